This design comes from an exercise in tuning for small area on the open sky130 flow, not from production work.
At most, simulation tests tie the RTL to the original design; equivalence was not proved.
The runs stand in the order in which they began. Some may have run side by side, so a run need not build on the results above it, and the first need not be the original design.
Some runs may be left out. An edit can pass the tests and still lose a function that they never use.
Only the layout flow was run in runs 3 to 7, 13 and 14; the RTL was not checked for function there.
Power figures rest on the tool's default switching activity, not on a simulated workload. The flow treats the clock pin as an ideal source, which a real chip does not have.

--- design/flow/config.mk ---
export PLATFORM = sky130hd
export DESIGN_NAME = FIFO
export DESIGN_NICKNAME = FIFO
export VERILOG_FILES = /design/flow/design.v
export SDC_FILE = /design/flow/constraint.sdc
export NUM_CORES = 4
export LEC_CHECK = 0
export CAP_MARGIN = 20
export CORE_MARGIN = 2
export CORE_UTILIZATION = 40
export SLEW_MARGIN = 20
--- design/flow/constraint.sdc ---
create_clock -name core_clock -period 5.0 [get_ports {clk}]
set_input_delay 1.0000 -clock core_clock [delete_from_list [all_inputs] [get_ports {clk}]]
set_output_delay 1.0000 -clock core_clock [all_outputs]
set_load 0.01 [all_outputs]
--- design/flow/design.v ---
module FIFO #(
  parameter DEPTH   = 16,
  parameter DATA_W  = 32
)(
  input         wire              clk,
  input         wire              reset,
  input         wire              push_i,
  input         wire[DATA_W-1:0]  push_data_i,
  input         wire              pop_i,
  output        wire[DATA_W-1:0]  pop_data_o,
  output        wire              full_o,
  output        wire              empty_o
);
  logic [DATA_W - 1 : 0] mem [DEPTH - 1 : 0];  
  logic [$clog2(DEPTH) : 0] wp;  
  logic [$clog2(DEPTH) : 0] rp;  
  logic [DATA_W - 1 : 0] data_out;  
  always_ff @(posedge clk or posedge reset)
    begin
      if(reset)
        wp <= 0;
      else if(push_i & ~full_o)
        wp <= wp + 1;
      else
        wp <= wp;
    end
  always_ff @(posedge clk or posedge reset)
    begin
      if(reset)
        rp <= 0;
      else if(pop_i & ~empty_o)
        rp <= rp + 1;
      else
        rp <= rp;
    end
  assign full_o = (wp[$clog2(DEPTH)] != rp[$clog2(DEPTH)] &
                   wp[$clog2(DEPTH) - 1 : 0] == rp[$clog2(DEPTH) - 1 : 0]);
  assign empty_o = (wp == rp);
  always_ff @(posedge clk or posedge reset)
    begin
      if(reset)
        begin
          for(int i =0; i<DEPTH; i++)
            begin
              mem[i] <= 0;
            end
        end
      else if(push_i & ~full_o)
        mem[wp[$clog2(DEPTH) - 1 : 0]] <= push_data_i;
      else
        mem[wp[$clog2(DEPTH) - 1 : 0]] <= mem[wp[$clog2(DEPTH) - 1 : 0]] ;
    end
  always_ff @(posedge clk or posedge reset)
    begin
      if(reset)
        data_out <= 0;
      else if(pop_i & ~empty_o)
        data_out <= mem[rp[$clog2(DEPTH) - 1 : 0]];
      else
        data_out <= 0;
    end
  assign pop_data_o = data_out;
endmodule 
--- design/flow/run.sh ---
#!/bin/bash
# synth_recipe.tcl (not shown) runs the flow's synth.tcl, then flattens the netlist and writes it again
# the make line also repeats each setting of config.mk as NAME=value (left out here)
make -C /OpenROAD-flow-scripts/flow DESIGN_CONFIG=/design/flow/config.mk WORK_HOME=/design/flow/orfs CLKGATE_MAP_FILE= SYNTH_SCRIPT=/design/flow/synth_recipe.tcl finish
==> results of run 1 <==
-- through the flow --
stage,cell area [µm²],hold WS [ns]
after floorplan,28300,0.458
after global placement,29800,0.483
after detailed placement,29900,0.491
after CTS,31800,0.504
after global routing,31800,0.527
final,31800,0.505
-- flip-flops by register name, summed over array words and instances (netlist names) --
register	count
rp	5
data_out	32
wp	5
mem	512
-- path summary, 6_finish.rpt --
path                             start          end  depth (start not counted)
setup / recovery                 wp[3]       full_o                          4
hold / removal             mem[10][11]  mem[10][11]                          2
setup reg to reg                 wp[3]  mem[10][23]                          7
hold reg to reg            mem[10][11]  mem[10][11]                          2
max in group asynchronous        reset        rp[2]                          3
min in group asynchronous        reset    mem[1][3]                          2
-- layout make-up --
class | instances | area, µm² | area share (%)
well taps | 940 | 1180 | 3.69
clock inverters | 19 | 181 | 0.570
clock buffers | 91 | 1800 | 5.66
flip-flops and latches | 554 | 13900 | 43.6
repair buffers | 170 | 1590 | 5.01
multi-input cells | 2101 | 13000 | 40.9
inverters | 47 | 180 | 0.566
-- power groups by stage --
stage | Clock [W] | Sequential, W | Combinational, W
after detailed placement | 0 | 0.00893 | 0.0129
after global routing | 0.00479 | 0.00921 | 0.0142
final | 0.00454 | 0.00895 | 0.0132
after CTS | 0.00459 | 0.00887 | 0.0129
after global placement | 0 | 0.00884 | 0.0126
after floorplan | 0 | 0.00818 | 0.00887
-- cell usage after synthesis (38+ instances only) --
cell type    n
a221oi_1   103
a222oi_1    79
nand2_1    562
nand3_1     67
mux2_2      41
o21ai_0    540
a22o_1      70
a22oi_1     76
clkbuf_1   235
nor2_1      80
a21oi_1     87
inv_1       47
o211ai_1    38
dfrtp_1    554
-- critical path, delay by kind of cell, from the launching register on --
kind,cells,cell delay [ns]
flops,1,0.82
buf+inv,1,0.66
simple gates,2,0.64
xor+xnor,1,0.19
-- per-layer routing --
| metal | up-vias | GRT usage (%) | part of all wire [%] |
|---|---|---|---|
| li1 | 11000 | - | - |
| met3 | 340 | 6.07 | 11 |
| met5 | - | 0 | 0 |
| met2 | 1634 | 44.4 | 44 |
| met1 | 12500 | 40.0 | 40 |
| met4 | 0 | 13.9 | 4.9 |
-- placed cells by master, fill, tap and decap left out, types with 41 or more instances in the layout --
cell             synthesis  final
clkbuf_16                0     63
nor2_1                  80     80
a22oi_1                 76     76
nand3_1                 67     67
mux2_2                  41     41
a22o_1                  70     70
o21ai_0                540    540
clkdlybuf4s50_1          0     68
a222oi_1                79     79
a21oi_1                 87     86
dfrtp_1                554    550
inv_1                   47     45
buf_4                   16     89
a221oi_1               103    103
nand2_1                562    546
-- cells by family after synthesis --
group           share of synthesized area, %
compound gates                          28.3
xor+xnor                               0.433
fa+ha+maj                              0.353
buf+inv                                 5.86
flops                                   48.9
mux                                     3.75
simple gates                            12.4
==> Implementation_results.wiki, run 1 <==
{| class="wikitable"
! Metric !! Value
|-
| Run status || complete, no violations
|-
| Antenna violations before repair || 2
|-
| Antenna diode instance count || 0
|-
| Maximum vdd ir drop || 0.000412 V
|-
| Clk root buf || clkbuf_16
|-
| Shortest clock period the worst path allows after layout || 3.96 ns
|-
| Total nets after synthesis || about 3100
|-
| Worst relative slew slack || a little over a quarter
|-
| Number of cells produced by synthesis || between 3000 and 4000
|-
| Cell Rows || 97
|-
| Core utilization of the finished layout || a little under half
|-
| Remaining routing DRC violations || 0
|-
| Core area || 70000 µm²
|-
| Endpoint required time on the critical path || 4.00 ns
|-
| EDFF count, synth || 0
|-
| # IOs || 70
|-
| Seq/Total Area, Yosys || between 40% and 50%
|-
| Setup fix buffers added after clock tree synthesis || 0
|-
| CP peak stage delay || 0.82 ns
|-
| Timing-limited maximum frequency || around 250 MHz
|-
| Seq cells post-synth || between 500 and 600
|-
| Number of global-route vias before repair || around 25000
|-
| Placed instance count || 3812
|-
| Detailed-route wire length || between 100000 and 150000 µm
|-
| Area contributors post-synth || dfrtp_1 49%, o21ai_0 9.5%, nand2_1 7.4%, a221oi_1 3.2%, clkbuf_1 3.1%
|-
| Data arrival time of the worst path || 2.96 ns
|-
| Start-to-end type of the worst setup path || flip-flop to output pin
|-
| Deepest clock path buffer count || 3
|-
| Power per Cell Area || ~840 nW/µm²
|-
| Count of vias placed by the detailed router || 25500
|-
| Routability congestion estimate || a little under 0.9
|-
| Area share of the largest cell type after synthesis || between 40% and 50%
|-
| Final std cells w/o fill || approximately 3900
|-
| Max-slew violation count || 0
|-
| CTS Buf Count || around 60
|-
| Internal power || approximately 0.014 W
|-
| Register clock-pin slew on the reported worst setup and hold paths || 0.06 ns
|-
| Library cell occupying the most area in the post-synthesis netlist || dfrtp_1
|-
| Capturing element type of the critical path || output pin
|-
| Slew of the pin with the lowest slew margin || 1.11 ns
|-
| Synth-to-Final Area Change || 12.4%
|-
| Die footprint || about 73000 µm²
|-
| H-tree depth || 2
|-
| TritonCTS sink count || between 500 and 600
|-
| Part of the total power dissipated in combinational logic || roughly 50%
|-
| Fin nets || approximately 3000
|-
| Count of hold buffers inserted by post-cts repair || 0
|-
| Switching power of the nets || ~0.013 W
|-
| Setup total negative slack || 0 ns
|-
| Hold WC Path Type || flip-flop to flip-flop
|-
| Mean routed wirelength per cell || between 20 and 30 µm
|-
| Wire length of the first global-routing pass || ~160000 µm
|-
| Fill cell instance count of the final layout || approximately 6600
|-
| Proportion of total power due to net switching || a little under half
|-
| Post-CTS sizing || 0
|-
| Fraction of the cycle the final worst path needs || 79.2%
|-
| Flip-flop cell with the highest count after synthesis || dfrtp_1
|-
| Fraction of final layout cells with drive strength greater than 1 || a little over a tenth
|-
| Critical Path Slowest Stage Cell || dfrtp_4
|-
| Share of flip-flops with an asynchronous set or reset || 100%
|-
| Unrepaired setup endpoints after global routing || false
|-
| Post-DP HPWL || roughly 62000 µm
|-
| Post-route total power || 0.0267 W
|-
| Max Cap Viol || 0
|-
| Starting utilization of the core area || 40.5%
|-
| Later-pin clock latency in the skew report || between 0.6 and 0.7 ns
|-
| Average vias per placed instance || 6.50
|-
| Hold Violations, Final || 0
|-
| Largest net degree at the start of global routing || 151
|-
| Cell breakdown of the critical path || xnor2_1, nand4_1, nor2_1, clkdlybuf4s50_1
|-
| Worst clock skew || between 0.01 and 0.015 ns
|-
| Proportion of power drawn by the clock network || 17.0%
|-
| Height of the die || around 270 µm
|-
| Number of iterations in the first detailed-routing pass || 10
|-
| Reported leakage power || 13.5 nW
|-
| Count of port buffers added during placement || 69
|-
| Number of DRC markers after the initial detailed-route iteration || around 3900
|-
| GR Overflow Total || 0
|-
| Mapped cell area || 28300 µm²
|-
| Avg Cell Area, Syn || slightly above 9 µm²
|-
| Distinct cell type count after synthesis || 62
|-
| TritonCTS clock tree || done
|-
| Largest fanout of any net on the critical path || 44
|-
| Synthesis warning total || 2
|-
| Post-route ant nets || 0
|-
| DIE WIDTH || approximately 270 µm
|-
| Share of power burned in registers || roughly a third
|-
| Launching element type of the critical path || flip-flop
|-
| PnR worst setup slack || between 1 and 1.5 ns
|-
| Dpl ws || roughly 1.3 ns
|-
| Register-to-register path setup slack || 1.25 ns
|-
| Number of setup violations in the final report || 0
|-
| Overall track demand over capacity in global routing || 29.3%
|}
==> inputs of run 2 (changes only) <==
==> design/flow/design.v (replaced) <==
module FIFO #(
  parameter DEPTH   = 16,
  parameter DATA_W  = 32
)(
  input         wire              clk,
  input         wire              reset,
  input         wire              push_i,
  input         wire[DATA_W-1:0]  push_data_i,
  input         wire              pop_i,
  output        wire[DATA_W-1:0]  pop_data_o,
  output        wire              full_o,
  output        wire              empty_o
);
  localparam AW = $clog2(DEPTH);
  logic [DATA_W-1:0] mem [DEPTH];   
  logic [AW:0]       cnt;           
  logic              popped;        
  assign full_o  = cnt[AW];
  assign empty_o = (cnt == 0);
  wire push_ok = push_i & ~full_o;
  wire pop_ok  = pop_i & ~empty_o;
  always_ff @(posedge clk or posedge reset)
    if (reset) begin
      cnt    <= '0;
      popped <= 1'b0;
    end else begin
      cnt    <= cnt + {{AW{1'b0}}, push_ok} - {{AW{1'b0}}, pop_ok};
      popped <= pop_ok;
    end
  always_ff @(posedge clk)
    if (push_ok) begin
      mem[0] <= push_data_i;
      for (int i = 1; i < DEPTH; i++)
        mem[i] <= mem[i-1];
    end
  assign pop_data_o = popped ? mem[cnt[AW-1:0]] : '0;
endmodule
==> run 2 against run 1 <==
Effect of this change: still clean; first-iteration DRC count down 64%; combinational power down 68%; cell count down 54%; register-to-register slack better by 0.37 ns; global-route usage down 11 points; power down 45%; flip-flop and latch count down 36; via count down 58%.
==> Implementation_results.wiki, run 2 <==
{| class="wikitable"
! Metric !! Value
|-
| Run status || complete, no violations
|-
| Post-route ant nets || 0 (unchanged)
|-
| Area contributors post-synth || edfxtp_1 79%, a22o_1 4.5%, a222oi_1 2.9%, mux2_2 1.5%, a221oi_1 1.2%
|-
| Overall track demand over capacity in global routing || 18.1% (-11 points)
|-
| Worst R2R Start || cnt[0]
|-
| Remaining routing DRC violations || 0 (unchanged)
|-
| Clk root buf || clkbuf_16
|-
| Registers with the most flip-flops || mem x512, cnt x5, popped x1
|-
| Max-slew violation count || 0 (unchanged)
|-
| Number of cell instances on the worst register-to-register path || 12 (+5)
|-
| Cell Rows || 80 (-18%)
|-
| Largest fanout of any net on the critical path || 44 (unchanged)
|-
| Unrepaired setup endpoints after global routing || false
|-
| Maximum vdd ir drop || 0.000345 V (-16%)
|-
| Max Cap Viol || 0 (unchanged)
|-
| Number of cells produced by synthesis || 1065 (-65%)
|-
| Die footprint || 50500 µm² (-31%)
|-
| Fill cell instance count of the final layout || 4040 (-39%)
|-
| Hold WC Path Type || flip-flop to flip-flop
|-
| Count of vias placed by the detailed router || 10700 (-58%)
|-
| H-tree depth || 2 (unchanged)
|-
| Largest delay share family, worst path || buffers and inverters
|-
| Detailed-route wire length || 46100 µm (-58%)
|-
| GR Overflow Total || 0 (unchanged)
|-
| Start-to-end type of the worst setup path || flip-flop to output pin
|-
| Number of setup violations in the final report || 0 (unchanged)
|-
| Antenna diode instance count || 0 (unchanged)
|-
| Largest net degree at the start of global routing || 100 (-34%)
|-
| Critical Path Slowest Stage Cell || clkdlybuf4s50_1
|-
| Total stage count of the critical path || 9 (+5)
|-
| Count of port buffers added during placement || 69 (unchanged)
|-
| Post-DP HPWL || 25200 µm (-59%)
|-
| Library cell occupying the most area in the post-synthesis netlist || edfxtp_1
|-
| Later-pin clock latency in the skew report || 0.60 ns (-0.04 ns)
|-
| Most common library cell in the layout ignoring fill and taps || edfxtp_1
|-
| Average vias per placed instance || 5.96 (-8.3%)
|-
| DIE WIDTH || 225 µm (-17%)
|-
| Slew of the pin with the lowest slew margin || 0.923 ns (-0.182 ns)
|-
| Core utilization of the finished layout || 47.2% (+1.7 points)
|-
| Power per Cell Area || 648 nW/µm² (-23%)
|-
| Launching element type of the critical path || flip-flop
|-
| Shortest clock period the worst path allows after layout || 4.78 ns (+0.821 ns)
|-
| Number of iterations in the first detailed-routing pass || 8 (-2)
|-
| Core area || 47900 µm² (-32%)
|-
| Starting utilization of the core area || 40.7% (+0.22 points)
|-
| Height of the die || 225 µm (-17%)
|-
| Flip-flop cell with the highest count after synthesis || edfxtp_1
|-
| Number of global-route vias before repair || 10900 (-57%)
|-
| Worst relative slew slack || 38.5% (+12 points)
|-
| Seq/Total Area, Yosys || 79.6% (+31 points)
|-
| Min-Delay Endpoint || mem[3][19]
|-
| EDFF count, synth || 512 (+512)
|-
| Worst slack on hold paths || 0.432 ns (-0.0729 ns)
|-
| CP peak stage delay || 0.62 ns (-0.20 ns)
|-
| Post-CTS sizing || 0 (unchanged)
|-
| Register-to-register path setup slack || 1.62 ns (+0.37 ns)
|-
| Switching power of the nets || 0.00474 W (-62%)
|-
| Most prevalent standard cell on the critical path || buf_4
|-
| Endpoint required time on the critical path || 4.00 ns (about the same)
|-
| Part of the total power dissipated in combinational logic || 28.4% (-21 points)
|-
| Worst clock skew || 0.0291 ns (+0.0163 ns)
|-
| # IOs || 70 (unchanged)
|-
| Flip-flop count of the largest register, all copies and words added || 512 (unchanged)
|-
| Internal power || 0.00993 W (-30%)
|-
| Routability congestion estimate || 0.770 (-14%)
|-
| Total nets after synthesis || 1110 (-64%)
|-
| CTS Buf Count || 52 (-15%)
|-
| Register name with the most flops || mem
|-
| Mean routed wirelength per cell || 25.6 µm (-7.4%)
|-
| Capturing element type of the critical path || output pin
|-
| TritonCTS sink count || 518 (-6.5%)
|-
| Timing-limited maximum frequency || 209 MHz (-17%)
|-
| Synthesis warning total || 2 (unchanged)
|-
| Area share of the largest cell type after synthesis || 78.8% (+30 points)
|-
| Leading post-synthesis cells by instance count || 512 x edfxtp_1, 100 x a22o_1, 57 x a222oi_1
|-
| Distinct cell type count after synthesis || 48 (-23%)
|-
| Number of DRC markers after the initial detailed-route iteration || 1390 (-64%)
|-
| Setup fix buffers added after clock tree synthesis || 0 (unchanged)
|-
| Capture point of the worst reg-to-reg path || cnt[4]
|-
| Fraction of the cycle the final worst path needs || 95.7% (+16 points)
|-
| Share of flip-flops with an asynchronous set or reset || 1.16% (-99 points)
|-
| Leading cell type by number of instances after synthesis || edfxtp_1
|-
| Fraction of final layout cells with drive strength greater than 1 || 12.5% (+1.9 points)
|-
| Register clock-pin slew on the reported worst setup and hold paths || 0.06 ns (about the same)
|-
| Share of power burned in registers || 45.5% (+12 points)
|-
| Fin nets || 1188 (-60%)
|-
| Synth-to-Final Area Change || 16.0%
|-
| TritonCTS clock tree || done
|-
| Reported leakage power || 7.33 nW (-45%)
|-
| Cell breakdown of the critical path || inv_1, ha_2, buf_4, nor3b_4, buf_4, nand2_1, and3_1, a31oi_1, clkdlybuf4s50_1
|-
| Most frequent cells in the layout || 512 x edfxtp_1, 100 x a22o_1, 69 x clkdlybuf4s50_1, 57 x a222oi_1, 54 x clkbuf_16
|-
| Mapped cell area || 19500 µm² (-31%)
|-
| Wire length of the first global-routing pass || 68500 µm (-58%)
|-
| Hold Violations, Final || 0 (unchanged)
|-
| Deepest clock path buffer count || 3 (unchanged)
|-
| Proportion of power drawn by the clock network || 26.1% (+9.1 points)
|-
| Data arrival time of the worst path || 3.78 ns (+0.82 ns)
|-
| Seq cells post-synth || 518 (-6.5%)
|-
| Antenna violations before repair || 0 (-2)
|-
| Count of hold buffers inserted by post-cts repair || 0 (unchanged)
|-
| Worst path buffer plus inverter count || 4 (+3)
|-
| Worst hold path startpoint || mem[2][19]
|-
| Proportion of total power due to net switching || 32.3% (-15 points)
|-
| Avg Cell Area, Syn || 18.3 µm² (+96%)
|-
| Cell count of the worst hold path || 0 (-2)
|}
-- run 2: kinds of logic after synthesis --
group	Yosys count	synth area share (%)
compound gates	301	12.4
mux	38	2.12
fa+ha+maj	9	0.616
buf+inv	91	2.32
simple gates	104	2.80
flops	518	79.6
xor+xnor	4	0.180
-- run 2: area by class of cell --
class	instances	area [µm²]	share of cell area, %
repair buffers	104	1070	4.71
clock buffers	67	1410	6.23
inverters	11	45.0	0.199
flip-flops and latches	518	15500	68.6
clock inverters	29	251	1.11
multi-input cells	456	3560	15.7
well taps	615	769	3.40
-- run 2: how the worst max path moves through the flow --
stage	startpoint	to	slack, ns
CTS	cnt[3]	pop_data_o[9]	0.23
finish	cnt[3]	pop_data_o[5]	0.22
detailed placement	cnt[3]	pop_data_o[9]	0.90
global route	cnt[2]	pop_data_o[18]	0.08
global placement	cnt[3]	pop_data_o[5]	0.94
floorplan	push_i	mem[0][0]	-4.16
-- run 2: worst reg2reg max path: cells and delay by family (launching register included) --
family / cells / cell delay [ns]
buffers and inverters: 4 / 0.82
flip-flops: 1 / 0.77
AND/OR/NAND/NOR: 2 / 0.51
adder cells (fa/ha/maj): 3 / 0.89
AO/OA/AOI/OAI: 2 / 0.20
XOR/XNOR: 1 / 0.13
-- run 2: per-layer routing --
metal / global-route usage, % / part of all wire [%]
met5: 0 / 0
met4: 5.47 / 2.4
met3: 3.38 / 7.7
met2: 28.8 / 48
met1: 25.5 / 42
-- run 2: per-stage QoR --
step           setup WS [ns]  area (µm²)  power (W)  TNS (ns)  cells
2_1_floorplan          -4.16       19500    0.00938  -2128.29   1065
3_3_place_gp           0.936       21000     0.0108         0   1704
3_5_place_dp           0.897       21000     0.0109         0   1704
4_1_cts                0.227       22600     0.0148         0   1800
5_1_grt               0.0849       22600     0.0153         0   1800
6_report               0.217       22600     0.0147         0   1800
-- run 2: power by group through the flow --
stage                     clock network (W)  logic [W]  registers, W
final                               0.00383    0.00416       0.00667
after floorplan                           0    0.00261       0.00676
after global routing                0.00408    0.00446       0.00677
after detailed placement                  0    0.00416       0.00674
after global placement                    0    0.00414       0.00671
after CTS                           0.00393    0.00419       0.00667
==> inputs of run 3 (changes only) <==
--- a/design/flow/design.v
+++ b/design/flow/design.v
@@ -34,4 +34,29 @@
         mem[i] <= mem[i-1];
     end
-  assign pop_data_o = popped ? mem[cnt[AW-1:0]] : '0;
+  logic [15:0] sel;
+  always_comb
+    for (int i = 0; i < 16; i++)
+      sel[i] = popped & (cnt[AW-1:0] == AW'(i));
+  for (genvar b = 0; b < DATA_W; b++) begin : g_rd
+    wire [5:0] t;
+    wire [1:0] u;
+    FIFO_aoi222 u_t0 (.a(sel[0]),  .b(mem[0][b]),  .c(sel[1]),  .d(mem[1][b]),  .e(sel[2]),  .f(mem[2][b]),  .y(t[0]));
+    FIFO_aoi222 u_t1 (.a(sel[3]),  .b(mem[3][b]),  .c(sel[4]),  .d(mem[4][b]),  .e(sel[5]),  .f(mem[5][b]),  .y(t[1]));
+    FIFO_aoi222 u_t2 (.a(sel[6]),  .b(mem[6][b]),  .c(sel[7]),  .d(mem[7][b]),  .e(sel[8]),  .f(mem[8][b]),  .y(t[2]));
+    FIFO_aoi222 u_t3 (.a(sel[9]),  .b(mem[9][b]),  .c(sel[10]), .d(mem[10][b]), .e(sel[11]), .f(mem[11][b]), .y(t[3]));
+    FIFO_aoi222 u_t4 (.a(sel[12]), .b(mem[12][b]), .c(sel[13]), .d(mem[13][b]), .e(sel[14]), .f(mem[14][b]), .y(t[4]));
+    FIFO_nand2  u_t5 (.a(sel[15]), .b(mem[15][b]), .y(t[5]));
+    FIFO_nand3  u_u0 (.a(t[0]), .b(t[1]), .c(t[2]), .y(u[0]));
+    FIFO_nand3  u_u1 (.a(t[3]), .b(t[4]), .c(t[5]), .y(u[1]));
+    assign pop_data_o[b] = u[0] | u[1];
+  end
 endmodule
+module FIFO_aoi222 (input wire a, b, c, d, e, f, output wire y);
+  assign y = ~((a & b) | (c & d) | (e & f));
+endmodule
+module FIFO_nand2 (input wire a, b, output wire y);
+  assign y = ~(a & b);
+endmodule
+module FIFO_nand3 (input wire a, b, c, output wire y);
+  assign y = ~(a & b & c);
+endmodule
--- a/design/flow/config.mk
+++ b/design/flow/config.mk
@@ -8,4 +8,6 @@
 export CAP_MARGIN = 20
 export CORE_MARGIN = 2
-export CORE_UTILIZATION = 40
+export CORE_UTILIZATION = 60
+export CTS_BUF_LIST = sky130_fd_sc_hd__clkbuf_2 sky130_fd_sc_hd__clkbuf_4 sky130_fd_sc_hd__clkbuf_8
 export SLEW_MARGIN = 20
+export SYNTH_HIERARCHICAL = 1
==> run 3 against run 2 <==
Effect of this change: critical path type unchanged; synthesized area decreased by 7.0%; flip-flop and latch count unchanged; register-to-register slack improved by 0.78 ns; combinational power shrank 42%.
==> Implementation_results.wiki, run 3 <==
{| class="wikitable"
! Metric !! Value
|-
| TritonCTS sink count || 518 (unchanged)
|-
| Slew of the pin with the lowest slew margin || 0.780 ns (-0.143 ns)
|-
| Number of DRC markers after the initial detailed-route iteration || 1842 (+33%)
|-
| Most common library cell in the layout ignoring fill and taps || edfxtp_1
|-
| Worst R2R Start || cnt[3]
|-
| Worst relative slew slack || 47.9% (+9.4 points)
|-
| Power per Cell Area || 580 nW/µm² (-11%)
|-
| Seq/Total Area, Yosys || 85.6% (+6.0 points)
|-
| Worst slack on hold paths || 0.441 ns (+0.00882 ns)
|-
| Start-to-end type of the worst setup path || flip-flop to output pin
|-
| Detailed-route wire length || 38300 µm (-17%)
|-
| Share of power burned in registers || 53.4% (+7.9 points)
|-
| Setup fix buffers added after clock tree synthesis || 0 (unchanged)
|-
| Starting utilization of the core area || 61.1% (+20 points)
|-
| Number of setup violations in the final report || 0 (unchanged)
|-
| Core utilization of the finished layout || 71.5% (+24 points)
|-
| Fraction of the mapped netlist area in simple logic gates || 4.38% (+1.6 points)
|-
| Flip-flop cell with the highest count after synthesis || edfxtp_1
|-
| Area share of the largest cell type after synthesis || 84.7% (+5.9 points)
|-
| Reported leakage power || 7.11 nW (-3.1%)
|-
| Launching element type of the critical path || flip-flop
|-
| Area contributors post-synth || edfxtp_1 85%, a222oi_1 8.8%, nand3_1 1.8%, or2_2 1.1%, dfrtp_1 0.83%
|-
| Main combinational cell family by area after synthesis || compound AO/OA/AOI/OAI gates
|-
| Timing endpoint of the critical path || pop_data_o[11]
|-
| Fraction of final layout cells with drive strength greater than 1 || 18.6% (+6.1 points)
|-
| Most frequent cells in the layout || 512 x edfxtp_1, 160 x a222oi_1, 82 x clkbuf_8, 69 x clkdlybuf4s50_1, 64 x nand3_1
|-
| Fill cell instance count of the final layout || 1821 (-55%)
|-
| Endpoint required time on the critical path || 4.00 ns (about the same)
|-
| Unrepaired setup endpoints after global routing || false
|-
| Count of port buffers added during placement || 69 (unchanged)
|-
| Part of the total power dissipated in combinational logic || 19.5% (-8.9 points)
|-
| Distinct cell type count after synthesis || 21 (-56%)
|-
| Later-pin clock latency in the skew report || 0.59 ns (about the same)
|-
| Worst clock skew || 0.0249 ns (-0.00422 ns)
|-
| Cell Rows || 63 (-21%)
|-
| Count of hold buffers inserted by post-cts repair || 0 (unchanged)
|-
| Run status || complete, no violations
|-
| Proportion of total power due to net switching || 27.7% (-4.6 points)
|-
| Fin nets || 1089 (-8.3%)
|-
| Number of cells produced by synthesis || 862 (-19%)
|-
| Max Cap Viol || 0 (unchanged)
|-
| Deepest clock path buffer count || 3 (unchanged)
|-
| GR Overflow Total || 0 (unchanged)
|-
| Fraction of the cycle the final worst path needs || 92.3% (-3.4 points)
|-
| Leading post-synthesis cells by instance count || 512 x edfxtp_1, 160 x a222oi_1, 64 x nand3_1
|-
| CTS Buf Count || 79 (+52%)
|-
| DIE WIDTH || 178 µm (-21%)
|-
| Register-to-register path setup slack || 2.40 ns (+0.78 ns)
|-
| Seq cells post-synth || 518 (unchanged)
|-
| Post-route ant nets || 0 (unchanged)
|-
| Height of the die || 178 µm (-21%)
|-
| Internal power || 0.00891 W (-10%)
|-
| GR Util met1 || 36.2% (+11 points)
|-
| Proportion of synthesized area in mux cells || 0% (-2.1 points)
|-
| Number of cell instances on the worst register-to-register path || 12 (unchanged)
|-
| EDFF count, synth || 512 (unchanged)
|-
| Post-DP HPWL || 20700 µm (-18%)
|-
| Registers with the most flip-flops || mem x512, cnt x5, popped x1
|-
| Largest fanout of any net on the critical path || 19 (-57%)
|-
| Avg Cell Area, Syn || 21.0 µm² (+15%)
|-
| Routability congestion estimate || 0.773 (+0.40%)
|-
| Data arrival time of the worst path || 3.61 ns (-0.17 ns)
|-
| Dpl ws || 0.997 ns (+0.100 ns)
|-
| Maximum vdd ir drop || 0.000299 V (-13%)
|-
| Overall track demand over capacity in global routing || 24.6% (+6.5 points)
|-
| Max-slew violation count || 0 (unchanged)
|-
| Hold Violations, Final || 0 (unchanged)
|-
| Share of synthesized cell area in full adder, half adder and majority cells || 0.662% (+0.046 points)
|-
| # IOs || 70 (unchanged)
|-
| Count of vias placed by the detailed router || 9951 (-7.3%)
|-
| Number of global-route vias before repair || 10100 (-7.4%)
|-
| Switching power of the nets || 0.00342 W (-28%)
|-
| Leading cell type by number of instances after synthesis || edfxtp_1
|-
| Antenna diode instance count || 0 (unchanged)
|-
| Launch point of the critical path || cnt[1]
|-
| Largest net degree at the start of global routing || 128 (+28%)
|-
| Wire length of the first global-routing pass || 58600 µm (-14%)
|-
| Synthesis warning total || 9 (+7)
|-
| Capturing element type of the critical path || output pin
|-
| Met2 routing resource usage after global routing || 37.1% (+8.3 points)
|-
| Flip-flop count of the largest register, all copies and words added || 512 (unchanged)
|-
| Core area || 29700 µm² (-38%)
|-
| Post-CTS sizing || 0 (unchanged)
|-
| Number of iterations in the first detailed-routing pass || 9 (+1)
|-
| Proportion of power drawn by the clock network || 27.1% (+1.0 points)
|-
| Shortest clock period the worst path allows after layout || 4.61 ns (-0.169 ns)
|-
| Worst hold path startpoint || mem[11][6]
|-
| Share of flip-flops with an asynchronous set or reset || 1.16% (unchanged)
|-
| Met3 Track Usage GR || 5.68% (+2.3 points)
|-
| Timing-limited maximum frequency || 217 MHz (+3.7%)
|-
| Mapped cell area || 18100 µm² (-7.0%)
|-
| Peak-usage layer in the global routing report || met2
|-
| Antenna violations before repair || 0 (unchanged)
|-
| Library cell occupying the most area in the post-synthesis netlist || edfxtp_1
|-
| Synthesized-area fraction occupied by ao, oa, aoi and oai cells || 8.92% (-3.5 points)
|-
| Die footprint || 31600 µm² (-37%)
|-
| Hold WC Path Type || flip-flop to flip-flop
|-
| Capture point of the worst reg-to-reg path || cnt[4]
|-
| Cell count of the worst hold path || 0 (unchanged)
|-
| Register clock-pin slew on the reported worst setup and hold paths || 0.06 ns (about the same)
|-
| TritonCTS clock tree || done
|-
| Average vias per placed instance || 6.67 (+12%)
|-
| Clk root buf || clkbuf_8
|-
| Mean routed wirelength per cell || 25.7 µm (+0.18%)
|-
| Synth-to-Final Area Change || 17.2%
|-
| Total nets after synthesis || 907 (-18%)
|-
| H-tree depth || 3 (+1)
|-
| Register name with the most flops || mem
|-
| Remaining routing DRC violations || 0 (unchanged)
|-
| Share of the synthesized netlist area taken by xor and xnor gates || 0.193% (+0.013 points)
|-
| PnR worst setup slack || 0.386 ns (+0.169 ns)
|}
-- run 3: cell count changes in the layout (fill, tap and decap cells not counted), moves of 32 or more --
cell       change
o21ai_0       -34
nand3_1       +57
clkbuf_8      +81
a222oi_1     +103
a22o_1       -100
clkbuf_16     -54
or2_2         +32
a31oi_1       -32
-- run 3: area by class of cell --
type / instances / area, µm² / area share (%)
inverter: 9 / 37.5 / 0.177
clock inverter: 30 / 160 / 0.753
multi-input combinational: 333 / 2690 / 12.6
clock buffer: 109 / 1330 / 6.26
tap: 390 / 488 / 2.30
sequential: 518 / 15500 / 73.0
timing repair buffer: 103 / 1030 / 4.86
-- run 3: cells by family (layout without fill, tap and decap cells) --
family / Yosys count / count (layout)
and+or+nand+nor: 157 / 157
AOI/OAI and AO/OA: 163 / 163
buffers and inverters: 11 / 251
DFF: 518 / 518
xor gates and xnor gates: 4 / 4
adders and majority gates: 9 / 9
-- run 3: how the worst min path moves through the flow --
stage                        endpoint  slack [ns]
final                      mem[12][6]        0.44
after global routing        mem[8][5]        0.45
after CTS                 mem[11][18]        0.44
after detailed placement   mem[2][25]        0.43
after global placement     mem[13][7]        0.43
after floorplan            mem[10][0]        0.43
-- run 3: power by group through the flow --
stage	Sequential [W]	Combinational, W	Clock, W
floorplan	0.00676	0.00131	0
global placement	0.00657	0.00234	0
detailed placement	0.00664	0.00242	0
CTS	0.00658	0.00242	0.00342
global route	0.00668	0.00260	0.00360
finish	0.00658	0.00241	0.00334
-- run 3: stage by stage --
step	cells	area (µm²)	power [W]	setup TNS [ns]
2_1_floorplan	862	18200	0.00807	-2128.29
3_3_place_gp	1353	19800	0.00891	0
3_5_place_dp	1353	19800	0.00906	0
4_1_cts	1492	21300	0.0124	0
5_1_grt	1492	21300	0.0129	0
6_report	1492	21300	0.0123	0
-- run 3: modules after synthesis (local to each module, per instance) --
module	flops+latches	cell area, µm²
FIFO_nand3	0	5.00
FIFO_aoi222	0	10.0
FIFO_nand2	0	3.75
FIFO	518	16100
-- run 3: per-layer routing --
| metal | share of wire (%) | vias up |
|---|---|---|
| li1 | - | 4242 |
| met2 | 47 | 558 |
| met4 | 2.1 | 0 |
| met1 | 41 | 5074 |
| met5 | 0 | - |
| met3 | 10 | 77 |
-- run 3: critical path: stages (launching register included) --
cell,delay [ns]
dfrtp_1,0.67
inv_1,0.13
nand2_1,0.32
nor2_4,0.19
buf_4,0.28
a222oi_1,0.38
nand3_1,0.21
or2_2,0.34
clkdlybuf4s50_1,0.49
==> inputs of run 4 (changes only) <==
--- a/design/flow/config.mk
+++ b/design/flow/config.mk
@@ -9,5 +9,5 @@
 export CORE_MARGIN = 2
 export CORE_UTILIZATION = 60
-export CTS_BUF_LIST = sky130_fd_sc_hd__clkbuf_2 sky130_fd_sc_hd__clkbuf_4 sky130_fd_sc_hd__clkbuf_8
+export CTS_BUF_LIST = sky130_fd_sc_hd__clkbuf_4
 export SLEW_MARGIN = 20
 export SYNTH_HIERARCHICAL = 1
==> run 4 against run 3 <==
Effect of this change: core utilization grew 0.58 points; clock power grew 4%; die area is the same; routed wire length grew 1.6%; first-iteration DRC count grew 8.7%; clock-buffer cell count grew 77; critical endpoint unchanged; global-route usage grew 0.59 points; synthesized cell count is the same; worst setup slack gained 0.011 ns; via count grew 3.5%.
==> Implementation_results.wiki, run 4 <==
{| class="wikitable"
! Metric !! Value
|-
| Setup total negative slack || 0 ns (unchanged)
|-
| Later-pin clock latency in the skew report || 0.78 ns (+0.19 ns)
|-
| Starting utilization of the core area || 61.1% (unchanged)
|-
| Met2 routing resource usage after global routing || 37.1% (-0.048 points)
|-
| Start-to-end type of the worst setup path || flip-flop to output pin
|-
| EDFF count, synth || 512 (unchanged)
|-
| Worst hold path startpoint || mem[10][12]
|-
| CTS Buf Count || 134 (+70%)
|-
| Die footprint || 31600 µm² (unchanged)
|-
| Library cell occupying the most area in the post-synthesis netlist || edfxtp_1
|-
| Met3 Track Usage GR || 6.90% (+1.2 points)
|-
| Number of cell instances on the worst register-to-register path || 12 (unchanged)
|-
| Worst R2R Start || cnt[3]
|-
| Share of flip-flops with an asynchronous set or reset || 1.16% (unchanged)
|-
| Total nets after synthesis || 907 (unchanged)
|-
| Maximum vdd ir drop || 0.000346 V (+16%)
|-
| Shortest clock period the worst path allows after layout || 4.60 ns (-0.0109 ns)
|-
| Worst relative slew slack || 46.6% (-1.3 points)
|-
| Avg Cell Area, Syn || 21.0 µm² (unchanged)
|-
| Register name with the most flops || mem
|-
| Average vias per placed instance || 6.52 (-2.2%)
|-
| Power per Cell Area || 582 nW/µm² (+0.34%)
|-
| Cell Rows || 63 (unchanged)
|-
| Capturing element type of the critical path || output pin
|-
| Fill cell instance count of the final layout || 1824 (+0.16%)
|-
| Synthesis warning total || 9 (unchanged)
|-
| Fraction of the cycle the final worst path needs || 92.1% (-0.22 points)
|-
| Remaining routing DRC violations || 0 (unchanged)
|-
| Most frequent cells in the layout || 512 x edfxtp_1, 186 x clkbuf_4, 160 x a222oi_1, 69 x clkdlybuf4s50_1, 64 x nand3_1
|-
| Number of iterations in the first detailed-routing pass || 6 (-3)
|-
| Area contributors post-synth || edfxtp_1 85%, a222oi_1 8.8%, nand3_1 1.8%, or2_2 1.1%, dfrtp_1 0.83%
|-
| GR Util met1 || 36.3% (+0.066 points)
|-
| Peak-usage layer in the global routing report || met2
|-
| Endpoint required time on the critical path || 4.00 ns (about the same)
|-
| Seq cells post-synth || 518 (unchanged)
|-
| Register clock-pin slew on the reported worst setup and hold paths || 0.06 ns (about the same)
|-
| H-tree depth || 4 (+1)
|-
| Seq/Total Area, Yosys || 85.6% (unchanged)
|-
| DIE WIDTH || 178 µm (unchanged)
|-
| Leading post-synthesis cells by instance count || 512 x edfxtp_1, 160 x a222oi_1, 64 x nand3_1
|-
| Core area || 29700 µm² (unchanged)
|-
| Number of cells produced by synthesis || 862 (unchanged)
|-
| Number of DRC markers after the initial detailed-route iteration || 2002 (+8.7%)
|-
| Post-route ant nets || 0 (unchanged)
|-
| TritonCTS clock tree || done
|-
| Fraction of final layout cells with drive strength greater than 1 || 24.4% (+5.8 points)
|-
| Detailed-route wire length || 38900 µm (+1.6%)
|-
| Area share of the largest cell type after synthesis || 84.7% (unchanged)
|-
| Capture point of the worst reg-to-reg path || cnt[4]
|-
| Unrepaired setup endpoints after global routing || false
|-
| Launching element type of the critical path || flip-flop
|-
| Run status || complete, no violations
|-
| Most common library cell in the layout ignoring fill and taps || edfxtp_1
|-
| Launch point of the critical path || cnt[1]
|-
| Distinct cell type count after synthesis || 21 (unchanged)
|-
| Registers with the most flip-flops || mem x512, cnt x5, popped x1
|-
| Hold WC Path Type || flip-flop to flip-flop
|-
| Number of global-route vias before repair || 10600 (+4.9%)
|-
| Hold Violations, Final || 0 (unchanged)
|-
| Timing endpoint of the critical path || pop_data_o[11]
|-
| Count of vias placed by the detailed router || 10300 (+3.5%)
|-
| Mapped cell area || 18100 µm² (unchanged)
|-
| Deepest clock path buffer count || 3 (unchanged)
|-
| Reported leakage power || 7.29 nW (+2.5%)
|-
| Antenna violations before repair || 1 (+1)
|-
| Slew of the pin with the lowest slew margin || 0.799 ns (+0.0197 ns)
|-
| Largest fanout of any net on the critical path || 19 (unchanged)
|-
| Routability congestion estimate || 0.773 (unchanged)
|-
| # IOs || 70 (unchanged)
|-
| GR Overflow Total || 0 (unchanged)
|-
| Timing-limited maximum frequency || 217 MHz (+0.24%)
|-
| Max Cap Viol || 0 (unchanged)
|-
| Count of port buffers added during placement || 69 (unchanged)
|-
| Post-DP HPWL || 20700 µm (unchanged)
|-
| Largest net degree at the start of global routing || 128 (unchanged)
|-
| Clk root buf || clkbuf_4
|-
| Worst clock skew || 0.0440 ns (+0.0191 ns)
|-
| Flip-flop count of the largest register, all copies and words added || 512 (unchanged)
|-
| Data arrival time of the worst path || 3.60 ns (about the same)
|-
| Fin nets || 1148 (+5.4%)
|-
| Wire length of the first global-routing pass || 59700 µm (+2.0%)
|-
| Register-to-register path setup slack || 2.42 ns (+0.02 ns)
|-
| Synth-to-Final Area Change || 18.1%
|-
| Leading cell type by number of instances after synthesis || edfxtp_1
|-
| Count of hold buffers inserted by post-cts repair || 0 (unchanged)
|-
| Number of setup violations in the final report || 0 (unchanged)
|-
| Flip-flop cell with the highest count after synthesis || edfxtp_1
|-
| Height of the die || 178 µm (unchanged)
|-
| Area of the multi-input gates || 2690 µm² (unchanged)
|-
| TritonCTS sink count || 518 (unchanged)
|-
| Core utilization of the finished layout || 72.1% (+0.58 points)
|-
| Overall track demand over capacity in global routing || 25.2% (+0.59 points)
|-
| Footprint of the flip-flops and latches || 15500 µm² (about the same)
|-
| Mean routed wirelength per cell || 24.6 µm (-4.1%)
|-
| Max-slew violation count || 0 (unchanged)
|}
## run 4: cell counts after synthesis
Identical to the previous run, type by type.
## run 4: per-layer routing
layer | wire [µm] | part of all wire [%] | vias to the layer above
li1 | - | - | 4439
met1 | 15500 | 40 | 5181
met2 | 18500 | 47 | 629
met3 | 4360 | 11 | 53
met4 | 579 | 1.5 | 0
met5 | 0 | 0 | -
## run 4: kinds of logic (layout without fill, tap and decap cells)
| family | Yosys count | count (layout) | synth area share [%] |
|---|---|---|---|
| other | 0 | 1 | 0 |
| AO/OA/AOI/OAI | 163 | 163 | 8.92 |
| AND/OR/NAND/NOR | 157 | 157 | 4.38 |
| adder cells (fa/ha/maj) | 9 | 9 | 0.662 |
| flip-flops | 518 | 518 | 85.6 |
| XOR/XNOR | 4 | 4 | 0.193 |
| buffers and inverters | 11 | 338 | 0.276 |
## run 4: worst min path at each step
| stage | endpoint | cells past startpoint | slack [ns] |
|---|---|---|---|
| floorplan | mem[10][0] | 0 | 0.43 |
| global placement | mem[13][7] | 0 | 0.43 |
| detailed placement | mem[2][25] | 0 | 0.43 |
| CTS | cnt[0] | 2 | 0.39 |
| global route | cnt[0] | 2 | 0.42 |
| finish | mem[11][12] | 0 | 0.42 |
## run 4: where the power goes
part	internal, W	switching (W)	total, W
sequential	0.00609	0.000486	0.00658
combinational	0.00105	0.00136	0.00241
clock	0.00182	0.00166	0.00348
total	0.00896	0.00351	0.0125
## run 4: stage by stage
| step | cell area (µm²) | power, W | instances | hold slack, ns | worst slack (ns) |
|---|---|---|---|---|---|
| after detailed placement | 19800 | 0.00906 | 1353 | 0.432 | 0.997 |
| final | 21400 | 0.0125 | 1580 | 0.420 | 0.397 |
| after global routing | 21400 | 0.0131 | 1580 | 0.421 | 0.166 |
| after floorplan | 18200 | 0.00807 | 862 | 0.425 | -4.16 |
| after global placement | 19800 | 0.00891 | 1353 | 0.430 | 1.10 |
| after CTS | 21400 | 0.0126 | 1575 | 0.392 | 0.131 |
## run 4: final cells by class
| cell class | instances | area share [%] |
|---|---|---|
| antenna | 1 | 0.0117 |
| sequential | 518 | 72.4 |
| multi-input combinational | 333 | 12.5 |
| clock buffer | 186 | 6.51 |
| clock inverter | 36 | 1.03 |
| tap | 390 | 2.28 |
| inverter | 9 | 0.175 |
| timing repair buffer | 107 | 5.02 |
## run 4: critical path, cell delays in order, from the launching register on
cell,delay (ns)
dfrtp_2,0.54
inv_1,0.11
nand2_1,0.30
nor2_4,0.18
buf_4,0.28
a222oi_1,0.38
nand3_1,0.21
or2_2,0.35
clkdlybuf4s50_1,0.48
## run 4: per-module statistics from Yosys (local to each module, per instance)
| module | copies in the design | cells inside |
|---|---|---|
| FIFO | 1 | 606 |
| FIFO_aoi222 | 160 | 1 |
| FIFO_nand3 | 64 | 1 |
| FIFO_nand2 | 32 | 1 |
## run 4: repair_timing
action,in CTS,in global routing
setup endpoints to repair,0,13
gates resized for setup,0,1
setup buffers,0,4
endpoints found under the hold margin,0,0
==> inputs of run 5 (changes only) <==
--- a/design/flow/config.mk
+++ b/design/flow/config.mk
@@ -9,5 +9,7 @@
 export CORE_MARGIN = 2
 export CORE_UTILIZATION = 60
-export CTS_BUF_LIST = sky130_fd_sc_hd__clkbuf_4
+export CTS_BUF_LIST = sky130_fd_sc_hd__clkbuf_2 sky130_fd_sc_hd__clkbuf_4 sky130_fd_sc_hd__clkbuf_8
+export CTS_CLUSTER_DIAMETER = 60
+export CTS_CLUSTER_SIZE = 20
 export SLEW_MARGIN = 20
 export SYNTH_HIERARCHICAL = 1
==> run 5 against run 4 <==
Effect of this change: still clean; core utilization fell by 3.2 points; clock-buffer cell count fell by 147; synthesized area did not move; flip-flop and latch count did not move; sequential share of layout area rose by 3.3 points; critical path type unchanged; critical endpoint unchanged; largest cell class unchanged.
==> Implementation_results.wiki, run 5 <==
{| class="wikitable"
! Metric !! Value
|-
| Run status || complete, no violations
|-
| Overall track demand over capacity in global routing || 23.7% (-1.5 points)
|-
| EDFF count, synth || 512 (unchanged)
|-
| Max Cap Viol || 0 (unchanged)
|-
| Share of flip-flops with an asynchronous set or reset || 1.16% (unchanged)
|-
| Synth-to-Final Area Change || 13.0%
|-
| Unrepaired setup endpoints after global routing || false
|-
| Die footprint || 31600 µm² (unchanged)
|-
| Deepest clock path buffer count || 3 (unchanged)
|-
| Launching element type of the critical path || flip-flop
|-
| DIE WIDTH || 178 µm (unchanged)
|-
| Number of DRC markers after the initial detailed-route iteration || 1994 (-0.40%)
|-
| Most common library cell in the layout ignoring fill and taps || edfxtp_1
|-
| Distinct cell type count after synthesis || 21 (unchanged)
|-
| Largest fanout of any net on the critical path || 19 (unchanged)
|-
| PnR worst setup slack || 0.394 ns (-0.00255 ns)
|-
| Shortest clock period the worst path allows after layout || 4.61 ns (+0.00255 ns)
|-
| Seq/Total Area, Yosys || 85.6% (unchanged)
|-
| Slew of the pin with the lowest slew margin || 0.787 ns (-0.0126 ns)
|-
| Largest net degree at the start of global routing || 128 (unchanged)
|-
| Core utilization of the finished layout || 69.0% (-3.2 points)
|-
| Total nets after synthesis || 907 (unchanged)
|-
| Share of synthesized cell area in full adder, half adder and majority cells || 0.662% (unchanged)
|-
| Synthesized-area fraction occupied by ao, oa, aoi and oai cells || 8.92% (unchanged)
|-
| Number of iterations in the first detailed-routing pass || 7 (+1)
|-
| Area share of the largest cell type after synthesis || 84.7% (unchanged)
|-
| Clk root buf || clkbuf_8
|-
| H-tree depth || 2 (-2)
|-
| Reported leakage power || 6.67 nW (-8.4%)
|-
| Fin nets || 1046 (-8.9%)
|-
| Flip-flop count of the largest register, all copies and words added || 512 (unchanged)
|-
| Flip-flop cell with the highest count after synthesis || edfxtp_1
|-
| Library cell occupying the most area in the post-synthesis netlist || edfxtp_1
|-
| Height of the die || 178 µm (unchanged)
|-
| Count of port buffers added during placement || 69 (unchanged)
|-
| CTS Buf Count || 36 (-73%)
|-
| Registers with the most flip-flops || mem x512, cnt x5, popped x1
|-
| Mapped cell area || 18100 µm² (unchanged)
|-
| Wire length of the first global-routing pass || 56600 µm (-5.2%)
|-
| Proportion of synthesized area in mux cells || 0% (unchanged)
|-
| Data arrival time of the worst path || 3.61 ns (about the same)
|-
| Register clock-pin slew on the reported worst setup and hold paths || 0.12 ns (+0.06 ns)
|-
| Leading post-synthesis cells by instance count || 512 x edfxtp_1, 160 x a222oi_1, 64 x nand3_1
|-
| # IOs || 70 (unchanged)
|-
| Timing-limited maximum frequency || 217 MHz (about the same)
|-
| Hold Violations, Final || 0 (unchanged)
|-
| Detailed-route wire length || 37400 µm (-4.0%)
|-
| Cell Rows || 63 (unchanged)
|-
| Setup total negative slack || 0 ns (unchanged)
|-
| Maximum vdd ir drop || 0.000316 V (-8.7%)
|-
| Fraction of the mapped netlist area in simple logic gates || 4.38% (unchanged)
|-
| Later-pin clock latency in the skew report || 0.57 ns (-0.21 ns)
|-
| Count of vias placed by the detailed router || 9631 (-6.5%)
|-
| Power per Cell Area || 546 nW/µm² (-6.2%)
|-
| Starting utilization of the core area || 61.1% (unchanged)
|-
| Post-DP HPWL || 20700 µm (unchanged)
|-
| Post-CTS sizing || 0 (unchanged)
|-
| Average vias per placed instance || 6.84 (+4.8%)
|-
| Max-slew violation count || 0 (unchanged)
|-
| Seq cells post-synth || 518 (unchanged)
|-
| Number of cells produced by synthesis || 862 (unchanged)
|-
| Core area || 29700 µm² (unchanged)
|-
| Area contributors post-synth || edfxtp_1 85%, a222oi_1 8.8%, nand3_1 1.8%, or2_2 1.1%, dfrtp_1 0.83%
|-
| Number of global-route vias before repair || 9604 (-9.0%)
|-
| Main combinational cell family by area after synthesis || compound AO/OA/AOI/OAI gates
|-
| Launch point of the critical path || cnt[1]
|-
| Leading cell type by number of instances after synthesis || edfxtp_1
|-
| Fraction of final layout cells with drive strength greater than 1 || 13.5% (-11 points)
|-
| Start-to-end type of the worst setup path || flip-flop to output pin
|-
| Endpoint required time on the critical path || 4.00 ns (about the same)
|-
| Mean routed wirelength per cell || 26.5 µm (+7.7%)
|-
| Dpl ws || 0.997 ns (unchanged)
|-
| Antenna diode instance count || 0 (-1)
|-
| Routability congestion estimate || 0.773 (unchanged)
|-
| Fraction of the cycle the final worst path needs || 92.1% (about the same)
|-
| Capturing element type of the critical path || output pin
|-
| Synthesis warning total || 9 (unchanged)
|-
| Worst slack on hold paths || 0.452 ns (+0.0318 ns)
|-
| Setup fix buffers added after clock tree synthesis || 0 (unchanged)
|-
| Worst relative slew slack || 47.4% (+0.84 points)
|-
| Worst R2R Start || cnt[3]
|-
| Share of the synthesized netlist area taken by xor and xnor gates || 0.193% (unchanged)
|-
| Hold WC Path Type || flip-flop to flip-flop
|-
| Worst hold path startpoint || mem[3][7]
|-
| Cell Area, Placed || 19800 µm² (unchanged)
|-
| Remaining routing DRC violations || 0 (unchanged)
|-
| Most frequent cells in the layout || 512 x edfxtp_1, 160 x a222oi_1, 69 x clkdlybuf4s50_1, 64 x nand3_1, 38 x nand2_1
|-
| Count of hold buffers inserted by post-cts repair || 0 (unchanged)
|-
| TritonCTS clock tree || done
|-
| Worst clock skew || 0.0209 ns (-0.0231 ns)
|-
| Register name with the most flops || mem
|-
| Avg Cell Area, Syn || 21.0 µm² (unchanged)
|-
| GR Overflow Total || 0 (unchanged)
|-
| Number of setup violations in the final report || 0 (unchanged)
|-
| Post-route ant nets || 0 (unchanged)
|-
| Final Instance Area || 20500 µm² (-4.4%)
|-
| TritonCTS sink count || 518 (unchanged)
|-
| Antenna violations before repair || 0 (-1)
|}
## run 5: power breakdown
group	internal (W)	switching, W
Clock	0.000894	0.00133
Sequential	0.00608	0.000482
Combinational	0.00104	0.00136
## run 5: logic make-up (layout without fill, tap and decap cells)
logic type / Yosys count / in the layout
adder cells (fa/ha/maj): 9 / 9
AND/OR/NAND/NOR: 157 / 157
XOR/XNOR: 4 / 4
buffers and inverters: 11 / 168
AO/OA/AOI/OAI: 163 / 163
flip-flops: 518 / 518
## run 5: per-stage QoR
step / instances / power (W)
after floorplan: 862 / 0.00807
after global placement: 1353 / 0.00891
after detailed placement: 1353 / 0.00906
after CTS: 1409 / 0.0113
after global routing: 1409 / 0.0117
final: 1409 / 0.0112
## run 5: path summary, 6_finish.rpt
| check | end | slack, ns | cells after the start |
|---|---|---|---|
| worst max-delay path | pop_data_o[11] | 0.39 | 8 |
| worst min-delay path | mem[4][7] | 0.45 | 0 |
| worst max register to register | cnt[4] | 2.39 | 12 |
| worst min register to register | mem[4][7] | 0.45 | 0 |
| max in group asynchronous | cnt[1] | 4.17 | 2 |
| min in group asynchronous | cnt[4] | 0.64 | 2 |
## run 5: Yosys stat by module (local to each module, per instance)
module | times used | flip-flops and latches | cells inside | cell area [µm²]
FIFO | 1 | 518 | 606 | 16100
FIFO_aoi222 | 160 | 0 | 1 | 10.0
FIFO_nand3 | 64 | 0 | 1 | 5.00
FIFO_nand2 | 32 | 0 | 1 | 3.75
## run 5: cell type report
type                       count  area [µm²]
multi-input combinational    333        2690
fill                        1843        9220
inverter                       9        37.5
tap                          390         488
clock buffer                  39         524
clock inverter                17         201
timing repair buffer         103        1030
sequential                   518       15500
## run 5: critical path: stages (launching register included)
cell,delay (ns)
dfrtp_1,0.68
inv_1,0.13
nand2_1,0.32
nor2_4,0.19
buf_4,0.28
a222oi_1,0.39
nand3_1,0.22
or2_2,0.34
clkdlybuf4s50_1,0.48
## run 5: routing by layer
| layer | part of all wire [%] | wire, µm | vias up | global-route usage (%) |
|---|---|---|---|---|
| met3 | 10 | 3830 | 68 | 4.41 |
| met4 | 2.3 | 855 | 0 | 6.93 |
| met5 | 0 | 0 | - | 0 |
| met2 | 46 | 17300 | 543 | 36.2 |
| li1 | - | - | 4115 | - |
| met1 | 41 | 15300 | 4905 | 35.7 |
==> inputs of run 6 (changes only) <==
==> design/flow/flow/run.sh (new file) <==
#!/bin/bash
set -e
export BUFFER_PORTS_ARGS="-buffer_cell sky130_fd_sc_hd__buf_1"
export CTS_ARGS="-sink_clustering_enable -repair_clock_nets -sink_clustering_size 24 -sink_clustering_max_diameter 80 -buf_list {sky130_fd_sc_hd__clkbuf_8 sky130_fd_sc_hd__clkbuf_16} -root_buf sky130_fd_sc_hd__clkbuf_16 -dont_use_dummy_load"
bash standard.sh > standard.log 2>&1
==> design/flow/standard.sh (new file) <==
#!/bin/bash
# synth_recipe.tcl (not shown) runs the flow's synth.tcl, then flattens the netlist and writes it again
# the make line also repeats each setting of config.mk as NAME=value (left out here)
make -C /OpenROAD-flow-scripts/flow DESIGN_CONFIG=/design/flow/config.mk WORK_HOME=/design/flow/orfs CLKGATE_MAP_FILE= SYNTH_SCRIPT=/design/flow/synth_recipe.tcl "${@:-finish}"
==> design/flow/config.mk (replaced) <==
export PLATFORM = sky130hd
export DESIGN_NAME = FIFO
export DESIGN_NICKNAME = FIFO
export VERILOG_FILES = /design/flow/design.v
export SDC_FILE = /design/flow/constraint.sdc
export NUM_CORES = 4
export LEC_CHECK = 0
export CAP_MARGIN = 20
export CORE_MARGIN = 2
export CORE_UTILIZATION = 70
export SLEW_MARGIN = 20
export SYNTH_HIERARCHICAL = 1
removed: design/flow/run.sh
==> run 6 against run 5 <==
Effect of this change: still clean on timing, DRC and antenna; synthesized area is the same; synthesized cell count is the same; design area shrank 3.6%; power shrank 4.4%; hold slack lost 0.13 ns; maximum frequency grew 2.9%; sequential share of layout area grew 2.8 points; core utilization grew 9.0 points; critical endpoint is now pop_data_o[0].
==> Implementation_results.wiki, run 6 <==
{| class="wikitable"
! Metric !! Value
|-
| Run status || complete, no violations
|-
| Mean routed wirelength per cell || 27.7 µm (+4.4%)
|-
| Worst relative slew slack || 17.9% (-30 points)
|-
| Timing-limited maximum frequency || 224 MHz (+2.9%)
|-
| Share of power burned in registers || 61.6% (+3.0 points)
|-
| Core area || 25300 µm² (-15%)
|-
| Total stage count of the critical path || 9 (+1)
|-
| Data arrival time of the worst path || 3.47 ns (-0.14 ns)
|-
| Detailed-route wire length || 36100 µm (-3.3%)
|-
| EDFF count, synth || 512 (unchanged)
|-
| Deepest clock path buffer count || 3 (unchanged)
|-
| Slew of the pin with the lowest slew margin || 1.23 ns (+0.445 ns)
|-
| Endpoint required time on the critical path || 4.00 ns (about the same)
|-
| Proportion of power drawn by the clock network || 19.4% (-0.4 points)
|-
| Flip-flop count of the largest register, all copies and words added || 512 (unchanged)
|-
| Most common library cell in the layout ignoring fill and taps || edfxtp_1
|-
| Fill cell instance count of the final layout || 1336 (-28%)
|-
| Antenna violations before repair || 1 (+1)
|-
| Later-pin clock latency in the skew report || 0.55 ns (-0.02 ns)
|-
| Avg Cell Area, Syn || 21.0 µm² (unchanged)
|-
| Clk root buf || clkbuf_16
|-
| Distinct cell type count after synthesis || 21 (unchanged)
|-
| Number of cells produced by synthesis || 862 (unchanged)
|-
| Seq/Total Area, Yosys || 85.6% (unchanged)
|-
| Register name with the most flops || mem
|-
| TritonCTS sink count || 518 (unchanged)
|-
| Fraction of final layout cells with drive strength greater than 1 || 10.1% (-3.5 points)
|-
| Antenna diode instance count || 0 (unchanged)
|-
| Fin nets || 1022 (-2.3%)
|-
| Max Cap Viol || 0 (unchanged)
|-
| Worst slack on hold paths || 0.327 ns (-0.125 ns)
|-
| Height of the die || 165 µm (-7.3%)
|-
| Count of port buffers added during placement || 69 (unchanged)
|-
| Start-to-end type of the worst setup path || flip-flop to output pin
|-
| Register clock-pin slew on the reported worst setup and hold paths || 0.09 ns (-0.03 ns)
|-
| Number of setup violations in the final report || 0 (unchanged)
|-
| Remaining routing DRC violations || 0 (unchanged)
|-
| Post-CTS sizing || 0 (unchanged)
|-
| Flip-flop cell with the highest count after synthesis || edfxtp_1
|-
| CTS Buf Count || 25 (-31%)
|-
| Library cell occupying the most area in the post-synthesis netlist || edfxtp_1
|-
| Leading cell type by number of instances after synthesis || edfxtp_1
|-
| Hold WC Path Type || input pin to async pin
|-
| Largest net degree at the start of global routing || 218 (+70%)
|-
| Capture point of the worst reg-to-reg path || mem[5][13]
|-
| Leading post-synthesis cells by instance count || 512 x edfxtp_1, 160 x a222oi_1, 64 x nand3_1
|-
| Mapped cell area || 18100 µm² (unchanged)
|-
| TritonCTS clock tree || done
|-
| Average vias per placed instance || 7.30 (+6.7%)
|-
| Post-route total power || 0.0107 W (-4.4%)
|-
| Registers with the most flip-flops || mem x512, cnt x5, popped x1
|-
| Number of cell instances on the worst register-to-register path || 4 (-8)
|-
| Routability congestion estimate || 0.857 (+11%)
|-
| Worst R2R Start || cnt[4]
|-
| Overall track demand over capacity in global routing || 26.9% (+3.1 points)
|-
| Critical Path Slowest Stage Cell || nor3_2
|-
| Capturing element type of the critical path || output pin
|-
| Count of vias placed by the detailed router || 9522 (-1.1%)
|-
| Share of flip-flops with an asynchronous set or reset || 1.16% (unchanged)
|-
| Largest delay share family, worst path || simple AND/OR/NAND/NOR gates
|-
| GR Overflow Total || 0 (unchanged)
|-
| Area contributors post-synth || edfxtp_1 85%, a222oi_1 8.8%, nand3_1 1.8%, or2_2 1.1%, dfrtp_1 0.83%
|-
| Placed instance count || 1279 (-5.5%)
|-
| # IOs || 70 (unchanged)
|-
| Timing endpoint of the critical path || pop_data_o[0]
|-
| Maximum vdd ir drop || 0.000379 V (+20%)
|-
| Number of DRC markers after the initial detailed-route iteration || 1799 (-9.8%)
|-
| Launch point of the critical path || cnt[2]
|-
| Internal power || 0.00767 W (-4.3%)
|-
| Part of the total power dissipated in combinational logic || 18.9% (-2.6 points)
|-
| Max-slew violation count || 0 (unchanged)
|-
| Unrepaired setup endpoints after global routing || false
|-
| Area share of the largest cell type after synthesis || 84.7% (unchanged)
|-
| Launching element type of the critical path || flip-flop
|-
| Wire length of the first global-routing pass || 54400 µm (-4.0%)
|-
| Shortest clock period the worst path allows after layout || 4.47 ns (-0.132 ns)
|-
| Most frequent cells in the layout || 512 x edfxtp_1, 160 x a222oi_1, 69 x buf_1, 64 x nand3_1, 38 x nand2_1
|-
| Final std cells w/o fill || 1305 (-7.4%)
|-
| Post-DP HPWL || 20300 µm (-1.7%)
|-
| Largest fanout of any net on the critical path || 21 (+2)
|-
| H-tree depth || 1 (-1)
|-
| Final Instance Area || 19800 µm² (-3.6%)
|-
| CP peak stage delay || 0.84 ns (+0.16 ns)
|-
| Number of iterations in the first detailed-routing pass || 8 (+1)
|-
| Power per Cell Area || 541 nW/µm² (-0.82%)
|-
| Seq cells post-synth || 518 (unchanged)
|-
| Setup fix buffers added after clock tree synthesis || 0 (unchanged)
|-
| Total nets after synthesis || 907 (unchanged)
|-
| Register-to-register path setup slack || 2.36 ns (-0.03 ns)
|-
| Reported leakage power || 6.36 nW (-4.6%)
|-
| Proportion of total power due to net switching || 28.3% (-0.083 points)
|-
| Die footprint || 27200 µm² (-14%)
|-
| Count of hold buffers inserted by post-cts repair || 0 (unchanged)
|-
| Fraction of the cycle the final worst path needs || 89.5% (-2.6 points)
|-
| Synth-to-Final Area Change || 8.87%
|-
| Worst clock skew || 0.0287 ns (+0.00779 ns)
|-
| Cell breakdown of the critical path || inv_1, ha_1, nand2_1, nor3_2, buf_4, a222oi_1, nand3_1, or2_2, buf_1
|-
| DIE WIDTH || 165 µm (-7.3%)
|-
| Cell Rows || 58 (-7.9%)
|-
| Switching power of the nets || 0.00302 W (-4.7%)
|-
| Post-route ant nets || 0 (unchanged)
|-
| Cell Area, Placed || 19100 µm² (-3.3%)
|-
| Synthesis warning total || 9 (unchanged)
|-
| Starting utilization of the core area || 71.6% (+11 points)
|-
| Number of global-route vias before repair || 9455 (-1.6%)
|-
| Hold Violations, Final || 0 (unchanged)
|-
| Worst path buffer plus inverter count || 3 (unchanged)
|}
## run 6: cell counts after synthesis
Identical to the previous run, type by type.
## run 6: kinds of logic (layout without fill, tap and decap cells)
| group | after synthesis | in the layout | synth area share, % |
|---|---|---|---|
| DFF | 518 | 518 | 85.6 |
| and+or+nand+nor | 157 | 157 | 4.38 |
| xor gates and xnor gates | 4 | 4 | 0.193 |
| buffers and inverters | 11 | 124 | 0.276 |
| adders and majority gates | 9 | 9 | 0.662 |
| AOI/OAI and AO/OA | 163 | 163 | 8.92 |
## run 6: final cells by class
cell class	count	area (µm²)	share of cell area, %
flip-flops and latches	518	15500	78.6
multi-input cells	333	2690	13.6
clock buffers	25	626	3.17
repair buffers	90	467	2.36
well taps	330	413	2.09
inverters	9	37.5	0.190
## run 6: worst min-delay path by stage
| stage | end | cells after the start |
|---|---|---|
| floorplan | mem[10][0] | 0 |
| global placement | mem[11][0] | 0 |
| detailed placement | mem[11][27] | 0 |
| CTS | cnt[1] | 2 |
| global route | cnt[1] | 2 |
| finish | cnt[0] | 2 |
## run 6: stage by stage
step                 TNS, ns  util, %  setup slack [ns]
finish                     0     78.0             0.526
global route               0     78.0             0.385
CTS                        0     77.9             0.573
detailed placement         0     75.4              1.19
global placement           0     75.4              1.27
floorplan           -2128.29        -             -4.16
## run 6: layer usage
layer,track usage (%),up-vias,routed length (µm)
li1,-,4057,-
met3,4.04,62,3540
met1,39.2,4822,13900
met5,0,-,13
met4,7.75,2,745
met2,43.4,579,17900
## run 6: per-module statistics from Yosys, one instance, submodules excluded
| module | cells inside | flip-flops and latches | area (µm²) | copies in the design |
|---|---|---|---|---|
| FIFO | 606 | 518 | 16100 | 1 |
| FIFO_nand3 | 1 | 0 | 5.00 | 64 |
| FIFO_aoi222 | 1 | 0 | 10.0 | 160 |
| FIFO_nand2 | 1 | 0 | 3.75 | 32 |
## run 6: worst register-to-register path, stage by stage, from the launching register on
cell	delay [ns]
dfrtp_1	0.47
nand2b_4	0.19
clkinvlp_4	0.32
buf_12	0.29
buf_12	0.64
## run 6: power by group through the flow
stage                     clock network (W)  registers, W  logic [W]
after detailed placement                  0       0.00666    0.00201
final                               0.00207       0.00659    0.00203
after floorplan                           0       0.00676    0.00131
after CTS                           0.00212       0.00659    0.00202
after global placement                    0       0.00658    0.00193
after global routing                0.00225       0.00669    0.00220
==> inputs of run 7 (changes only) <==
==> design/flow/flow/run.sh (replaced) <==
#!/bin/bash
set -e
export BUFFER_PORTS_ARGS="-buffer_cell sky130_fd_sc_hd__buf_1"
export CTS_ARGS="-sink_clustering_enable -repair_clock_nets -sink_clustering_size 20 -sink_clustering_max_diameter 60 -buf_list {sky130_fd_sc_hd__clkbuf_4 sky130_fd_sc_hd__clkbuf_8} -root_buf sky130_fd_sc_hd__clkbuf_16 -dont_use_dummy_load"
bash standard.sh > standard.log 2>&1
==> run 7 against run 6 <==
Effect of this change: register-to-register slack barely moved; combinational power hardly changed; still clean; highest routed layer is now met4; worst setup slack improved by 0.021 ns; die area unchanged; via count is 0.79% higher.
==> Implementation_results.wiki, run 7 <==
{| class="wikitable"
! Metric !! Value
|-
| Final Instance Area || 19700 µm² (-0.51%)
|-
| Worst slack on hold paths || 0.385 ns (+0.0580 ns)
|-
| Endpoint required time on the critical path || 4.00 ns (about the same)
|-
| Antenna violations before repair || 0 (-1)
|-
| Most common library cell in the layout ignoring fill and taps || edfxtp_1
|-
| Post-CTS sizing || 0 (unchanged)
|-
| Area share of the largest cell type after synthesis || 84.7% (unchanged)
|-
| TritonCTS clock tree || done
|-
| Number of DRC markers after the initial detailed-route iteration || 2180 (+21%)
|-
| Post-DP HPWL || 20300 µm (unchanged)
|-
| Cell Rows || 58 (unchanged)
|-
| Post-route ant nets || 0 (unchanged)
|-
| Met2 routing resource usage after global routing || 43.2% (-0.23 points)
|-
| Setup total negative slack || 0 ns (unchanged)
|-
| Hold Violations, Final || 0 (unchanged)
|-
| Later-pin clock latency in the skew report || 0.51 ns (-0.04 ns)
|-
| Leading cell type by number of instances after synthesis || edfxtp_1
|-
| Shortest clock period the worst path allows after layout || 4.45 ns (-0.0215 ns)
|-
| Distinct cell type count after synthesis || 21 (unchanged)
|-
| PnR worst setup slack || 0.548 ns (+0.0215 ns)
|-
| Worst clock skew || 0.0478 ns (+0.0192 ns)
|-
| GR Overflow Total || 0 (unchanged)
|-
| Library cell occupying the most area in the post-synthesis netlist || edfxtp_1
|-
| Height of the die || 165 µm (unchanged)
|-
| Count of hold buffers inserted by post-cts repair || 0 (unchanged)
|-
| DIE WIDTH || 165 µm (unchanged)
|-
| Capture point of the worst reg-to-reg path || mem[5][7]
|-
| Core utilization of the finished layout || 77.6% (-0.40 points)
|-
| Remaining routing DRC violations || 0 (unchanged)
|-
| Capturing element type of the critical path || output pin
|-
| Power per Cell Area || 534 nW/µm² (-1.4%)
|-
| Seq cells post-synth || 518 (unchanged)
|-
| Register clock-pin slew on the reported worst setup and hold paths || 0.11 ns (+0.02 ns)
|-
| Number of iterations in the first detailed-routing pass || 10 (+2)
|-
| Count of vias placed by the detailed router || 9597 (+0.79%)
|-
| Mean routed wirelength per cell || 27.7 µm (+0.11%)
|-
| CTS Buf Count || 34 (+36%)
|-
| GR Util met1 || 40.3% (+1.1 points)
|-
| Mapped cell area || 18100 µm² (unchanged)
|-
| Clk root buf || clkbuf_16
|-
| Data arrival time of the worst path || 3.45 ns (-0.02 ns)
|-
| Worst R2R Start || cnt[4]
|-
| Number of cells produced by synthesis || 862 (unchanged)
|-
| Starting utilization of the core area || 71.6% (unchanged)
|-
| Launching element type of the critical path || flip-flop
|-
| Number of cell instances on the worst register-to-register path || 4 (unchanged)
|-
| Overall track demand over capacity in global routing || 27.1% (+0.21 points)
|-
| Largest fanout of any net on the critical path || 21 (unchanged)
|-
| Number of global-route vias before repair || 9515 (+0.63%)
|-
| Wire length of the first global-routing pass || 54600 µm (+0.47%)
|-
| Dpl ws || 1.19 ns (unchanged)
|-
| Area contributors post-synth || edfxtp_1 85%, a222oi_1 8.8%, nand3_1 1.8%, or2_2 1.1%, dfrtp_1 0.83%
|-
| Flip-flop cell with the highest count after synthesis || edfxtp_1
|-
| Peak-usage layer in the global routing report || met2
|-
| Register-to-register path setup slack || 2.37 ns (about the same)
|-
| # IOs || 70 (unchanged)
|-
| Worst relative slew slack || 20.7% (+2.9 points)
|-
| Avg Cell Area, Syn || 21.0 µm² (unchanged)
|-
| EDFF count, synth || 512 (unchanged)
|-
| Hold WC Path Type || input pin to async pin
|-
| Timing-limited maximum frequency || 225 MHz (+0.48%)
|-
| Share of flip-flops with an asynchronous set or reset || 1.16% (unchanged)
|-
| Deepest clock path buffer count || 3 (unchanged)
|-
| Routability congestion estimate || 0.857 (unchanged)
|-
| Seq/Total Area, Yosys || 85.6% (unchanged)
|-
| Register name with the most flops || mem
|-
| Cell Area, Placed || 19100 µm² (unchanged)
|-
| Detailed-route wire length || 36400 µm (+0.80%)
|-
| Number of setup violations in the final report || 0 (unchanged)
|-
| Count of port buffers added during placement || 69 (unchanged)
|-
| Registers with the most flip-flops || mem x512, cnt x5, popped x1
|-
| Maximum vdd ir drop || 0.000419 V (+11%)
|-
| Most frequent cells in the layout || 512 x edfxtp_1, 160 x a222oi_1, 69 x buf_1, 64 x nand3_1, 38 x nand2_1
|-
| Slew of the pin with the lowest slew margin || 1.19 ns (-0.0459 ns)
|-
| Fraction of the cycle the final worst path needs || 89.0% (-0.43 points)
|-
| Fraction of final layout cells with drive strength greater than 1 || 10.9% (+0.82 points)
|-
| Setup fix buffers added after clock tree synthesis || 0 (unchanged)
|-
| Run status || complete, no violations
|-
| Start-to-end type of the worst setup path || flip-flop to output pin
|-
| Synthesis warning total || 9 (unchanged)
|-
| Total nets after synthesis || 907 (unchanged)
|-
| Max Cap Viol || 0 (unchanged)
|-
| Flip-flop count of the largest register, all copies and words added || 512 (unchanged)
|-
| Unrepaired setup endpoints after global routing || false
|-
| Reported leakage power || 6.33 nW (-0.60%)
|-
| Fin nets || 1031 (+0.88%)
|-
| H-tree depth || 2 (+1)
|-
| Largest net degree at the start of global routing || 218 (unchanged)
|-
| Core area || 25300 µm² (unchanged)
|-
| TritonCTS sink count || 518 (unchanged)
|-
| Antenna diode instance count || 0 (unchanged)
|-
| Die footprint || 27200 µm² (unchanged)
|-
| Max-slew violation count || 0 (unchanged)
|-
| Leading post-synthesis cells by instance count || 512 x edfxtp_1, 160 x a222oi_1, 64 x nand3_1
|-
| Synth-to-Final Area Change || 8.32%
|-
| Met3 Track Usage GR || 4.22% (+0.18 points)
|-
| Average vias per placed instance || 7.30 (about the same)
|}
-- run 7: cell counts after synthesis --
No cell type changed its count.
-- run 7: cell families after synthesis --
kind of cell | count (synthesis) | synth area share, %
flops | 518 | 85.6
compound gates | 163 | 8.92
simple gates | 157 | 4.38
buf+inv | 11 | 0.276
fa+ha+maj | 9 | 0.662
xor+xnor | 4 | 0.193
-- run 7: how the worst max path moves through the flow --
stage                 from        endpoint  slack, ns  cells past startpoint
finish              cnt[2]   pop_data_o[0]       0.55                      9
global route        cnt[2]   pop_data_o[0]       0.43                      9
CTS                 cnt[2]  pop_data_o[28]       0.63                      9
detailed placement  cnt[2]  pop_data_o[28]       1.19                      9
global placement    cnt[2]   pop_data_o[0]       1.27                      9
floorplan           push_i       mem[0][0]      -4.16                      2
-- run 7: layout make-up --
class	instances	area, µm²
Clock buffer	34	524
Fill cell	1348	5670
Inverter	9	37.5
Multi-Input combinational cell	333	2690
Sequential cell	518	15500
Tap cell	330	413
Timing Repair Buffer	90	467
-- run 7: per-module statistics from Yosys, one instance, submodules excluded --
module	times used	flip-flops and latches	cells inside	cell area (µm²)
FIFO_nand3	64	0	1	5.00
FIFO	1	518	606	16100
FIFO_aoi222	160	0	1	10.0
FIFO_nand2	32	0	1	3.75
-- run 7: where the power goes --
group          switching (W)  internal (W)  leakage (nW)
Combinational        0.00134      0.000683          1.18
Sequential          0.000497       0.00609          4.88
Clock                0.00117      0.000709         0.270
Total                0.00301       0.00748          6.33
-- run 7: through the flow --
stage,total power [W],std cells
3_3_place_gp,0.00851,1279
3_5_place_dp,0.00868,1279
6_report,0.0105,1314
2_1_floorplan,0.00807,862
4_1_cts,0.0105,1313
5_1_grt,0.0109,1314
-- run 7: worst max-delay path, stage by stage (launching register included) --
cell and delay, ns:
dfrtp_1 0.43, inv_1 0.12, ha_1 0.18, nand2_1 0.22, nor3_2 0.86, buf_4 0.51, a222oi_1 0.19, nand3_1 0.18
or2_2 0.13, buf_1 0.15
-- run 7: routing by layer --
layer / wire length (µm) / share of wire, %
met1: 14300 / 39
met3: 3600 / 9.9
met4: 782 / 2.1
met2: 17700 / 49
met5: 0 / 0
==> inputs of run 8 (changes only) <==
--- a/design/flow/design.v
+++ b/design/flow/design.v
@@ -12,18 +12,29 @@
   output        wire              empty_o
 );
-  localparam AW = $clog2(DEPTH);
-  logic [DATA_W-1:0] mem [DEPTH];   
-  logic [AW:0]       cnt;           
-  logic              popped;        
-  assign full_o  = cnt[AW];
-  assign empty_o = (cnt == 0);
+  logic [DATA_W-1:0] mem [16];   
+  logic [4:0]        cnt;        
+  logic              popped;     
+  assign full_o  = cnt[4];
+  assign empty_o = (cnt == 5'd0);
   wire push_ok = push_i & ~full_o;
   wire pop_ok  = pop_i & ~empty_o;
+  wire up      = push_ok & ~pop_ok;
+  wire down    = pop_ok & ~push_ok;
+  logic [4:0] tog, ones, zeros;   
+  always_comb begin
+    ones[0]  = 1'b1;
+    zeros[0] = 1'b1;
+    for (int i = 1; i < 5; i++) begin
+      ones[i]  = ones[i-1] & cnt[i-1];
+      zeros[i] = zeros[i-1] & ~cnt[i-1];
+    end
+    tog = ({5{up}} & ones) | ({5{down}} & zeros);
+  end
   always_ff @(posedge clk or posedge reset)
     if (reset) begin
-      cnt    <= '0;
+      cnt    <= 5'd0;
       popped <= 1'b0;
     end else begin
-      cnt    <= cnt + {{AW{1'b0}}, push_ok} - {{AW{1'b0}}, pop_ok};
+      cnt    <= cnt ^ tog;
       popped <= pop_ok;
     end
@@ -31,5 +42,5 @@
     if (push_ok) begin
       mem[0] <= push_data_i;
-      for (int i = 1; i < DEPTH; i++)
+      for (int i = 1; i < 16; i++)
         mem[i] <= mem[i-1];
     end
@@ -37,8 +48,8 @@
   always_comb
     for (int i = 0; i < 16; i++)
-      sel[i] = popped & (cnt[AW-1:0] == AW'(i));
+      sel[i] = popped & (cnt[3:0] == 4'(i));
   for (genvar b = 0; b < DATA_W; b++) begin : g_rd
     wire [5:0] t;
-    wire [1:0] u;
+    wire       x;
     FIFO_aoi222 u_t0 (.a(sel[0]),  .b(mem[0][b]),  .c(sel[1]),  .d(mem[1][b]),  .e(sel[2]),  .f(mem[2][b]),  .y(t[0]));
     FIFO_aoi222 u_t1 (.a(sel[3]),  .b(mem[3][b]),  .c(sel[4]),  .d(mem[4][b]),  .e(sel[5]),  .f(mem[5][b]),  .y(t[1]));
@@ -47,7 +58,6 @@
     FIFO_aoi222 u_t4 (.a(sel[12]), .b(mem[12][b]), .c(sel[13]), .d(mem[13][b]), .e(sel[14]), .f(mem[14][b]), .y(t[4]));
     FIFO_nand2  u_t5 (.a(sel[15]), .b(mem[15][b]), .y(t[5]));
-    FIFO_nand3  u_u0 (.a(t[0]), .b(t[1]), .c(t[2]), .y(u[0]));
-    FIFO_nand3  u_u1 (.a(t[3]), .b(t[4]), .c(t[5]), .y(u[1]));
-    assign pop_data_o[b] = u[0] | u[1];
+    FIFO_nand3  u_x  (.a(t[0]), .b(t[1]), .c(t[2]), .y(x));
+    FIFO_nand4b u_o  (.a_n(x), .b(t[3]), .c(t[4]), .d(t[5]), .y(pop_data_o[b]));
   end
 endmodule
@@ -61,2 +71,5 @@
   assign y = ~(a & b & c);
 endmodule
+module FIFO_nand4b (input wire a_n, b, c, d, output wire y);
+  assign y = ~(~a_n & b & c & d);
+endmodule
==> design/flow/flow/run.sh (replaced) <==
#!/bin/bash
set -e
export BUFFER_PORTS_ARGS="-buffer_cell sky130_fd_sc_hd__buf_1"
export CTS_ARGS="-sink_clustering_enable -repair_clock_nets -sink_clustering_size 16 -sink_clustering_max_diameter 50 -buf_list {sky130_fd_sc_hd__clkbuf_8} -root_buf sky130_fd_sc_hd__clkbuf_16 -dont_use_dummy_load"
bash standard.sh > standard.log 2>&1
--- a/design/flow/config.mk
+++ b/design/flow/config.mk
@@ -8,5 +8,5 @@
 export CAP_MARGIN = 20
 export CORE_MARGIN = 2
-export CORE_UTILIZATION = 70
+export CORE_UTILIZATION = 80
 export SLEW_MARGIN = 20
 export SYNTH_HIERARCHICAL = 1
==> run 8 against run 7 <==
Effect of this change: still clean on timing, DRC and antenna; clock-buffer cell count is 6 higher; first-iteration DRC count increased by 4.8%; synthesized cell count down 4.5%; global-route usage increased by 4.5 points; register-to-register slack better by 0.59 ns; sequential power increased by 1%; synthesized area down 0.77%; combinational power decreased by 6%; worst setup slack better by 0.33 ns; critical endpoint is now pop_data_o[18]; largest power group unchanged.
==> Implementation_results.wiki, run 8 <==
{| class="wikitable"
! Metric !! Value
|-
| Run status || complete, no violations
|-
| Worst clock skew || 0.0241 ns (-0.0237 ns)
|-
| Most common library cell in the layout ignoring fill and taps || edfxtp_1
|-
| Post-CTS sizing || 0 (unchanged)
|-
| # IOs || 70 (unchanged)
|-
| Area contributors post-synth || edfxtp_1 85%, a222oi_1 8.9%, nand4b_1 1.6%, nand3_1 0.95%, dfrtp_1 0.83%
|-
| Avg Cell Area, Syn || 21.9 µm² (+3.9%)
|-
| Registers with the most flip-flops || mem x512, cnt x5, popped x1
|-
| Most frequent cells in the layout || 512 x edfxtp_1, 160 x a222oi_1, 69 x buf_1, 35 x clkbuf_8
|-
| Height of the die || 154 µm (-6.7%)
|-
| Antenna violations before repair || 0 (unchanged)
|-
| Flip-flop cell with the highest count after synthesis || edfxtp_1
|-
| Number of setup violations in the final report || 0 (unchanged)
|-
| Data arrival time of the worst path || 3.12 ns (-0.33 ns)
|-
| Endpoint required time on the critical path || 4.00 ns (about the same)
|-
| Start-to-end type of the worst setup path || flip-flop to output pin
|-
| TritonCTS clock tree || done
|-
| Shortest clock period the worst path allows after layout || 4.12 ns (-0.328 ns)
|-
| Setup fix buffers added after clock tree synthesis || 0 (unchanged)
|-
| Remaining routing DRC violations || 0 (unchanged)
|-
| Total met3 wirelength after detailed routing || 5240 µm (+46%)
|-
| Capturing element type of the critical path || output pin
|-
| Clk root buf || clkbuf_16
|-
| Fraction of the cycle the final worst path needs || 82.5% (-6.6 points)
|-
| Seq/Total Area, Yosys || 86.2% (+0.66 points)
|-
| Largest fanout of any net on the critical path || 32 (+52%)
|-
| Wire length of the first global-routing pass || 55400 µm (+1.5%)
|-
| Fraction of the mapped netlist area in simple logic gates || 4.09% (-0.29 points)
|-
| Placed instance count || 1182 (-7.6%)
|-
| Flip-flop count of the largest register, all copies and words added || 512 (unchanged)
|-
| Count of port buffers added during placement || 69 (unchanged)
|-
| Share of flip-flops with an asynchronous set or reset || 1.16% (unchanged)
|-
| Antenna diode instance count || 0 (unchanged)
|-
| Later-pin clock latency in the skew report || 0.51 ns (about the same)
|-
| Fraction of final layout cells with drive strength greater than 1 || 8.54% (-2.3 points)
|-
| Post-DP HPWL || 20000 µm (-1.8%)
|-
| Launching element type of the critical path || flip-flop
|-
| Register-to-register path setup slack || 2.96 ns (+0.59 ns)
|-
| Starting utilization of the core area || 82.0% (+10 points)
|-
| CTS Buf Count || 40 (+18%)
|-
| Seq cells post-synth || 518 (unchanged)
|-
| Highest signal layer in the routed design || met4
|-
| Max Cap Viol || 0 (unchanged)
|-
| Synthesized-area fraction occupied by ao, oa, aoi and oai cells || 9.00% (+0.076 points)
|-
| Number of global-route vias before repair || 9726 (+2.2%)
|-
| Total nets after synthesis || 862 (-5.0%)
|-
| Area share of the largest cell type after synthesis || 85.4% (+0.65 points)
|-
| Number of cell instances on the worst register-to-register path || 2 (-2)
|-
| Share of synthesized cell area in full adder, half adder and majority cells || 0.208% (-0.45 points)
|-
| Mean routed wirelength per cell || 30.6 µm (+11%)
|-
| Routability congestion estimate || 0.805 (-6.1%)
|-
| Fin nets || 989 (-4.1%)
|-
| Largest net degree at the start of global routing || 193 (-11%)
|-
| Met2 WL post-DR || 18100 µm (+1.9%)
|-
| Register name with the most flops || mem
|-
| Met1 routed wirelength after detailed routing || 13200 µm (-7.5%)
|-
| Count of hold buffers inserted by post-cts repair || 0 (unchanged)
|-
| Proportion of power drawn by the clock network || 19.0% (+1.1 points)
|-
| Worst relative slew slack || 22.5% (+1.8 points)
|-
| GR Overflow Total || 0 (unchanged)
|-
| Final std cells w/o fill || 1228 (-6.5%)
|-
| Capture point of the worst reg-to-reg path || mem[4][4]
|-
| Unrepaired setup endpoints after global routing || false
|-
| Switching power of the nets || 0.00306 W (+2.0%)
|-
| Number of cells produced by synthesis || 823 (-4.5%)
|-
| Register clock-pin slew on the reported worst setup and hold paths || 0.08 ns (-0.03 ns)
|-
| Maximum vdd ir drop || 0.000420 V (+0.30%)
|-
| Main combinational cell family by area after synthesis || compound AO/OA/AOI/OAI gates
|-
| Count of vias placed by the detailed router || 9761 (+1.7%)
|-
| Leading cell type by number of instances after synthesis || edfxtp_1
|-
| Synth-to-Final Area Change || 8.75%
|-
| Cell Area, Placed || 18800 µm² (-1.4%)
|-
| Hold Violations, Final || 0 (unchanged)
|-
| Hold WC Path Type || input pin to async pin
|-
| Part of the total power dissipated in combinational logic || 17.9% (-1.4 points)
|-
| Worst R2R Start || cnt[4]
|-
| Average vias per placed instance || 7.95 (+8.8%)
|-
| Deepest clock path buffer count || 3 (unchanged)
|-
| Distinct cell type count after synthesis || 25 (+19%)
|-
| DIE WIDTH || 154 µm (-6.7%)
|-
| Internal power || 0.00754 W (+0.73%)
|-
| Die footprint || 23700 µm² (-13%)
|-
| Reported leakage power || 6.12 nW (-3.3%)
|-
| Proportion of total power due to net switching || 28.9% (+0.25 points)
|-
| Final Instance Area || 19600 µm² (-0.37%)
|-
| Leading post-synthesis cells by instance count || 512 x edfxtp_1, 160 x a222oi_1, 34 x nand2_1, 34 x nand3_1, 32 x nand4b_1
|-
| Detailed-route wire length || 37600 µm (+3.3%)
|-
| Mapped cell area || 18000 µm² (-0.77%)
|-
| Number of iterations in the first detailed-routing pass || 7 (-3)
|-
| Proportion of synthesized area in mux cells || 0.0556% (+0.056 points)
|-
| Power per Cell Area || 541 nW/µm² (+1.5%)
|-
| Post-route total power || 0.0106 W (+1.1%)
|-
| Share of power burned in registers || 63.0% (+0.2 points)
|-
| Synthesis warning total || 9 (unchanged)
|-
| Share of the synthesized netlist area taken by xor and xnor gates || 0.243% (+0.050 points)
|-
| Slew of the pin with the lowest slew margin || 1.16 ns (-0.0269 ns)
|-
| TritonCTS sink count || 518 (unchanged)
|-
| Library cell occupying the most area in the post-synthesis netlist || edfxtp_1
|-
| Post-route ant nets || 0 (unchanged)
|-
| Max-slew violation count || 0 (unchanged)
|-
| Number of DRC markers after the initial detailed-route iteration || 2284 (+4.8%)
|-
| Core area || 22000 µm² (-13%)
|-
| H-tree depth || 2 (unchanged)
|-
| EDFF count, synth || 512 (unchanged)
|-
| Cell Rows || 54 (-6.9%)
|-
| Overall track demand over capacity in global routing || 31.6% (+4.5 points)
|-
| Timing-limited maximum frequency || 242 MHz (+8.0%)
|}
## run 8: cell count changes after synthesis, moves of 2 or more
cell | before | now
xnor2_1 | 2 | 5
xor2_1 | 2 | 0
or2_2 | 32 | 0
nand2_1 | 38 | 34
nand3_1 | 64 | 34
inv_1 | 9 | 3
ha_1 | 8 | 3
nand4b_1 | 0 | 32
nor2_1 | 13 | 17
nor3_1 | 4 | 0
## run 8: critical path, stage by stage, from the launching register on
cell	delay, ns
dfrtp_1	0.55
nand2_1	0.33
nor2_4	0.98
a222oi_1	0.22
nand3_1	0.24
nand4b_1	0.13
buf_1	0.16
## run 8: cell families after synthesis
| kind of cell | after synthesis |
|---|---|
| flops | 518 |
| compound gates | 163 |
| simple gates | 127 |
| buf+inv | 6 |
| xor+xnor | 5 |
| fa+ha+maj | 3 |
| mux | 1 |
## run 8: layout make-up
type,instances,area [µm²]
clock buffer,40,607
timing repair buffer,88,542
fill,782,2380
multi-input combinational,299,2540
inverter,3,11.3
tap,280,350
sequential,518,15500
## run 8: power by group through the flow
stage	Sequential, W	Combinational [W]	Clock, W
finish	0.00668	0.00190	0.00202
global placement	0.00662	0.00174	0
floorplan	0.00672	0.00118	0
CTS	0.00666	0.00183	0.00204
global route	0.00676	0.00203	0.00217
detailed placement	0.00673	0.00184	0
## run 8: worst max-delay path by stage
| stage | start | end | slack (ns) | depth (start not counted) |
|---|---|---|---|---|
| after floorplan | push_i | cnt[4] | -4.92 | 5 |
| after global placement | cnt[0] | pop_data_o[15] | 1.58 | 6 |
| after detailed placement | cnt[0] | pop_data_o[18] | 1.47 | 6 |
| after CTS | cnt[3] | pop_data_o[6] | 0.91 | 8 |
| after global routing | cnt[3] | pop_data_o[10] | 0.76 | 8 |
| final | cnt[0] | pop_data_o[18] | 0.88 | 6 |
## run 8: modules after synthesis (local to each module, per instance)
module | flip-flops and latches | area (µm²)
FIFO_nand3 | 0 | 5.00
FIFO | 518 | 15800
FIFO_nand4b | 0 | 8.76
FIFO_aoi222 | 0 | 10.0
FIFO_nand2 | 0 | 3.75
## run 8: routing by layer
metal,GRT usage [%],up-vias
met3,7.89,91
met2,47.1,877
met4,15.7,0
met5,0,-
li1,-,3995
met1,45.3,4798
## run 8: metrics by stage
step / utilization, % / worst slack (ns) / TNS (ns) / hold slack [ns]
6_report: 89.2 / 0.876 / 0 / 0.381
5_1_grt: 89.2 / 0.756 / 0 / 0.374
4_1_cts: 88.6 / 0.906 / 0 / 0.370
3_5_place_dp: 85.8 / 1.47 / 0 / 0.432
3_3_place_gp: 85.8 / 1.58 / 0 / 0.428
2_1_floorplan: - / -4.92 / -2131.78 / 0.425
==> inputs of run 9 (changes only) <==
==> design/flow/flow/run.sh (replaced) <==
#!/bin/bash
set -e
export BUFFER_PORTS_ARGS="-buffer_cell sky130_fd_sc_hd__buf_1"
export CTS_ARGS="-sink_clustering_enable -repair_clock_nets -sink_clustering_size 24 -sink_clustering_max_diameter 80 -buf_list {sky130_fd_sc_hd__clkbuf_16} -root_buf sky130_fd_sc_hd__clkbuf_16 -dont_use_dummy_load"
bash standard.sh > standard.log 2>&1
==> run 9 against run 8 <==
Effect of this change: register-to-register slack is essentially flat; first-iteration DRC count shrank 2.3%; design area is essentially flat; combinational power is essentially flat; clock power grew 3%; power grew 0.96%; flip-flop and latch count is the same; synthesized cell count is the same; via count grew 0.34%.
==> Implementation_results.wiki, run 9 <==
{| class="wikitable"
! Metric !! Value
|-
| Library cell occupying the most area in the post-synthesis netlist || edfxtp_1
|-
| Run status || complete, no violations
|-
| Total nets after synthesis || 862 (unchanged)
|-
| Synthesized-area fraction occupied by ao, oa, aoi and oai cells || 9.00% (unchanged)
|-
| Power per Cell Area || 547 nW/µm² (+0.96%)
|-
| Start-to-end type of the worst setup path || flip-flop to output pin
|-
| Area share of the largest cell type after synthesis || 85.4% (unchanged)
|-
| Max Cap Viol || 0 (unchanged)
|-
| Register name with the most flops || mem
|-
| Footprint of the flip-flops and latches || 15500 µm² (unchanged)
|-
| Count of hold buffers inserted by post-cts repair || 0 (unchanged)
|-
| Critical Path Slowest Stage Cell || nor2_4
|-
| Starting utilization of the core area || 82.0% (unchanged)
|-
| Max-slew violation count || 0 (unchanged)
|-
| Mean routed wirelength per cell || 32.2 µm (+5.1%)
|-
| Main combinational cell family by area after synthesis || compound AO/OA/AOI/OAI gates
|-
| Die footprint || 23700 µm² (unchanged)
|-
| Proportion of synthesized area in mux cells || 0.0556% (unchanged)
|-
| Overall track demand over capacity in global routing || 32.1% (+0.55 points)
|-
| Largest net degree at the start of global routing || 193 (unchanged)
|-
| Worst R2R Start || cnt[0]
|-
| Timing-limited maximum frequency || 233 MHz (-3.9%)
|-
| Number of cells produced by synthesis || 823 (unchanged)
|-
| Number of iterations in the first detailed-routing pass || 9 (+2)
|-
| Most common library cell in the layout ignoring fill and taps || edfxtp_1
|-
| Largest delay share family, worst path || simple AND/OR/NAND/NOR gates
|-
| Count of vias placed by the detailed router || 9794 (+0.34%)
|-
| Seq cells post-synth || 518 (unchanged)
|-
| Share of the synthesized netlist area taken by xor and xnor gates || 0.243% (unchanged)
|-
| Synthesis warning total || 9 (unchanged)
|-
| TritonCTS clock tree || done
|-
| H-tree depth || 1 (-1)
|-
| Distinct cell type count after synthesis || 25 (unchanged)
|-
| Reported leakage power || 6.10 nW (-0.22%)
|-
| Average vias per placed instance || 8.08 (+1.7%)
|-
| Worst relative slew slack || 19.3% (-3.3 points)
|-
| Register clock-pin slew on the reported worst setup and hold paths || 0.09 ns (about the same)
|-
| Cell breakdown of the critical path || nand2_1, nor2_4, a222oi_1, nand3_1, nand4b_1, buf_1
|-
| Area contributors post-synth || edfxtp_1 85%, a222oi_1 8.9%, nand4b_1 1.6%, nand3_1 0.95%, dfrtp_1 0.83%
|-
| Height of the die || 154 µm (unchanged)
|-
| Cell Area, Placed || 18800 µm² (unchanged)
|-
| Mapped cell area || 18000 µm² (unchanged)
|-
| Endpoint required time on the critical path || 4.00 ns (about the same)
|-
| Antenna violations before repair || 0 (unchanged)
|-
| Final Instance Area || 19600 µm² (about the same)
|-
| Cell Rows || 54 (unchanged)
|-
| Leading post-synthesis cells by instance count || 512 x edfxtp_1, 160 x a222oi_1, 34 x nand2_1, 34 x nand3_1, 32 x nand4b_1
|-
| Synth-to-Final Area Change || 8.74% (about the same)
|-
| Number of cell instances on the worst register-to-register path || 7 (+5)
|-
| Capturing element type of the critical path || output pin
|-
| Hold Violations, Final || 0 (unchanged)
|-
| GR Overflow Total || 0 (unchanged)
|-
| Fin nets || 973 (-1.6%)
|-
| Post-CTS sizing || 0 (unchanged)
|-
| Clk root buf || clkbuf_16
|-
| Largest fanout of any net on the critical path || 32 (unchanged)
|-
| Seq/Total Area, Yosys || 86.2% (unchanged)
|-
| Post-route ant nets || 0 (unchanged)
|-
| Number of global-route vias before repair || 9701 (-0.26%)
|-
| Shortest clock period the worst path allows after layout || 4.29 ns (+0.168 ns)
|-
| Most frequent cells in the layout || 512 x edfxtp_1, 160 x a222oi_1, 69 x buf_1, 34 x nand2_1, 34 x nand3_1
|-
| Count of port buffers added during placement || 69 (unchanged)
|-
| Flip-flop cell with the highest count after synthesis || edfxtp_1
|-
| Flip-flop count of the largest register, all copies and words added || 512 (unchanged)
|-
| Detailed-route wire length || 39000 µm (+3.7%)
|-
| Registers with the most flip-flops || mem x512, cnt x5, popped x1
|-
| # IOs || 70 (unchanged)
|-
| Fill cell instance count of the final layout || 757 (-3.2%)
|-
| CTS Buf Count || 25 (-38%)
|-
| Deepest clock path buffer count || 3 (unchanged)
|-
| Worst clock skew || 0.0347 ns (+0.0106 ns)
|-
| Routability congestion estimate || 0.805 (unchanged)
|-
| Worst path buffer plus inverter count || 1 (unchanged)
|-
| Post-route total power || 0.0107 W (+0.96%)
|-
| CP peak stage delay || 1.02 ns (+0.04 ns)
|-
| Wire length of the first global-routing pass || 56400 µm (+1.7%)
|-
| Number of DRC markers after the initial detailed-route iteration || 2231 (-2.3%)
|-
| Number of setup violations in the final report || 0 (unchanged)
|-
| Hold WC Path Type || input pin to async pin
|-
| Capture point of the worst reg-to-reg path || cnt[2]
|-
| EDFF count, synth || 512 (unchanged)
|-
| Share of synthesized cell area in full adder, half adder and majority cells || 0.208% (unchanged)
|-
| Later-pin clock latency in the skew report || 0.57 ns (+0.06 ns)
|-
| Core area || 22000 µm² (unchanged)
|-
| Register-to-register path setup slack || 2.97 ns (about the same)
|-
| Setup fix buffers added after clock tree synthesis || 0 (unchanged)
|-
| Unrepaired setup endpoints after global routing || false
|-
| Slew of the pin with the lowest slew margin || 1.21 ns (+0.0487 ns)
|-
| Remaining routing DRC violations || 0 (unchanged)
|-
| Leading cell type by number of instances after synthesis || edfxtp_1
|-
| Launching element type of the critical path || flip-flop
|-
| Fraction of final layout cells with drive strength greater than 1 || 6.97% (-1.6 points)
|-
| TritonCTS sink count || 518 (unchanged)
|-
| Fraction of the mapped netlist area in simple logic gates || 4.09% (unchanged)
|-
| Fraction of the cycle the final worst path needs || 85.8% (+3.4 points)
|-
| Antenna diode instance count || 0 (unchanged)
|-
| Share of flip-flops with an asynchronous set or reset || 1.16% (unchanged)
|-
| Data arrival time of the worst path || 3.29 ns (+0.17 ns)
|-
| Avg Cell Area, Syn || 21.9 µm² (unchanged)
|-
| DIE WIDTH || 154 µm (unchanged)
|-
| Post-DP HPWL || 20000 µm (unchanged)
|-
| Area of the multi-input gates || 2540 µm² (unchanged)
|-
| Maximum vdd ir drop || 0.000422 V (+0.32%)
|}
==> run 9: cell counts after synthesis <==
Identical to the previous run, type by type.
==> run 9: stage by stage <==
step / worst slack, ns / hold slack (ns) / TNS [ns] / util [%] / std cells
global route: 0.613 / 0.347 / 0 / 89.2 / 1212
CTS: 0.797 / 0.339 / 0 / 88.6 / 1207
finish: 0.708 / 0.339 / 0 / 89.2 / 1212
detailed placement: 1.47 / 0.432 / 0 / 85.8 / 1182
global placement: 1.58 / 0.428 / 0 / 85.8 / 1182
floorplan: -4.92 / 0.425 / -2131.78 / - / 823
==> run 9: area by class of cell <==
| type | count | share of cell area (%) |
|---|---|---|
| clock buffers | 25 | 3.20 |
| inverters | 3 | 0.0575 |
| flip-flops and latches | 518 | 79.3 |
| well taps | 280 | 1.79 |
| repair buffers | 87 | 2.66 |
| multi-input cells | 299 | 13.0 |
==> run 9: how the worst max path moves through the flow <==
stage	startpoint	end	slack, ns	cells after the start
after floorplan	push_i	cnt[4]	-4.92	5
after detailed placement	cnt[0]	pop_data_o[18]	1.47	6
final	cnt[0]	pop_data_o[18]	0.71	6
after CTS	cnt[0]	pop_data_o[18]	0.80	6
after global routing	cnt[0]	pop_data_o[18]	0.61	6
after global placement	cnt[0]	pop_data_o[15]	1.58	6
==> run 9: worst register-to-register path, stage by stage, from the launching register on <==
cell and delay (ns):
dfrtp_1 0.52, or2_4 0.36, nor4_4 0.19, nor2b_1 0.13
ha_1 0.24, nor3b_2 0.19, a31oi_1 0.19, xnor2_1 0.14
==> run 9: kinds of logic (layout without fill, tap and decap cells) <==
group           after synthesis  in the layout
fa+ha+maj                     3              3
simple gates                127            127
buf+inv                       6            115
compound gates              163            163
flops                       518            518
mux                           1              1
xor+xnor                      5              5
==> run 9: where the power goes <==
part / switching, W / internal [W] / total, W / leakage (nW)
logic: 0.00132 / 0.000587 / 0.00191 / 0.884
clock network: 0.00120 / 0.000894 / 0.00209 / 0.308
registers: 0.000570 / 0.00613 / 0.00670 / 4.91
==> run 9: Yosys stat by module (local to each module, per instance) <==
module,flip-flops and latches,cells
FIFO_nand4b,0,1
FIFO_aoi222,0,1
FIFO_nand2,0,1
FIFO,518,567
FIFO_nand3,0,1
==> run 9: per-layer routing <==
metal  share of wire [%]  global-route usage (%)  vias to the layer above
met5                   0                       0                        -
li1                    -                       -                     3970
met1                  34                    46.0                     4769
met4                 3.4                    15.1                        0
met2                  48                    49.0                      930
met3                  14                    7.24                      125
==> inputs of run 10 (changes only) <==
==> design/flow/flow/run.sh (replaced) <==
#!/bin/bash
set -e
export BUFFER_PORTS_ARGS="-buffer_cell sky130_fd_sc_hd__buf_1"
export CTS_ARGS="-sink_clustering_enable -repair_clock_nets -sink_clustering_size 32 -sink_clustering_max_diameter 100 -buf_list {sky130_fd_sc_hd__clkbuf_16} -root_buf sky130_fd_sc_hd__clkbuf_16 -dont_use_dummy_load"
bash standard.sh > standard.log 2>&1
==> run 10 against run 9 <==
Effect of this change: clock skew is 0.030 ns higher; via count is 0.42% higher; die area stayed put; maximum frequency is 1.5% higher; combinational power hardly changed; critical path type unchanged; critical path depth is 2 higher; flip-flop and latch count stayed put; hold slack hardly changed; synthesized area stayed put; clock-buffer cell count is 5 lower; global-route usage is 0.54 points higher; register-to-register slack worse by 0.02 ns.
==> Implementation_results.wiki, run 10 <==
{| class="wikitable"
! Metric !! Value
|-
| Count of hold buffers inserted by post-cts repair || 0 (unchanged)
|-
| Worst R2R Start || cnt[4]
|-
| Post-route ant nets || 0 (unchanged)
|-
| Fill cell instance count of the final layout || 786 (+3.8%)
|-
| Run status || complete, no violations
|-
| Final std cells w/o fill || 1206 (-0.50%)
|-
| Register clock-pin slew on the reported worst setup and hold paths || 0.12 ns (+0.03 ns)
|-
| Max-slew violation count || 0 (unchanged)
|-
| Number of DRC markers after the initial detailed-route iteration || 2619 (+17%)
|-
| Deepest clock path buffer count || 3 (unchanged)
|-
| TritonCTS clock tree || done
|-
| Most frequent cells in the layout || 512 x edfxtp_1, 160 x a222oi_1, 69 x buf_1, 34 x nand2_1, 34 x nand3_1
|-
| DIE WIDTH || 154 µm (unchanged)
|-
| Hold WC Path Type || input pin to async pin
|-
| Share of the synthesized netlist area taken by xor and xnor gates || 0.243% (unchanged)
|-
| Average vias per placed instance || 8.16 (+0.92%)
|-
| PnR worst setup slack || 0.773 ns (+0.0650 ns)
|-
| Unrepaired setup endpoints after global routing || false
|-
| Post-CTS sizing || 0 (unchanged)
|-
| TritonCTS sink count || 518 (unchanged)
|-
| Number of iterations in the first detailed-routing pass || 10 (+1)
|-
| Detailed-route wire length || 38900 µm (-0.33%)
|-
| Die footprint || 23700 µm² (unchanged)
|-
| Main combinational cell family by area after synthesis || compound AO/OA/AOI/OAI gates
|-
| Wire length of the first global-routing pass || 57400 µm (+1.8%)
|-
| Start-to-end type of the worst setup path || flip-flop to output pin
|-
| H-tree depth || 1 (unchanged)
|-
| Data arrival time of the worst path || 3.23 ns (-0.06 ns)
|-
| Synthesis warning total || 9 (unchanged)
|-
| Timing-limited maximum frequency || 237 MHz (+1.5%)
|-
| Post-DP HPWL || 20000 µm (unchanged)
|-
| Worst clock skew || 0.0645 ns (+0.0299 ns)
|-
| Max Cap Viol || 0 (unchanged)
|-
| Flip-flop count of the largest register, all copies and words added || 512 (unchanged)
|-
| Registers with the most flip-flops || mem x512, cnt x5, popped x1
|-
| Dpl ws || 1.47 ns (unchanged)
|-
| Area contributors post-synth || edfxtp_1 85%, a222oi_1 8.9%, nand4b_1 1.6%, nand3_1 0.95%, dfrtp_1 0.83%
|-
| Leading post-synthesis cells by instance count || 512 x edfxtp_1, 160 x a222oi_1, 34 x nand2_1, 34 x nand3_1, 32 x nand4b_1
|-
| Mapped cell area || 18000 µm² (unchanged)
|-
| EDFF count, synth || 512 (unchanged)
|-
| Power per Cell Area || 540 nW/µm² (-1.2%)
|-
| CTS Buf Count || 20 (-20%)
|-
| Later-pin clock latency in the skew report || 0.56 ns (about the same)
|-
| Hold Violations, Final || 0 (unchanged)
|-
| Clk root buf || clkbuf_16
|-
| Shortest clock period the worst path allows after layout || 4.23 ns (-0.0650 ns)
|-
| Library cell occupying the most area in the post-synthesis netlist || edfxtp_1
|-
| Number of cells produced by synthesis || 823 (unchanged)
|-
| Height of the die || 154 µm (unchanged)
|-
| Count of vias placed by the detailed router || 9835 (+0.42%)
|-
| Fin nets || 967 (-0.62%)
|-
| Most common library cell in the layout ignoring fill and taps || edfxtp_1
|-
| Flip-flop cell with the highest count after synthesis || edfxtp_1
|-
| Capturing element type of the critical path || output pin
|-
| Remaining routing DRC violations || 0 (unchanged)
|-
| Distinct cell type count after synthesis || 25 (unchanged)
|-
| Placed instance count || 1182 (unchanged)
|-
| Worst relative slew slack || 20.8% (+1.5 points)
|-
| Mean routed wirelength per cell || 32.2 µm (+0.17%)
|-
| Avg Cell Area, Syn || 21.9 µm² (unchanged)
|-
| Maximum vdd ir drop || 0.000420 V (-0.46%)
|-
| Starting utilization of the core area || 82.0% (unchanged)
|-
| Largest net degree at the start of global routing || 193 (unchanged)
|-
| Synth-to-Final Area Change || 8.02%
|-
| Leading cell type by number of instances after synthesis || edfxtp_1
|-
| Setup fix buffers added after clock tree synthesis || 0 (unchanged)
|-
| Register name with the most flops || mem
|-
| Number of setup violations in the final report || 0 (unchanged)
|-
| # IOs || 70 (unchanged)
|-
| Core utilization of the finished layout || 88.6% (-0.59 points)
|-
| Total nets after synthesis || 862 (unchanged)
|-
| Fraction of final layout cells with drive strength greater than 1 || 6.37% (-0.60 points)
|-
| Core area || 22000 µm² (unchanged)
|-
| Overall track demand over capacity in global routing || 32.7% (+0.54 points)
|-
| Proportion of synthesized area in mux cells || 0.0556% (unchanged)
|-
| Launching element type of the critical path || flip-flop
|-
| Register-to-register path setup slack || 2.95 ns (-0.02 ns)
|-
| Count of port buffers added during placement || 69 (unchanged)
|-
| Cell Rows || 54 (unchanged)
|-
| Synthesized-area fraction occupied by ao, oa, aoi and oai cells || 9.00% (unchanged)
|-
| Routability congestion estimate || 0.805 (unchanged)
|-
| Worst slack on hold paths || 0.339 ns (-0.000371 ns)
|-
| Antenna violations before repair || 0 (unchanged)
|-
| Share of synthesized cell area in full adder, half adder and majority cells || 0.208% (unchanged)
|-
| Number of global-route vias before repair || 9841 (+1.4%)
|-
| GR Overflow Total || 0 (unchanged)
|-
| Antenna diode instance count || 0 (unchanged)
|-
| Endpoint required time on the critical path || 4.00 ns (about the same)
|-
| Seq/Total Area, Yosys || 86.2% (unchanged)
|-
| Slew of the pin with the lowest slew margin || 1.18 ns (-0.0230 ns)
|-
| Share of flip-flops with an asynchronous set or reset || 1.16% (unchanged)
|-
| Capture point of the worst reg-to-reg path || mem[14][24]
|-
| Largest fanout of any net on the critical path || 18 (-44%)
|-
| Reported leakage power || 6.04 nW (-1.0%)
|-
| Area share of the largest cell type after synthesis || 85.4% (unchanged)
|-
| Fraction of the cycle the final worst path needs || 84.5% (-1.3 points)
|-
| Number of cell instances on the worst register-to-register path || 2 (-5)
|-
| Seq cells post-synth || 518 (unchanged)
|-
| Fraction of the mapped netlist area in simple logic gates || 4.09% (unchanged)
|}
-- run 10: cell counts after synthesis --
Identical to the previous run, type by type.
-- run 10: cells by family (layout without fill, tap and decap cells) --
kind of cell,after synthesis,after routing
DFF,518,518
AOI/OAI and AO/OA,163,163
and+or+nand+nor,127,127
buffers and inverters,6,109
xor gates and xnor gates,5,5
adders and majority gates,3,3
muxes,1,1
-- run 10: power by group --
group          leakage [nW]  switching [W]  internal [W]
logic                 0.882        0.00133      0.000585
registers              4.91       0.000567       0.00613
clock network         0.246        0.00116      0.000726
-- run 10: layer usage --
metal | track usage [%] | part of all wire (%)
met5 | 0 | 0
met4 | 15.0 | 3.3
met2 | 50.8 | 48
met3 | 6.79 | 14
met1 | 46.4 | 34
-- run 10: worst max path at each step --
stage	cells past startpoint	slack [ns]	endpoint	start
after floorplan	5	-4.92	cnt[4]	push_i
after global placement	6	1.58	pop_data_o[15]	cnt[0]
after detailed placement	6	1.47	pop_data_o[18]	cnt[0]
after CTS	6	0.84	pop_data_o[18]	cnt[0]
after global routing	7	0.67	pop_data_o[1]	cnt[2]
final	8	0.77	pop_data_o[10]	cnt[3]
-- run 10: area by class of cell --
| class | count | area (µm²) | share of cell area, % |
|---|---|---|---|
| clock buffers | 20 | 500 | 2.57 |
| well taps | 280 | 350 | 1.80 |
| inverters | 3 | 11.3 | 0.0579 |
| multi-input cells | 299 | 2540 | 13.1 |
| repair buffers | 86 | 517 | 2.66 |
| flip-flops and latches | 518 | 15500 | 79.8 |
-- run 10: through the flow --
stage	instance area, µm²	TNS, ns	power, W
4_1_cts	19300	0	0.0104
2_1_floorplan	18000	-2131.78	0.00790
3_5_place_dp	18800	0	0.00856
6_report	19400	0	0.0105
5_1_grt	19400	0	0.0108
3_3_place_gp	18800	0	0.00836
-- run 10: per-module statistics from Yosys (local to each module, per instance) --
module / flip-flops and latches / cells inside / copies in the design / cell area (µm²)
FIFO_nand4b: 0 / 1 / 32 / 8.76
FIFO_nand2: 0 / 1 / 32 / 3.75
FIFO_nand3: 0 / 1 / 32 / 5.00
FIFO: 518 / 567 / 1 / 15800
FIFO_aoi222: 0 / 1 / 160 / 10.0
-- run 10: critical path, cell delays in order, from the launching register on --
cell and delay [ns]:
dfrtp_1 0.51, nor2_1 0.25, nand2_1 0.25, nor2_4 0.61, buf_4 0.39, a222oi_1 0.15
nand3_1 0.18, nand4b_1 0.17, buf_1 0.18
==> inputs of run 11 (changes only) <==
--- a/design/flow/config.mk
+++ b/design/flow/config.mk
@@ -6,7 +6,7 @@
 export NUM_CORES = 4
 export LEC_CHECK = 0
-export CAP_MARGIN = 20
+export CAP_MARGIN = 5
 export CORE_MARGIN = 2
 export CORE_UTILIZATION = 80
-export SLEW_MARGIN = 20
+export SLEW_MARGIN = 5
 export SYNTH_HIERARCHICAL = 1
==> run 11 against run 10 <==
Effect of this change: synthesized cell count is the same; routed wire length shrank 0.86%; maximum frequency shrank 0.28%; hold slack gained 0.0058 ns; combinational power shrank 2%; clock skew shrank 0.00084 ns; clock-buffer cell count is the same; power shrank 0.41%; critical path type unchanged.
==> Implementation_results.wiki, run 11 <==
{| class="wikitable"
! Metric !! Value
|-
| Worst R2R Start || cnt[4]
|-
| Number of setup violations in the final report || 0 (unchanged)
|-
| Max-slew violation count || 0 (unchanged)
|-
| Later-pin clock latency in the skew report || 0.56 ns (about the same)
|-
| Number of global-route vias before repair || 9841 (unchanged)
|-
| Max Cap Viol || 0 (unchanged)
|-
| Area contributors post-synth || edfxtp_1 85%, a222oi_1 8.9%, nand4b_1 1.6%, nand3_1 0.95%, dfrtp_1 0.83%
|-
| CTS Buf Count || 20 (unchanged)
|-
| Largest fanout of any net on the critical path || 32 (+14)
|-
| Register name with the most flops || mem
|-
| Run status || complete, no violations
|-
| Number of DRC markers after the initial detailed-route iteration || 2561 (-2.2%)
|-
| Start-to-end type of the worst setup path || flip-flop to output pin
|-
| Slew of the pin with the lowest slew margin || 1.28 ns (+0.0902 ns)
|-
| Maximum vdd ir drop || 0.000414 V (-1.3%)
|-
| Avg Cell Area, Syn || 21.9 µm² (unchanged)
|-
| Launching element type of the critical path || flip-flop
|-
| Capturing element type of the critical path || output pin
|-
| Count of hold buffers inserted by post-cts repair || 0 (unchanged)
|-
| Launch point of the critical path || cnt[2]
|-
| Critical Path Slowest Stage Cell || nor2_4
|-
| Fill cell instance count of the final layout || 802 (+2.0%)
|-
| Routability congestion estimate || 0.805 (unchanged)
|-
| Count of vias placed by the detailed router || 9809 (-0.26%)
|-
| Clk root buf || clkbuf_16
|-
| Number of iterations in the first detailed-routing pass || 12 (+2)
|-
| Average vias per placed instance || 8.16 (about the same)
|-
| Final Instance Area || 19300 µm² (-0.57%)
|-
| Number of cell instances on the worst register-to-register path || 2 (unchanged)
|-
| Count of port buffers added during placement || 69 (unchanged)
|-
| Overall track demand over capacity in global routing || 32.7% (unchanged)
|-
| Wire length of the first global-routing pass || 57400 µm (unchanged)
|-
| Worst relative slew slack || 14.8% (-6.0 points)
|-
| H-tree depth || 1 (unchanged)
|-
| Cell Rows || 54 (unchanged)
|-
| # IOs || 70 (unchanged)
|-
| Register-to-register path setup slack || 2.94 ns (about the same)
|-
| Library cell occupying the most area in the post-synthesis netlist || edfxtp_1
|-
| Seq cells post-synth || 518 (unchanged)
|-
| DIE WIDTH || 154 µm (unchanged)
|-
| Shortest clock period the worst path allows after layout || 4.24 ns (+0.0119 ns)
|-
| Remaining routing DRC violations || 0 (unchanged)
|-
| Data arrival time of the worst path || 3.24 ns (about the same)
|-
| Placed instance count || 1182 (unchanged)
|-
| Most common library cell in the layout ignoring fill and taps || edfxtp_1
|-
| Cell breakdown of the critical path || inv_1, nand3_1, nor2_4, a222oi_1, nand4b_1, buf_1
|-
| Leading post-synthesis cells by instance count || 512 x edfxtp_1, 160 x a222oi_1, 34 x nand2_1, 34 x nand3_1, 32 x nand4b_1
|-
| GR Overflow Total || 0 (unchanged)
|-
| Register clock-pin slew on the reported worst setup and hold paths || 0.12 ns (about the same)
|-
| Area share of the largest cell type after synthesis || 85.4% (unchanged)
|-
| Final std cells w/o fill || 1202 (-0.33%)
|-
| Largest net degree at the start of global routing || 193 (unchanged)
|-
| Distinct cell type count after synthesis || 25 (unchanged)
|-
| Die footprint || 23700 µm² (unchanged)
|-
| Worst clock skew || 0.0637 ns (-0.000839 ns)
|-
| Deepest clock path buffer count || 3 (unchanged)
|-
| Setup total negative slack || 0 ns (unchanged)
|-
| Antenna diode instance count || 0 (unchanged)
|-
| TritonCTS sink count || 518 (unchanged)
|-
| Most frequent cells in the layout || 512 x edfxtp_1, 160 x a222oi_1, 69 x buf_1, 34 x nand2_1, 34 x nand3_1
|-
| Number of cells produced by synthesis || 823 (unchanged)
|-
| Detailed-route wire length || 38500 µm (-0.86%)
|-
| Fraction of the cycle the final worst path needs || 84.8% (+0.24 points)
|-
| Starting utilization of the core area || 82.0% (unchanged)
|-
| Cell Area, Placed || 18800 µm² (unchanged)
|-
| Hold WC Path Type || input pin to async pin
|-
| Synth-to-Final Area Change || 7.41%
|-
| Mapped cell area || 18000 µm² (unchanged)
|-
| Post-CTS sizing || 0 (unchanged)
|-
| Flip-flop count of the largest register, all copies and words added || 512 (unchanged)
|-
| Post-route ant nets || 0 (unchanged)
|-
| Worst slack on hold paths || 0.345 ns (+0.00577 ns)
|-
| Timing-limited maximum frequency || 236 MHz (-0.28%)
|-
| Height of the die || 154 µm (unchanged)
|-
| Setup fix buffers added after clock tree synthesis || 0 (unchanged)
|-
| Power per Cell Area || 541 nW/µm² (+0.16%)
|-
| Capture point of the worst reg-to-reg path || mem[11][9]
|-
| Leading cell type by number of instances after synthesis || edfxtp_1
|-
| Post-DP HPWL || 20000 µm (unchanged)
|-
| Hold Violations, Final || 0 (unchanged)
|-
| Fraction of final layout cells with drive strength greater than 1 || 5.97% (-0.41 points)
|-
| Reported leakage power || 5.99 nW (-0.76%)
|-
| Flip-flop cell with the highest count after synthesis || edfxtp_1
|-
| Registers with the most flip-flops || mem x512, cnt x5, popped x1
|-
| CP peak stage delay || 1.03 ns (+0.42 ns)
|-
| Fin nets || 963 (-0.41%)
|-
| TritonCTS clock tree || done
|-
| Synthesis warning total || 9 (unchanged)
|-
| Total nets after synthesis || 862 (unchanged)
|-
| Mean routed wirelength per cell || 32.1 µm (-0.53%)
|-
| Endpoint required time on the critical path || 4.00 ns (about the same)
|-
| Core area || 22000 µm² (unchanged)
|-
| Seq/Total Area, Yosys || 86.2% (unchanged)
|-
| Unrepaired setup endpoints after global routing || false
|-
| Antenna violations before repair || 0 (unchanged)
|-
| EDFF count, synth || 512 (unchanged)
|-
| Share of flip-flops with an asynchronous set or reset || 1.16% (unchanged)
|}
==> run 11: cell counts after synthesis <==
No cell type changed its count.
==> run 11: metal layers <==
metal | track usage, % | part of all wire, % | up-vias
met4 | 15.0 | 4.3 | 0
met1 | 46.4 | 34 | 4770
li1 | - | - | 3946
met3 | 6.79 | 14 | 151
met2 | 50.8 | 48 | 942
met5 | 0 | 0 | -
==> run 11: final cells by class <==
cell class / instances / area [µm²] / share of cell area [%]
clock buffers: 20 / 500 / 2.59
flip-flops and latches: 518 / 15500 / 80.3
well taps: 280 / 350 / 1.81
multi-input cells: 299 / 2540 / 13.2
repair buffers: 82 / 407 / 2.10
inverters: 3 / 11.3 / 0.0582
==> run 11: cells by family (layout without fill, tap and decap cells) <==
group | count (synthesis) | count (layout) | synth area share (%)
xor+xnor | 5 | 5 | 0.243
flops | 518 | 518 | 86.2
buf+inv | 6 | 105 | 0.181
simple gates | 127 | 127 | 4.09
fa+ha+maj | 3 | 3 | 0.209
mux | 1 | 1 | 0.0556
compound gates | 163 | 163 | 9.00
==> run 11: worst max path at each step <==
stage / to / slack, ns / cells past startpoint
after CTS: pop_data_o[18] / 0.84 / 6
after floorplan: cnt[4] / -4.92 / 5
final: pop_data_o[9] / 0.76 / 6
after detailed placement: pop_data_o[18] / 1.47 / 6
after global placement: pop_data_o[15] / 1.58 / 6
after global routing: pop_data_o[1] / 0.67 / 7
==> run 11: worst max-delay path, delay by kind of cell (launching register included) <==
kind,cells,cell delay (ns)
AOI/OAI and AO/OA,1,0.34
buffers and inverters,2,0.30
DFF,1,0.50
and+or+nand+nor,3,1.56
==> run 11: Yosys stat by module, one instance, submodules excluded <==
module | cells inside | cell area [µm²] | flops+latches
FIFO | 567 | 15800 | 518
FIFO_nand2 | 1 | 3.75 | 0
FIFO_nand3 | 1 | 5.00 | 0
FIFO_nand4b | 1 | 8.76 | 0
FIFO_aoi222 | 1 | 10.0 | 0
==> run 11: report_power, final <==
group	total (W)	internal, W	switching (W)
Combinational	0.00188	0.000565	0.00132
Clock	0.00188	0.000727	0.00116
Sequential	0.00670	0.00613	0.000566
Total	0.0105	0.00742	0.00304
==> run 11: stage by stage <==
stage,power (W),setup WS (ns),utilization (%)
CTS,0.0104,0.841,88.1
global route,0.0108,0.671,88.1
finish,0.0105,0.761,88.1
floorplan,0.00790,-4.92,-
detailed placement,0.00856,1.47,85.8
global placement,0.00836,1.58,85.8
==> inputs of run 12 (changes only) <==
==> design/flow/flow/run.sh (replaced) <==
#!/bin/bash
set -e
export BUFFER_PORTS_ARGS="-buffer_cell sky130_fd_sc_hd__buf_1"
export CTS_ARGS="-sink_clustering_enable -repair_clock_nets -sink_clustering_size 28 -sink_clustering_max_diameter 90 -buf_list {sky130_fd_sc_hd__clkbuf_16} -root_buf sky130_fd_sc_hd__clkbuf_16 -dont_use_dummy_load"
bash standard.sh > standard.log 2>&1
--- a/design/flow/config.mk
+++ b/design/flow/config.mk
@@ -8,5 +8,5 @@
 export CAP_MARGIN = 5
 export CORE_MARGIN = 2
-export CORE_UTILIZATION = 80
+export CORE_UTILIZATION = 88
 export SLEW_MARGIN = 5
 export SYNTH_HIERARCHICAL = 1
==> run 12 against run 11 <==
Effect of this change: the run now fails in detailed placement; synthesized area stayed put; synthesized cell count unchanged.
==> Implementation_results.wiki, run 12 <==
{| class="wikitable"
! Metric !! Value
|-
| EDFF count, synth || 512 (unchanged)
|-
| Area contributors post-synth || edfxtp_1 85%, a222oi_1 8.9%, nand4b_1 1.6%, nand3_1 0.95%, dfrtp_1 0.83%
|-
| Seq cells post-synth || 518 (unchanged)
|-
| Library cell occupying the most area in the post-synthesis netlist || edfxtp_1
|-
| Run status || aborted with a tool error
|-
| Cell Rows || 52 (-3.7%)
|-
| Stage reached || detailed placement
|-
| Flip-flop cell with the highest count after synthesis || edfxtp_1
|-
| Share of flip-flops with an asynchronous set or reset || 1.16% (unchanged)
|-
| Synthesis warning total || 9 (unchanged)
|-
| Avg Cell Area, Syn || 21.9 µm² (unchanged)
|-
| Starting utilization of the core area || 89.3% (+7.3 points)
|-
| Count of port buffers added during placement || 69 (unchanged)
|-
| Routability congestion estimate || 0.838 (+4.0%)
|-
| Mapped cell area || 18000 µm² (unchanged)
|-
| Post-DP HPWL || 24700 µm (+24%)
|-
| Run Error || [ERROR DPL-0033] detailed placement checks failed during check placement.
|-
| DIE WIDTH || 147 µm (-4.5%)
|-
| Area share of the largest cell type after synthesis || 85.4% (unchanged)
|-
| Leading post-synthesis cells by instance count || 512 x edfxtp_1, 160 x a222oi_1, 34 x nand2_1, 34 x nand3_1, 32 x nand4b_1
|-
| Seq/Total Area, Yosys || 86.2% (unchanged)
|-
| Leading cell type by number of instances after synthesis || edfxtp_1
|-
| # IOs || 70 (unchanged)
|-
| Total nets after synthesis || 862 (unchanged)
|-
| Height of the die || 147 µm (-4.5%)
|-
| Number of cells produced by synthesis || 823 (unchanged)
|-
| Distinct cell type count after synthesis || 25 (unchanged)
|}
-- run 12: cell counts after synthesis --
Identical to the previous run, type by type.
-- run 12: per-stage QoR --
step           hold WS, ns  instances   TNS, ns  total power, W  setup WS, ns
2_1_floorplan        0.425        823  -2131.78         0.00790         -4.92
3_3_place_gp         0.429       1164         0         0.00835          1.46
-- run 12: how the worst min path moves through the flow --
stage              startpoint     endpoint  slack, ns  depth (start not counted)
floorplan           mem[9][0]   mem[10][0]       0.43                          0
global placement  mem[14][29]  mem[15][29]       0.43                          0
-- run 12: cells by family after synthesis --
| logic type | count (synthesis) | synth area share, % |
|---|---|---|
| multiplexers | 1 | 0.0556 |
| XOR/XNOR | 5 | 0.243 |
| AND/OR/NAND/NOR | 127 | 4.09 |
| buffers and inverters | 6 | 0.181 |
| flip-flops | 518 | 86.2 |
| adder cells (fa/ha/maj) | 3 | 0.209 |
| AO/OA/AOI/OAI | 163 | 9.00 |
-- run 12: Yosys stat by module, one instance, submodules excluded --
module       flops+latches  cell area (µm²)  cells inside
FIFO                   518            15800           567
FIFO_aoi222              0             10.0             1
FIFO_nand2               0             3.75             1
FIFO_nand3               0             5.00             1
FIFO_nand4b              0             8.76             1
-- run 12: power groups by stage --
stage                   clock network [W]  registers (W)  logic [W]
after global placement                  0        0.00662    0.00173
after floorplan                         0        0.00672    0.00118
==> inputs of run 13 (changes only) <==
--- a/design/flow/design.v
+++ b/design/flow/design.v
@@ -58,6 +58,6 @@
     FIFO_aoi222 u_t4 (.a(sel[12]), .b(mem[12][b]), .c(sel[13]), .d(mem[13][b]), .e(sel[14]), .f(mem[14][b]), .y(t[4]));
     FIFO_nand2  u_t5 (.a(sel[15]), .b(mem[15][b]), .y(t[5]));
-    FIFO_nand3  u_x  (.a(t[0]), .b(t[1]), .c(t[2]), .y(x));
-    FIFO_nand4b u_o  (.a_n(x), .b(t[3]), .c(t[4]), .d(t[5]), .y(pop_data_o[b]));
+    FIFO_and3   u_x  (.a(t[0]), .b(t[1]), .c(t[2]), .y(x));
+    FIFO_nand4  u_o  (.a(x), .b(t[3]), .c(t[4]), .d(t[5]), .y(pop_data_o[b]));
   end
 endmodule
@@ -68,8 +68,8 @@
   assign y = ~(a & b);
 endmodule
-module FIFO_nand3 (input wire a, b, c, output wire y);
-  assign y = ~(a & b & c);
+module FIFO_and3 (input wire a, b, c, output wire y);
+  assign y = a & b & c;
 endmodule
-module FIFO_nand4b (input wire a_n, b, c, d, output wire y);
-  assign y = ~(~a_n & b & c & d);
+module FIFO_nand4 (input wire a, b, c, d, output wire y);
+  assign y = ~(a & b & c & d);
 endmodule
--- a/design/flow/config.mk
+++ b/design/flow/config.mk
@@ -8,5 +8,5 @@
 export CAP_MARGIN = 5
 export CORE_MARGIN = 2
-export CORE_UTILIZATION = 88
+export CORE_UTILIZATION = 84
 export SLEW_MARGIN = 5
 export SYNTH_HIERARCHICAL = 1
==> run 13 against run 12 <==
Effect of this change: the flow stops in clock tree synthesis; synthesized cell count did not move; synthesized area fell by 0.22%.
==> Implementation_results.wiki, run 13 <==
{| class="wikitable"
! Metric !! Value
|-
| Run status || aborted with a tool error
|-
| Stage reached || clock tree synthesis
|-
| Run Error || [ERROR DPL-0033] detailed placement checks failed during check placement.
|-
| Clk root buf || clkbuf_16
|-
| Avg Cell Area, Syn || 21.8 µm² (-0.22%)
|-
| DIE WIDTH || 150 µm (+2.2%)
|-
| Routability congestion estimate || 0.812 (-3.1%)
|-
| Mapped cell area || 18000 µm² (-0.22%)
|-
| Post-CTS sizing || 0
|-
| Seq cells post-synth || 518 (unchanged)
|-
| H-tree depth || 1
|-
| Count of hold buffers inserted by post-cts repair || 0
|-
| EDFF count, synth || 512 (unchanged)
|-
| Post-DP HPWL || 23100 µm (-6.6%)
|-
| Synthesis warning total || 9 (unchanged)
|-
| Height of the die || 150 µm (+2.2%)
|-
| Leading cell type by number of instances after synthesis || edfxtp_1
|-
| Cell Rows || 53 (+1.9%)
|-
| Total nets after synthesis || 862 (unchanged)
|-
| Number of cells produced by synthesis || 823 (unchanged)
|-
| Setup fix buffers added after clock tree synthesis || 0
|-
| TritonCTS sink count || about 520
|-
| Distinct cell type count after synthesis || 26 (+4.0%)
|-
| CTS Buf Count || 22
|-
| Starting utilization of the core area || 85.5% (-3.8 points)
|-
| Share of flip-flops with an asynchronous set or reset || 1.16% (unchanged)
|-
| Flip-flop cell with the highest count after synthesis || edfxtp_1
|-
| Leading post-synthesis cells by instance count || 512 x edfxtp_1, 160 x a222oi_1, 34 x nand2_1
|-
| Area contributors post-synth || edfxtp_1 86%, a222oi_1 8.9%, and3_1 1.1%, nand4_1 1.1%, dfrtp_1 0.84%
|-
| Seq/Total Area, Yosys || 86.4% (+0.19 points)
|-
| # IOs || 70 (unchanged)
|-
| Count of port buffers added during placement || 69 (unchanged)
|-
| Area share of the largest cell type after synthesis || 85.6% (+0.19 points)
|-
| Library cell occupying the most area in the post-synthesis netlist || edfxtp_1
|-
| Deepest clock path buffer count || 3
|}
[run 13: through the flow]
stage	instance area (µm²)	worst slack, ns	power, W	hold WS (ns)	std cells
2_1_floorplan	18000	-4.92	0.00789	0.425	823
3_3_place_gp	18800	1.36	0.00836	0.430	1185
3_5_place_dp	18800	1.01	0.00862	0.434	1185
[run 13: logic make-up after synthesis]
logic type / synth area share (%)
and+or+nand+nor: 3.87
DFF: 86.4
xor gates and xnor gates: 0.244
AOI/OAI and AO/OA: 9.02
buffers and inverters: 0.181
muxes: 0.0557
adders and majority gates: 0.209
[run 13: power by group through the flow]
stage          Combinational, W  Clock (W)  Sequential [W]
2_1_floorplan           0.00117          0         0.00672
3_3_place_gp            0.00174          0         0.00662
3_5_place_dp            0.00187          0         0.00675
[run 13: modules after synthesis, one instance, submodules excluded]
module	cell area (µm²)	cells inside
FIFO_aoi222	10.0	1
FIFO_and3	6.26	1
FIFO_nand4	6.26	1
FIFO_nand2	3.75	1
FIFO	15800	567
[run 13: worst max-delay path by stage]
stage	startpoint	endpoint	cells after the start
3_5_place_dp	cnt[2]	pop_data_o[26]	7
3_3_place_gp	cnt[3]	pop_data_o[26]	7
2_1_floorplan	push_i	cnt[4]	5
==> inputs of run 14 (changes only) <==
==> design/flow/flow/run.sh (replaced) <==
#!/bin/bash
set -e
export BUFFER_PORTS_ARGS="-buffer_cell sky130_fd_sc_hd__buf_1"
export CTS_ARGS="-sink_clustering_enable -repair_clock_nets -sink_clustering_size 32 -sink_clustering_max_diameter 100 -buf_list {sky130_fd_sc_hd__clkbuf_16} -root_buf sky130_fd_sc_hd__clkbuf_16 -dont_use_dummy_load"
bash standard.sh > standard.log 2>&1
--- a/design/flow/config.mk
+++ b/design/flow/config.mk
@@ -8,5 +8,5 @@
 export CAP_MARGIN = 5
 export CORE_MARGIN = 2
-export CORE_UTILIZATION = 84
+export CORE_UTILIZATION = 80
 export SLEW_MARGIN = 5
 export SYNTH_HIERARCHICAL = 1
==> run 14 against run 13 <==
Effect of this change: the run now finishes clean; synthesized area unchanged; synthesized cell count unchanged.
==> Implementation_results.wiki, run 14 <==
{| class="wikitable"
! Metric !! Value
|-
| DIE WIDTH || 154 µm (+2.4%)
|-
| Count of hold buffers inserted by post-cts repair || 0 (unchanged)
|-
| Register clock-pin slew on the reported worst setup and hold paths || 0.12 ns
|-
| Most frequent cells in the layout || 512 x edfxtp_1, 160 x a222oi_1, 69 x buf_1, 34 x nand2_1
|-
| Registers with the most flip-flops || mem x512, cnt x5, popped x1
|-
| Capture point of the worst reg-to-reg path || mem[5][14]
|-
| Capturing element type of the critical path || output pin
|-
| Fraction of final layout cells with drive strength greater than 1 || a little over 7%
|-
| Library cell occupying the most area in the post-synthesis netlist || edfxtp_1
|-
| Core area || approximately 22000 µm²
|-
| Hold WC Path Type || input pin to async pin
|-
| Count of vias placed by the detailed router || roughly 10000
|-
| Leading post-synthesis cells by instance count || 512 x edfxtp_1, 160 x a222oi_1, 34 x nand2_1
|-
| Cell Rows || 54 (+1.9%)
|-
| Largest net degree at the start of global routing || around 110
|-
| CTS Buf Count || 20 (-9.1%)
|-
| Reported leakage power || 5.96 nW
|-
| Wire length of the first global-routing pass || 58900 µm
|-
| Antenna diode instance count || 0
|-
| TritonCTS clock tree || done
|-
| Overall track demand over capacity in global routing || between 30% and 40%
|-
| H-tree depth || 1 (unchanged)
|-
| Height of the die || 154 µm (+2.4%)
|-
| Fin nets || 975
|-
| Clk root buf || clkbuf_16
|-
| Mapped cell area || 18000 µm² (unchanged)
|-
| Run status || complete, no violations
|-
| Dpl ws || 1.35 ns (+0.343 ns)
|-
| Share of flip-flops with an asynchronous set or reset || 1.16% (unchanged)
|-
| Launching element type of the critical path || flip-flop
|-
| Post-DP HPWL || 21800 µm (-5.8%)
|-
| Number of global-route vias before repair || 9852
|-
| Post-CTS sizing || 0 (unchanged)
|-
| Shortest clock period the worst path allows after layout || between 4 and 5 ns
|-
| Register-to-register path setup slack || between 2 and 3 ns
|-
| Register name with the most flops || mem
|-
| Placed instance count || 1194 (+0.76%)
|-
| EDFF count, synth || 512 (unchanged)
|-
| Routability congestion estimate || 0.802 (-1.2%)
|-
| Later-pin clock latency in the skew report || 0.56 ns
|-
| Unrepaired setup endpoints after global routing || false
|-
| Number of iterations in the first detailed-routing pass || 10
|-
| Max Cap Viol || 0
|-
| Area contributors post-synth || edfxtp_1 86%, a222oi_1 8.9%, and3_1 1.1%, nand4_1 1.1%, dfrtp_1 0.84%
|-
| Number of setup violations in the final report || 0
|-
| Detailed-route wire length || 39900 µm
|-
| Number of DRC markers after the initial detailed-route iteration || about 2200
|-
| Distinct cell type count after synthesis || 26 (unchanged)
|-
| Leading cell type by number of instances after synthesis || edfxtp_1
|-
| Max-slew violation count || 0
|-
| Number of cell instances on the worst register-to-register path || 2
|-
| Synth-to-Final Area Change || 7.95%
|-
| Average vias per placed instance || between 8 and 9
|-
| Area share of the largest cell type after synthesis || 85.6% (unchanged)
|-
| Worst slack on hold paths || around 0.33 ns
|-
| Setup fix buffers added after clock tree synthesis || 0 (unchanged)
|-
| Antenna violations before repair || 0
|-
| Timing-limited maximum frequency || between 200 and 250 MHz
|-
| Power per Cell Area || ~540 nW/µm²
|-
| Seq/Total Area, Yosys || 86.4% (unchanged)
|-
| Most common library cell in the layout ignoring fill and taps || edfxtp_1
|-
| Fraction of the cycle the final worst path needs || between 80% and 90%
|-
| Flip-flop count of the largest register, all copies and words added || slightly above 500
|-
| Slew of the pin with the lowest slew margin || around 1.3 ns
|-
| PnR worst setup slack || between 0.6 and 0.7 ns
|-
| Endpoint required time on the critical path || 4.00 ns
|-
| Final std cells w/o fill || around 1200
|-
| Number of cells produced by synthesis || 823 (unchanged)
|-
| Post-route ant nets || 0
|-
| Remaining routing DRC violations || 0
|-
| Maximum vdd ir drop || 0.000371 V
|-
| Flip-flop cell with the highest count after synthesis || edfxtp_1
|-
| Fill cell instance count of the final layout || 809
|-
| GR Overflow Total || 0
|-
| Worst clock skew || roughly 0.065 ns
|-
| Synthesis warning total || 9 (unchanged)
|-
| TritonCTS sink count || 518 (unchanged)
|-
| Deepest clock path buffer count || 3 (unchanged)
|-
| Start-to-end type of the worst setup path || flip-flop to output pin
|-
| # IOs || 70 (unchanged)
|-
| Seq cells post-synth || 518 (unchanged)
|-
| Worst relative slew slack || between 10% and 20%
|-
| Mean routed wirelength per cell || 32.9 µm
|-
| Worst R2R Start || cnt[4]
|-
| Data arrival time of the worst path || approximately 3.3 ns
|-
| Count of port buffers added during placement || 69 (unchanged)
|-
| Die footprint || roughly 24000 µm²
|-
| Largest fanout of any net on the critical path || 32
|-
| Starting utilization of the core area || 81.8% (-3.6 points)
|-
| Hold Violations, Final || 0
|-
| Avg Cell Area, Syn || 21.8 µm² (unchanged)
|-
| Total nets after synthesis || 862 (unchanged)
|}
==> run 14: cell counts after synthesis <==
No cell type changed its count.
==> run 14: area by class of cell <==
cell class                      count  area, µm²  share of cell area [%]
Clock buffer                       20        500                    2.58
Inverter                            3       11.3                  0.0581
Multi-Input combinational cell    299       2480                    12.8
Sequential cell                   518      15500                    80.1
Tap cell                          280        350                    1.81
Timing Repair Buffer               94        522                    2.69
==> run 14: report_power, final <==
part           total (W)  switching, W  internal (W)  leakage, nW
combinational    0.00193       0.00134      0.000590        0.803
clock            0.00189       0.00116      0.000726        0.246
sequential       0.00669      0.000572       0.00612         4.91
total             0.0105       0.00307       0.00743         5.96
==> run 14: metal layers <==
| layer | part of all wire, % | track usage [%] | up-vias |
|---|---|---|---|
| met5 | 0 | 0 | - |
| met4 | 3.2 | 12.6 | 0 |
| met3 | 14 | 7.27 | 118 |
| met2 | 49 | 53.9 | 966 |
| met1 | 34 | 47.7 | 4826 |
| li1 | - | - | 3966 |
==> run 14: worst max path at each step <==
stage | start | cells past startpoint | slack [ns] | to
after floorplan | push_i | 5 | -4.92 | cnt[4]
after global placement | cnt[3] | 6 | 1.48 | pop_data_o[31]
after detailed placement | cnt[3] | 6 | 1.35 | pop_data_o[6]
after CTS | cnt[3] | 8 | 0.74 | pop_data_o[22]
after global routing | cnt[3] | 8 | 0.60 | pop_data_o[22]
final | cnt[3] | 6 | 0.68 | pop_data_o[31]
==> run 14: stage by stage <==
step	utilization, %	cell area [µm²]	setup TNS [ns]	total power (W)
floorplan	-	18000	-2131.78	0.00789
global placement	86.0	18900	0	0.00839
detailed placement	86.0	18900	0	0.00862
CTS	88.3	19400	0	0.0105
global route	88.3	19400	0	0.0108
finish	88.3	19400	0	0.0105
==> run 14: logic make-up (layout without fill, tap and decap cells) <==
logic type      count (synthesis)  count (layout)  synth area share (%)
compound gates                163             163                  9.02
xor+xnor                        5               5                 0.244
fa+ha+maj                       3               3                 0.209
buf+inv                         6             117                 0.181
flops                         518             518                  86.4
mux                             1               1                0.0557
simple gates                  127             127                  3.87
==> run 14: per-module statistics from Yosys, one instance, submodules excluded <==
| module | cell area, µm² | flip-flops and latches | copies in the design |
|---|---|---|---|
| FIFO | 15800 | 518 | 1 |
| FIFO_aoi222 | 10.0 | 0 | 160 |
| FIFO_and3 | 6.26 | 0 | 32 |
| FIFO_nand4 | 6.26 | 0 | 32 |
| FIFO_nand2 | 3.75 | 0 | 32 |
==> run 14: critical path, stage by stage, from the launching register on <==
cell and delay [ns]:
dfrtp_1 0.50, nand3b_1 0.42, nor2_4 1.04, a222oi_1 0.14, and3_1 0.27, nand4_1 0.21, buf_1 0.18

==> port drivers added, routing unchanged <==
How much do the figures lean on ideal ports? The routed layouts below were timed once more, with nothing changed but the port constraints.
Step 1 (the two cells are an assumption about what drives the block):
set clk [get_ports {clk}]
set_driving_cell -lib_cell sky130_fd_sc_hd__clkbuf_16 $clk
set_driving_cell -lib_cell sky130_fd_sc_hd__buf_2 [delete_from_list [all_inputs] $clk]
Step 2 adds t to the input delays and takes it off the output delays; t is the mean of the earliest and latest rising clock arrival at the registers after step 1. Input paths then give back, and output paths get back, about the clock's delay inside the block.
Three values: ideal ports, drivers, drivers and shift; two values: the first two.
| run | t, ns | slack for setup (ns) | worst setup path at the end | latest minus earliest clock arrival (ns) | worst slew at a driven data input, ns |
|---|---|---|---|---|---|
| run 1 | 0.698 | 1.038 / 0.976 / 1.249 | register to register | 0.015 / 0.015 | 0.05 |
| run 2 | 0.639 | 0.217 / 0.164 / 0.803 | register to output | 0.030 / 0.029 | 0.04 |
| run 3 | 0.627 | 0.386 / 0.340 / 0.968 | register to output | 0.027 / 0.027 | 0.04 |
| run 4 | 0.807 | 0.397 / 0.348 / 1.155 | register to output | 0.058 / 0.058 | 0.04 |
| run 5 | 0.605 | 0.394 / 0.350 / 0.955 | register to output | 0.026 / 0.027 | 0.04 |
| run 6 | 0.586 | 0.526 / 0.479 / 1.065 | register to output | 0.039 / 0.038 | 0.04 |
| run 7 | 0.531 | 0.548 / 0.500 / 1.031 | register to output | 0.049 / 0.050 | 0.04 |
| run 8 | 0.544 | 0.876 / 0.829 / 1.374 | register to output | 0.031 / 0.031 | 0.05 |
| run 9 | 0.596 | 0.708 / 0.659 / 1.255 | register to output | 0.040 / 0.040 | 0.04 |
| run 10 | 0.579 | 0.773 / 0.725 / 1.304 | register to output | 0.067 / 0.067 | 0.05 |
| run 11 | 0.575 | 0.761 / 0.714 / 1.289 | register to output | 0.069 / 0.069 | 0.05 |
| run 14 | 0.577 | 0.677 / 0.628 / 1.205 | register to output | 0.066 / 0.066 | 0.05 |
After both steps setup and hold are still met in every run listed.
